Source: an optimization exercise on an open RTL-to-GDS flow (aim: small area and few clock cycles). Production flows keep margins and buffers that such runs may drop.
Only simulation tests tie the RTL to the original design; equivalence was not proved.
Order is by start time. A run may have started before the one above it ended, and the first run may already hold edits.
Some runs may be left out. An edit can pass the tests and still lose a function that they never use.
Power is estimated from default activity; no workload was simulated.

### design/flow/run.sh
#!/bin/bash
# synth_recipe.tcl (not shown) runs the flow's synth.tcl, then flattens the netlist and writes it again
# the make line also repeats each setting of config.mk as NAME=value (left out here)
make -C /OpenROAD-flow-scripts/flow DESIGN_CONFIG=/design/flow/config.mk WORK_HOME=/design/flow/orfs CLKGATE_MAP_FILE= SYNTH_SCRIPT=/design/flow/synth_recipe.tcl finish
### design/flow/config.mk
export PLATFORM = sky130hd
export DESIGN_NAME = cpu
export DESIGN_NICKNAME = cpu
export VERILOG_FILES = /design/flow/design.v
export SDC_FILE = /design/flow/constraint.sdc
export NUM_CORES = 4
export LEC_CHECK = 0
export CAP_MARGIN = 20
export CORE_MARGIN = 2
export CORE_UTILIZATION = 25
export PLACE_DENSITY = 0.45
export SLEW_MARGIN = 20
### design/flow/constraint.sdc
create_clock -name core_clock -period 11.0 [get_ports {clk}]
set_input_delay 2.2000 -clock core_clock [delete_from_list [all_inputs] [get_ports {clk}]]
set_output_delay 2.2000 -clock core_clock [all_outputs]
set_load 0.01 [all_outputs]
### design/flow/design.v
`default_nettype none
module alu(
    input wire [31:0] In0,
    input wire [31:0] In1,
    input wire [3:0]    Op,
    output reg [31:0] Out,
    output reg                  OF
);
    wire signed [31:0] SIn0 = $signed(In0);
    wire signed [31:0] SIn1 = $signed(In1);
    wire signed [31:0] SOut = $signed(Out);
    always@(*)
    begin
        case (Op)
            4'h1 :
            begin
                Out = In0 & In1;
            end
            4'h2 :
            begin
                Out = In0 | In1;
            end
            4'h3 :
            begin
                Out = In0 ^ In1;
            end
            4'h4 :
            begin
                Out = In0 + In1;
            end
            4'h5 :
            begin
                Out = In0 + In1;
            end
            4'h6 :
            begin
                Out = In0 - In1;
            end
            4'h7 :
            begin
                Out = In0 - In1;
            end
            4'h8 :
            begin
                Out = In0 >> In1;
            end
            4'h9 :
            begin
                Out = In0 << In1;
            end
            default:
            begin
                Out = In0;
            end
        endcase
    end
    always@(*)
    begin
        OF = 1'b0;
        case(Op)
            4'h4:
            begin
                if(((SIn0 > 0) && (SIn1 > 0) && (SOut < 0)) || 
                    ((SIn0 < 0) && (SIn1 < 0) && (SOut > 0)))
                begin
                    OF = 1'b1;
                end
                else
                begin
                    OF = 1'b0;
                end
            end
            4'h6:
            begin
                if(((SIn0 < 0) && (SIn1 > 0) && (SOut > 0)) || 
                    ((SIn0 > 0) && (SIn1 < 0) && (SOut < 0)))
                begin
                    OF = 1'b1;
                end
                else
                begin
                    OF = 1'b0;
                end
            end
        endcase
    end
endmodule
module gpr(
    input  wire                     clk,
    input  wire                     reset_,
    input  wire [4:0]     RdAddr0,
    output wire [31:0]    RdData0,
    input  wire [4:0]     RdAddr1,
    output wire [31:0]    RdData1,
    input  wire                     WE_,
    input  wire [4:0]     WrAddr,
    input  wire [31:0]    WrData
);
    reg [31:0] GPR[0 : 32 - 1];
    integer i;
    assign RdData0 = ((WE_ == 1'b0) && (WrAddr == RdAddr0)) ? WrData : GPR[RdAddr0];
    assign RdData1 = ((WE_ == 1'b0) && (WrAddr == RdAddr1)) ? WrData : GPR[RdAddr1];
    always @(posedge clk or negedge reset_)
    begin
        if(reset_ == 1'b0)
        begin
            for(i = 0; i < 32; i = i + 1)
            begin
                GPR[i] <= 32'h0;
            end
        end
        else
        begin
            if(WE_ == 1'b0)
            begin
                GPR[WrAddr] <= WrData;
            end
        end
    end
endmodule
module bus_if(
    input wire                      clk,
    input wire                      reset_,
    input wire                      Stall,
    input wire                      Flush,
    output reg                      Busy,
    input wire [29:0]     Addr,
    input wire                      As_,
    input wire                      RW,
    input wire [31:0]     WrData,
    output reg [31:0]     RdData,
    input wire [31:0]     SPMRdData,
    output wire [11:0]     SPMAddr,
    output reg                      SPMAs_,
    output wire                     SPMRW,
    output wire [31:0]    SPMWrData,
    input wire [31:0]     BusRdData,
    input wire                      BusRdy_,
    input wire                      BusGrnt_,
    output reg                      BusReq_,
    output reg  [29:0]    BusAddr,
    output reg                      BusAs_,
    output reg                      BusRW,
    output reg  [31:0]    BusWrData
);
    reg  [1:0]    state;
    reg  [31:0]       RdBuf;
    wire [2:0] sIndex;
    assign sIndex = Addr[29:27];
    assign SPMAddr = Addr;
    assign SPMRW = RW;
    assign SPMWrData = WrData;
    always @(*)
    begin
        RdData = 32'h0;
        SPMAs_ = 1'b1;
        Busy = 1'b0;
        case(state)
            2'h0:
            begin 
                if((Flush == 1'b0) && (As_ == 1'b0))
                begin
                    if(sIndex == 1)
                    begin
                        if(Stall == 1'b0)
                        begin
                            SPMAs_ = 1'b0;
                            if(RW == 1'b1)
                            begin
                                RdData = SPMRdData;
                            end
                        end
                    end
                    else
                    begin
                        Busy = 1'b1;
                    end
                end
            end
            2'h1:
            begin 
                Busy = 1'b1;
            end
            2'h2:
            begin 
                if(BusRdy_ == 1'b0)
                begin
                    if(RW == 1'b1)
                    begin
                        RdData = BusRdData;
                    end
                end
                else
                begin
                    Busy = 1'b1;
                end
            end
            2'h3:
            begin 
                if(RW == 1'b1)
                begin
                    RdData = RdBuf;
                end
            end
        endcase
    end
    always @(posedge clk or negedge reset_)
    begin
        if(reset_ == 1'b0)
        begin
            state       <= 2'h0;
            BusReq_     <= 1'b1;
            BusAddr     <= 30'h0;
            BusAs_      <= 1'b1;
            BusRW       <= 1'b1;
            BusWrData   <= 32'h0;
            RdBuf       <= 32'h0;
        end
        else
        begin
            case (state)
                2'h0:
                begin
                    if((Flush == 1'b0) && (As_ == 1'b0) &&
                       (sIndex != 1))
                    begin
                        state       <= 2'h1;
                        BusReq_     <= 1'b0;
                        BusAddr     <= Addr;
                        BusRW       <= RW;
                        BusWrData   <= WrData;
                    end
                end
                2'h1:
                begin
                    if(BusGrnt_ == 1'b0)
                    begin
                        state   <= 2'h2;
                        BusAs_  <= 1'b0;
                    end
                end
                2'h2:
                begin
                    BusAs_ <= 1'b1;
                    if(BusRdy_ == 1'b0)
                    begin
                        BusReq_ <= 1'b1;
                        BusAddr <= 30'h0;
                        BusRW <= 1'b1;
                        BusWrData <= 32'h0;
                        if(BusRW == 1'b1)
                        begin
                            RdBuf <= BusRdData;
                        end
                        if(Stall == 1'b1)
                        begin
                            state <= 2'h3;
                        end
                        else
                        begin
                            state <= 2'h0;
                        end
                    end
                end
                2'h3:
                begin
                    if(Stall == 1'b0)
                    begin
                        state <= 2'h0;
                    end
                end
            endcase
        end
    end
endmodule
module if_reg(
    input wire                  clk,
    input wire                  reset_,
    input wire [31:0] Insn,
    input wire                  Stall,
    input wire                  Flush,
    input wire [29:0] NewPC,
    input wire                  BrTaken,
    input wire [29:0] BrAddr,
    output reg [29:0] IFPC,
    output reg [31:0] IFInsn,
    output reg                  IFEn
);
    always @(posedge clk or negedge reset_)
    begin
        if(reset_ == 1'b0)
        begin
            IFPC    <= 30'h0;
            IFInsn  <= 32'h0;
            IFEn    <= 1'b0;
        end
        else
        begin
            if(Stall == 1'b0)
            begin
                if(Flush == 1'b1)
                begin
                    IFPC    <= NewPC;
                    IFInsn  <= 32'h0;
                    IFEn    <= 1'b0;
                end
                else if (BrTaken == 1'b1)
                begin
                    IFPC    <= BrAddr;
                    IFInsn  <= Insn;
                    IFEn    <= 1'b1;
                end
                else
                begin
                    IFPC    <= IFPC + 1'd1;
                    IFInsn  <= Insn;
                    IFEn    <= 1'b1;
                end
            end
        end
    end
endmodule
module if_stage(
    input wire                      clk,
    input wire                      reset_,
    input wire                      Stall,
    input wire                      Flush,
    input wire [29:0]     NewPC,
    input wire                      BrTaken,
    input wire [29:0]     BrAddr,
    output wire [29:0]    IFPC,
    output wire [31:0]    IFInsn,
    output wire                     IFEn,
    output wire                     Busy,
    input wire [31:0]     SPMRdData,
    output wire [11:0]     SPMAddr,
    output wire                     SPMAs_,
    output wire                     SPMRW,
    output wire [31:0]    SPMWrData,
    input wire [31:0]     BusRdData,
    input wire                      BusRdy_,
    input wire                      BusGrnt_,
    output wire                     BusReq_,
    output wire [29:0]    BusAddr,
    output wire                     BusAs_,
    output wire                     BusRW,
    output wire [31:0]    BusWrData
);
    wire [31:0] Insn;
    bus_if BusIF(
        .clk(clk),
        .reset_(reset_),
        .Stall(Stall),
        .Flush(Flush),
        .Busy(Busy),
        .Addr(IFPC),
        .As_(1'b0),
        .RW(1'b1),
        .WrData(32'h0),
        .RdData(Insn),
        .SPMRdData(SPMRdData),
        .SPMAddr(SPMAddr),
        .SPMAs_(SPMAs_),
        .SPMRW(SPMRW),
        .SPMWrData(SPMWrData),
        .BusRdData(BusRdData),
        .BusRdy_(BusRdy_),
        .BusGrnt_(BusGrnt_),
        .BusReq_(BusReq_),
        .BusAddr(BusAddr),
        .BusAs_(BusAs_),
        .BusRW(BusRW),
        .BusWrData(BusWrData)
    );
    if_reg IFReg(
        .clk(clk),
        .reset_(reset_),
        .Insn(Insn),
        .Stall(Stall),
        .Flush(Flush),
        .NewPC(NewPC),
        .BrTaken(BrTaken),
        .BrAddr(BrAddr),
        .IFPC(IFPC),
        .IFInsn(IFInsn),
        .IFEn(IFEn)
    );
endmodule
module id_decoder(
    input  wire [29:0]    IFPC,
    input  wire [31:0]    IFInsn,
    input  wire                     IFEn,
    input  wire [31:0]    GPRRdData0,
    output wire [4:0]     GPRRdAddr0,
    input  wire [31:0]    GPRRdData1,
    output wire [4:0]     GPRRdAddr1,
    input  wire                     IDEn,
    input  wire [4:0]     IDDstAddr,
    input  wire                     IDGPRWE_,
    input  wire [1:0]       IDMemOp,
    input  wire                     EXEn,
    input  wire [4:0]     EXDstAddr,
    input  wire                     EXGPRWE_,
    input  wire [31:0]    EXFwdData,
    input  wire [31:0]    MemFwdData,
    input  wire [0:0] ExeMode,
    input  wire [31:0]    CRegRdData,
    output wire [4:0]     CRegRdAddr,
    output reg  [3:0]       ALUOp,
    output reg  [31:0]    ALUIn0,
    output reg  [31:0]    ALUIn1,
    output reg  [29:0]    BrAddr,
    output reg                      BrTaken,
    output reg                      BrFlag,
    output reg  [1:0]       MemOp,
    output wire [31:0]    MemWrData,
    output reg  [1:0]      CtrlOp,
    output reg  [4:0]     DstAddr,
    output reg                      GPRWE_,
    output reg  [2:0]      ExpCode,
    output reg                      LDHazard
);
    wire [5:0] Op = IFInsn[31:26];
    wire [4:0] RaAddr = IFInsn[25:21];
    wire [4:0] RbAddr = IFInsn[20:16];
    wire [4:0] RcAddr = IFInsn[15:11];
    wire [15:0] Imm = IFInsn[15:0];
    wire [31:0] ImmS = {{16{Imm[15]}}, Imm};
    wire [31:0] ImmU = {{16{1'b0}}, Imm};
    assign GPRRdAddr0 = RaAddr;
    assign GPRRdAddr1 = RbAddr;
    assign CRegRdAddr = RaAddr;
    reg [31:0] RaData;
    wire signed [31:0] SRaData = $signed(RaData);
    reg [31:0] RbData;
    wire signed [31:0] SRbData = $signed(RaData);
    assign MemWrData = RbData;
    wire [29:0] RetAddr = IFPC + 1'b1;
    wire [29:0] BrTarget = IFPC + ImmS[29:0];
    wire [29:0] JrTarget = RaData[31:2];
    always @(*)
    begin
        if((IDEn == 1'b1) && (IDGPRWE_ == 1'b0) && 
            (IDDstAddr == RaAddr))
        begin
            RaData = EXFwdData;      
        end
        else if((EXEn == 1'b1) && (EXGPRWE_ == 1'b0) && 
                (EXDstAddr == RaAddr))
        begin
            RaData = MemFwdData;     
        end
        else
        begin
            RaData = GPRRdData0;
        end
        if((IDEn == 1'b1) && (IDGPRWE_ == 1'b0) && 
            (IDDstAddr == RbAddr))
        begin
            RbData = EXFwdData;      
        end
        else if((EXEn == 1'b1) && (EXGPRWE_ == 1'b0) && 
                (EXDstAddr == RbAddr))
        begin
            RbData = MemFwdData;     
        end
        else
        begin
            RbData = GPRRdData1;
        end
    end
    always @(*)
    begin
        if((IDEn == 1'b1) && (IDMemOp == 2'h1) && 
            ((IDDstAddr == RaAddr) || (IDDstAddr == RbAddr)))
        begin
            LDHazard = 1'b1;
        end
        else
        begin
            LDHazard = 1'b0;
        end
    end
    always @(*)
    begin
        ALUOp = 4'h0;
        ALUIn0 = RaData;
        ALUIn1 = RbData;
        BrTaken = 1'b0;
        BrFlag = 1'b0;
        BrAddr = {30{1'b0}};
        MemOp = 2'h0;
        CtrlOp = 2'h0;
        DstAddr = RbAddr;
        GPRWE_ = 1'b1;
        ExpCode = 3'h0;
        if(IFEn == 1'b1)
        begin
            case (Op)
                6'h00:
                begin
                    ALUOp = 4'h1;
                    DstAddr = RcAddr;
                    GPRWE_ = 1'b0;
                end
                6'h01  :
                begin
                    ALUOp = 4'h1;
                    ALUIn1 = ImmU;
                    GPRWE_ = 1'b0;
                end
                6'h02   :
                begin
                    ALUOp = 4'h2;
                    DstAddr = RcAddr;
                    GPRWE_ = 1'b0;
                end
                6'h03   :
                begin
                    ALUOp = 4'h2;
                    ALUIn1 = ImmU;
                    GPRWE_ = 1'b0;
                end
                6'h04  :
                begin
                    ALUOp = 4'h3;
                    DstAddr = RcAddr;
                    GPRWE_ = 1'b0;
                end
                6'h05  :
                begin
                    ALUOp = 4'h3;
                    ALUIn1 = ImmU;
                    GPRWE_ = 1'b0;
                end
                6'h06 :
                begin
                    ALUOp = 4'h4;
                    DstAddr = RcAddr;
                    GPRWE_ = 1'b0;
                end
                6'h07 :
                begin
                    ALUOp = 4'h4;
                    ALUIn1 = ImmS;
                    GPRWE_ = 1'b0;
                end
                6'h08 :
                begin
                    ALUOp = 4'h5;
                    DstAddr = RcAddr;
                    GPRWE_ = 1'b0;
                end
                6'h09 :
                begin
                    ALUOp = 4'h5;
                    ALUIn1 = ImmS;               
                    GPRWE_ = 1'b0;
                end
                6'h0A :
                begin
                    ALUOp = 4'h6;
                    DstAddr = RcAddr;
                    GPRWE_ = 1'b0;
                end
                6'h0B :
                begin
                    ALUOp = 4'h7;
                    DstAddr = RcAddr;
                    GPRWE_ = 1'b0;
                end
                6'h0C :
                begin
                    ALUOp = 4'h8;
                    DstAddr = RcAddr;
                    GPRWE_ = 1'b0;
                end
                6'h0D :
                begin
                    ALUOp = 4'h8;
                    ALUIn1 = ImmU;
                    GPRWE_ = 1'b0;
                end
                6'h0E :
                begin
                    ALUOp = 4'h9;
                    DstAddr = RcAddr;
                    GPRWE_ = 1'b0;
                end
                6'h0F :
                begin
                    ALUOp = 4'h9;
                    ALUIn1 = ImmU;
                    GPRWE_ = 1'b0;
                end
                6'h10    :
                begin
                    BrAddr = BrTarget;
                    BrTaken = (RaData == RbData) ? 1'b1 : 1'b0;
                    BrFlag = 1'b1;
                end
                6'h11   :
                begin
                    BrAddr = BrTarget;
                    BrTaken = (RaData != RbData) ? 1'b1 : 1'b0;
                    BrFlag = 1'b1;
                end
                6'h12  :
                begin
                    BrAddr = BrTarget;
                    BrTaken = (SRaData < SRbData) ? 1'b1 : 1'b0;
                    BrFlag = 1'b1;
                end
                6'h13  :
                begin
                    BrAddr = BrTarget;
                    BrTaken = (RaData < RbData) ? 1'b1 : 1'b0;
                    BrFlag = 1'b1;
                end
                6'h14   :
                begin
                    BrAddr = JrTarget;
                    BrTaken = 1'b1;
                    BrFlag = 1'b1;
                end
                6'h15  :
                begin
                    ALUIn0 = {RetAddr, {2{1'b0}}};
                    BrAddr = JrTarget;
                    BrTaken = 1'b1;
                    BrFlag = 1'b1;
                    DstAddr = 5'd31;
                    GPRWE_ = 1'b0;
                end
                6'h16   :
                begin
                    ALUOp = 4'h5;
                    ALUIn1 = ImmS;
                    MemOp = 2'h1;
                    GPRWE_ = 1'b0;
                end
                6'h17   :
                begin
                    ALUOp = 4'h5;
                    ALUIn1 = ImmS;
                    MemOp = 2'h2;
                end
                6'h18  :
                begin
                    ExpCode = 3'h5;
                end
                6'h19  :
                begin
                    if(ExeMode == 1'b0)
                    begin
                        ALUIn0 = CRegRdData;
                        GPRWE_ = 1'b0;
                    end
                    else
                    begin
                        ExpCode = 3'h6;
                    end
                end
                6'h1A  :
                begin
                    if(ExeMode == 1'b0)
                    begin
                        CtrlOp = 2'h1;
                    end
                    else
                    begin
                        ExpCode = 3'h6;
                    end
                end
                6'h1B  :
                begin
                    if(ExeMode == 1'b0)
                    begin
                        CtrlOp = 2'h2;
                    end
                    else
                    begin
                        ExpCode = 3'h6;
                    end
                end
                default :
                begin
                    ExpCode = 3'h2;
                end
            endcase
        end
    end
endmodule
module id_reg(
    input  wire                     clk,
    input  wire                     reset_,
    input  wire [3:0]       ALUOp,
    input  wire [31:0]    ALUIn0,
    input  wire [31:0]    ALUIn1,
    input  wire                     BrFlag,
    input  wire [1:0]       MemOp,
    input  wire [31:0]    MemWrData,
    input  wire [1:0]      CtrlOp,
    input  wire [4:0]     DstAddr,
    input  wire                     GPRWE_,
    input  wire [2:0]      ExpCode,
    input  wire                     Stall,
    input  wire                     Flush,
    input  wire [29:0]    IFPC,
    input  wire                     IFEn,
    output reg  [29:0]    IDPC,
    output reg                      IDEn,
    output reg  [3:0]       IDALUOp,
    output reg  [31:0]    IDALUIn0,
    output reg  [31:0]    IDALUIn1,
    output reg                      IDBrFlag,
    output reg  [1:0]       IDMemOp,
    output reg  [31:0]    IDMemWrData,
    output reg  [1:0]      IDCtrlOp,
    output reg  [4:0]     IDDstAddr,
    output reg                      IDGPRWE_,
    output reg  [2:0]      IDExpCode
);
    always @(posedge clk or negedge reset_)
    begin
        if(reset_ == 1'b0)
        begin
            IDPC        <= 30'h0;
            IDEn        <= 1'b0;
            IDALUOp     <= 4'h0;
            IDALUIn0    <= 32'h0;
            IDALUIn1    <= 32'h0;
            IDBrFlag    <= 1'b0;
            IDMemOp     <= 2'h0;
            IDMemWrData <= 32'h0;
            IDCtrlOp    <= 2'h0;
            IDDstAddr   <= 5'h0;
            IDGPRWE_    <= 1'b1;
            IDExpCode   <= 3'h0;
        end
        else
        begin
            if(Stall == 1'b0)
            begin
                if(Flush == 1'b1)
                begin
                    IDPC        <= 30'h0;
                    IDEn        <= 1'b0;
                    IDALUOp     <= 4'h0;
                    IDALUIn0    <= 32'h0;
                    IDALUIn1    <= 32'h0;
                    IDBrFlag    <= 1'b0;
                    IDMemOp     <= 2'h0;
                    IDMemWrData <= 32'h0;
                    IDCtrlOp    <= 2'h0;
                    IDDstAddr   <= 5'h0;
                    IDGPRWE_    <= 1'b1;
                    IDExpCode   <= 3'h0;
                end
                else
                begin
                    IDPC        <= IFPC;
                    IDEn        <= IFEn;
                    IDALUOp     <= ALUOp;
                    IDALUIn0    <= ALUIn0;
                    IDALUIn1    <= ALUIn1;
                    IDBrFlag    <= BrFlag;
                    IDMemOp     <= MemOp;
                    IDMemWrData <= MemWrData;
                    IDCtrlOp    <= CtrlOp;
                    IDDstAddr   <= DstAddr;
                    IDGPRWE_    <= GPRWE_;
                    IDExpCode   <= ExpCode;
                end
            end
        end
    end
endmodule
module id_stage(
    input  wire                     clk,
    input  wire                     reset_,
    input  wire                     Stall,
    input  wire                     Flush,
    output wire [29:0]    IDPC,
    output wire                     IDEn,
    output wire [3:0]       IDALUOp,
    output wire [31:0]    IDALUIn0,
    output wire [31:0]    IDALUIn1,
    output wire                     IDBrFlag,
    output wire [1:0]       IDMemOp,
    output wire [31:0]    IDMemWrData,
    output wire [1:0]      IDCtrlOp,
    output wire [4:0]     IDDstAddr,
    output wire                     IDGPRWE_,
    output wire [2:0]      IDExpCode,
    input  wire                     IFEn,
    input  wire [29:0]    IFPC,
    input  wire [31:0]    IFInsn,
    input  wire [31:0]    GPRRdData0,
    input  wire [31:0]    GPRRdData1,
    output wire [4:0]     GPRRdAddr0,
    output wire [4:0]     GPRRdAddr1,
    input  wire [0:0] ExeMode,
    input  wire [31:0]    CRegRdData,
    output wire [4:0]     CRegRdAddr,
    input  wire                     EXEn,
    input  wire [31:0]    EXFwdData,
    input  wire [4:0]     EXDstAddr,
    input  wire                     EXGPRWE_,
    input  wire [31:0]    MemFwdData,
    output wire [29:0]    BrAddr,
    output wire                     BrTaken,
    output wire                     LDHazard
);
    wire [3:0] ALUOp;
    wire [31:0] ALUIn0;
    wire [31:0] ALUIn1;
    wire BrFlag;
    wire [1:0] MemOp;
    wire [31:0] MemWrData;
    wire [1:0] CtrlOp;
    wire [4:0] DstAddr;
    wire GPRWE_;
    wire [2:0] ExpCode;
    id_decoder IDDecoder(
        .IFPC          (IFPC),
        .IFInsn        (IFInsn),
        .IFEn          (IFEn),
        .GPRRdData0    (GPRRdData0),
        .GPRRdAddr0    (GPRRdAddr0),
        .GPRRdData1    (GPRRdData1),
        .GPRRdAddr1    (GPRRdAddr1),
        .IDEn          (IDEn),
        .IDDstAddr     (IDDstAddr),
        .IDGPRWE_      (IDGPRWE_),
        .IDMemOp       (IDMemOp),
        .EXEn          (EXEn),
        .EXDstAddr     (EXDstAddr),
        .EXGPRWE_      (EXGPRWE_),
        .EXFwdData     (EXFwdData),
        .MemFwdData    (MemFwdData),
        .ExeMode       (ExeMode),
        .CRegRdData    (CRegRdData),
        .CRegRdAddr    (CRegRdAddr),
        .ALUOp         (ALUOp),
        .ALUIn0        (ALUIn0),
        .ALUIn1        (ALUIn1),
        .BrAddr        (BrAddr),
        .BrTaken       (BrTaken),
        .BrFlag        (BrFlag),
        .MemOp         (MemOp),
        .MemWrData     (MemWrData),
        .CtrlOp        (CtrlOp),
        .DstAddr       (DstAddr),
        .GPRWE_        (GPRWE_),
        .ExpCode       (ExpCode),
        .LDHazard      (LDHazard)
    );
    id_reg IDReg(
        .clk           (clk),
        .reset_        (reset_),
        .ALUOp         (ALUOp),
        .ALUIn0        (ALUIn0),
        .ALUIn1        (ALUIn1),
        .BrFlag        (BrFlag),
        .MemOp         (MemOp),
        .MemWrData     (MemWrData),
        .CtrlOp        (CtrlOp),
        .DstAddr       (DstAddr),
        .GPRWE_        (GPRWE_),
        .ExpCode       (ExpCode),
        .Stall         (Stall),
        .Flush         (Flush),
        .IFPC          (IFPC),
        .IFEn          (IFEn),
        .IDPC          (IDPC),
        .IDEn          (IDEn),
        .IDALUOp       (IDALUOp),
        .IDALUIn0      (IDALUIn0),
        .IDALUIn1      (IDALUIn1),
        .IDBrFlag      (IDBrFlag),
        .IDMemOp       (IDMemOp),
        .IDMemWrData   (IDMemWrData),
        .IDCtrlOp      (IDCtrlOp),
        .IDDstAddr     (IDDstAddr),
        .IDGPRWE_      (IDGPRWE_),
        .IDExpCode     (IDExpCode)
    );
endmodule
module ex_reg(
    input wire                  clk,
    input wire                  reset_,
    input wire [31:0] ALUOut,
    input wire                  ALUOF,
    input wire                  Stall,
    input wire                  Flush,
    input wire                  IntDetect,
    input wire [29:0] IDPC,
    input wire                  IDEn,
    input wire                  IDBrFlag,
    input wire [1:0]    IDMemOp,
    input wire [31:0] IDMemWrData,
    input wire [1:0]   IDCtrlOp,
    input wire [4:0]  IDDstAddr,
    input wire                  IDGPRWE_,
    input wire [2:0]   IDExpCode,
    output reg [29:0] EXPC,
    output reg                  EXEn,
    output reg                  EXBrFlag,
    output reg [1:0]    EXMemOp,
    output reg [31:0] EXMemWrData,
    output reg [1:0]   EXCtrlOp,
    output reg [4:0]  EXDstAddr,
    output reg                  EXGPRWE_,
    output reg [2:0]   EXExpCode,
    output reg [31:0] EXOut
);
    always @(posedge clk or negedge reset_)
    begin
        if(reset_ == 1'b0)
        begin
            EXPC        <= 30'h0;
            EXEn        <= 1'b0;
            EXBrFlag    <= 1'b0;
            EXMemOp     <= 2'h0;
            EXMemWrData <= 32'h0;
            EXCtrlOp    <= 2'h0;
            EXDstAddr   <= 5'd0;
            EXGPRWE_    <= 1'b1;
            EXExpCode   <= 3'h0;
            EXOut       <= 32'h0;
        end 
        else
        begin
            if(Stall == 1'b0)
            begin
                if(Flush == 1'b1)
                begin
                    EXPC        <= 30'h0;
                    EXEn        <= 1'b0;
                    EXBrFlag    <= 1'b0;
                    EXMemOp     <= 2'h0;
                    EXMemWrData <= 32'h0;
                    EXCtrlOp    <= 2'h0;
                    EXDstAddr   <= 5'd0;
                    EXGPRWE_    <= 1'b1;
                    EXExpCode   <= 3'h0;
                    EXOut       <= 32'h0;
                end
                else if(IntDetect == 1'b1)
                begin
                    EXPC        <= IDPC;
                    EXEn        <= IDEn;
                    EXBrFlag    <= IDBrFlag;
                    EXMemOp     <= 2'h0;
                    EXMemWrData <= 32'h0;
                    EXCtrlOp    <= 2'h0;
                    EXDstAddr   <= 5'd0;
                    EXGPRWE_    <= 1'b1;
                    EXExpCode   <= 3'h1;
                    EXOut       <= 32'h0;
                end
                else if(ALUOF == 1'b1)
                begin
                    EXPC        <= IDPC;
                    EXEn        <= IDEn;
                    EXBrFlag    <= IDBrFlag;
                    EXMemOp     <= 2'h0;
                    EXMemWrData <= 32'h0;
                    EXCtrlOp    <= 2'h0;
                    EXDstAddr   <= 5'd0;
                    EXGPRWE_    <= 1'b1;
                    EXExpCode   <= 3'h3;
                    EXOut       <= 32'h0;
                end
                else
                begin
                    EXPC        <= IDPC;
                    EXEn        <= IDEn;
                    EXBrFlag    <= IDBrFlag;
                    EXMemOp     <= IDMemOp;
                    EXMemWrData <= IDMemWrData;
                    EXCtrlOp    <= IDCtrlOp;
                    EXDstAddr   <= IDDstAddr;
                    EXGPRWE_    <= IDGPRWE_;
                    EXExpCode   <= IDExpCode;
                    EXOut       <= ALUOut;
                end
            end
        end
    end
endmodule
module ex_stage(
    input  wire                     clk,
    input  wire                     reset_,
    input  wire                     IntDetect,
    input  wire                     Stall,
    input  wire                     Flush,
    output wire [29:0]    EXPC,
    output wire                     EXEn,
    output wire                     EXBrFlag,
    output wire [1:0]       EXMemOp,
    output wire [31:0]    EXMemWrData,
    output wire [1:0]      EXCtrlOp,
    output wire                     EXGPRWE_,
    output wire [2:0]      EXExpCode,
    output wire [31:0]    EXOut,
    output wire [31:0]    EXFwdData,
    output wire [4:0]     EXDstAddr,
    input  wire [29:0]    IDPC,
    input  wire                     IDEn,
    input  wire [3:0]       IDALUOp,
    input  wire [31:0]    IDALUIn0,
    input  wire [31:0]    IDALUIn1,
    input  wire                     IDBrFlag,
    input  wire [1:0]       IDMemOp,
    input  wire [31:0]    IDMemWrData,
    input  wire [1:0]      IDCtrlOp,
    input  wire [4:0]     IDDstAddr,
    input  wire                     IDGPRWE_,
    input  wire [2:0]      IDExpCode
);
    wire [31:0] ALUOut;
    assign EXFwdData = ALUOut;
    wire ALUOF;
    alu ALU(
        .In0 (IDALUIn0),
        .In1 (IDALUIn1),
        .Op  (IDALUOp),
        .Out (ALUOut),
        .OF  (ALUOF)
    );
    ex_reg EXReg(
        .clk            (clk),
        .reset_         (reset_),
        .ALUOut         (ALUOut),
        .ALUOF          (ALUOF),
        .Stall          (Stall),
        .Flush          (Flush),
        .IntDetect      (IntDetect),
        .IDPC           (IDPC),
        .IDEn           (IDEn),
        .IDBrFlag       (IDBrFlag),
        .IDMemOp        (IDMemOp),
        .IDMemWrData    (IDMemWrData),
        .IDCtrlOp       (IDCtrlOp),
        .IDDstAddr      (IDDstAddr),
        .IDGPRWE_       (IDGPRWE_),
        .IDExpCode      (IDExpCode),
        .EXPC           (EXPC),
        .EXEn           (EXEn),
        .EXBrFlag       (EXBrFlag),
        .EXMemOp        (EXMemOp),
        .EXMemWrData    (EXMemWrData),
        .EXCtrlOp       (EXCtrlOp),
        .EXDstAddr      (EXDstAddr),
        .EXGPRWE_       (EXGPRWE_),
        .EXExpCode      (EXExpCode),
        .EXOut          (EXOut)
    );
endmodule
module mem_ctrl(
    input  wire                     EXEn,
    input  wire [1:0]       EXMemOp,
    input  wire [31:0]    EXMemWrData,
    input  wire [31:0]    EXOut,
    input  wire [31:0]    RdData,
    output wire [29:0]    Addr,
    output reg                      As_,
    output reg                      RW,
    output wire [31:0]    WrData,
    output reg  [31:0]    Out,
    output reg                      MissAlign
);
    wire [1:0] Offset;
    assign WrData = EXMemWrData;
    assign Addr = EXOut[31:2];
    assign Offset = EXOut[1:0];
    always@(*)
    begin
        MissAlign = 1'b0;
        Out = 32'h0;
        As_ = 1'b1;
        RW = 1'b1;
        if(EXEn == 1'b1)
        begin
            case (EXMemOp)
                2'h1:
                begin
                    if(Offset == 2'b00)
                    begin
                        Out = RdData;
                        As_ = 1'b0;
                    end
                    else
                    begin
                        MissAlign = 1'b1;
                    end
                end
                2'h2:
                begin
                    if(Offset == 2'b00)
                    begin
                        RW = 1'b0;
                        As_ = 1'b0;
                    end
                    else
                    begin
                        MissAlign = 1'b1;
                    end
                end
                default:
                begin
                    Out = EXOut;
                end
            endcase
        end
    end
endmodule
module mem_reg(
    input  wire                     clk,
    input  wire                     reset_,
    input  wire [31:0]    Out,
    input  wire                     MissAlign,
    input  wire                     Stall,
    input  wire                     Flush,
    input  wire [29:0]    EXPC,
    input  wire                     EXEn,
    input  wire                     EXBrFlag,
    input  wire [1:0]      EXCtrlOp,
    input  wire [4:0]     EXDstAddr,
    input  wire                     EXGPRWE_,
    input  wire [2:0]      EXExpCode,
    output reg  [29:0]    MemPC,
    output reg                      MemEn,
    output reg                      MemBrFlag,
    output reg  [1:0]      MemCtrlOp,
    output reg  [4:0]     MemDstAddr,
    output reg                      MemGPRWE_,
    output reg  [2:0]      MemExpCode,
    output reg  [31:0]    MemOut
);
    always @(posedge clk or negedge reset_)
    begin
        if(reset_ == 1'b0)
        begin
            MemPC       <= 30'h0;
            MemEn       <= 1'b0;
            MemBrFlag   <= 1'b0;
            MemCtrlOp   <= 2'h0;
            MemDstAddr  <= 5'h0;
            MemGPRWE_   <= 1'b1;
            MemExpCode  <= 3'h0;
            MemOut      <= 32'h0;
        end
        else
        begin
            if(Stall == 1'b0)
            begin
                if(Flush == 1'b1)
                begin
                    MemPC       <= 30'h0;
                    MemEn       <= 1'b0;
                    MemBrFlag   <= 1'b0;
                    MemCtrlOp   <= 2'h0;
                    MemDstAddr  <= 5'h0;
                    MemGPRWE_   <= 1'b1;
                    MemExpCode  <= 3'h0;
                    MemOut      <= 32'h0;
                end
                else if(MissAlign == 1'b1)
                begin
                    MemPC       <= EXPC;
                    MemEn       <= EXEn;
                    MemBrFlag   <= EXBrFlag;
                    MemCtrlOp   <= 2'h0;
                    MemDstAddr  <= 5'h0;
                    MemGPRWE_   <= 1'b1;
                    MemExpCode  <= 3'h4;
                    MemOut      <= 32'h0;
                end
                else
                begin
                    MemPC       <= EXPC;
                    MemEn       <= EXEn;
                    MemBrFlag   <= EXBrFlag;
                    MemCtrlOp   <= EXCtrlOp;
                    MemDstAddr  <= EXDstAddr;
                    MemGPRWE_   <= EXGPRWE_; 
                    MemExpCode  <= EXExpCode;
                    MemOut      <= Out;
                end
            end
        end
    end
endmodule
module mem_stage(
    input  wire                     clk,
    input  wire                     reset_,
    input  wire                     Stall,
    input  wire                     Flush,
    output wire [31:0]    MemFwdData,
    output wire [29:0]    MemPC,
    output wire                     MemEn,
    output wire                     MemBrFlag,
    output wire [1:0]      MemCtrlOp,
    output wire [4:0]     MemDstAddr,
    output wire                     MemGPRWE_,
    output wire [2:0]      MemExpCode,
    output wire [31:0]    MemOut,
    output wire                     Busy,
    input  wire [31:0]    SPMRdData,
    output wire [11:0]     SPMAddr,
    output wire                     SPMAs_,
    output wire                     SPMRW,
    output wire [31:0]    SPMWrData,
    input  wire [31:0]    BusRdData,
    input  wire                     BusRdy_,
    input  wire                     BusGrnt_,
    output wire                     BusReq_,
    output wire [29:0]    BusAddr,
    output wire                     BusAs_,
    output wire                     BusRW,
    output wire [31:0]    BusWrData,
    input  wire                     EXEn,
    input  wire [1:0]       EXMemOp,
    input  wire [31:0]    EXMemWrData,
    input  wire [31:0]    EXOut,
    input  wire [29:0]    EXPC,
    input  wire                     EXBrFlag,
    input  wire [1:0]      EXCtrlOp,
    input  wire [4:0]     EXDstAddr,
    input  wire                     EXGPRWE_,
    input  wire [2:0]      EXExpCode
);
    wire [29:0] Addr;
    wire As_;
    wire RW;
    wire [31:0] WrData;
    wire [31:0] RdData;
    wire MissAlign;
    bus_if BusIf(
        .clk(clk),
        .reset_(reset_),
        .Stall(Stall),
        .Flush(Flush),
        .Busy(Busy),
        .Addr(Addr),
        .As_(As_),
        .RW(RW),
        .WrData(WrData),
        .RdData(RdData),
        .SPMRdData(SPMRdData),
        .SPMAddr(SPMAddr),
        .SPMAs_(SPMAs_),
        .SPMRW(SPMRW),
        .SPMWrData(SPMWrData),
        .BusRdData(BusRdData),
        .BusRdy_(BusRdy_),
        .BusGrnt_(BusGrnt_),
        .BusReq_(BusReq_),
        .BusAddr(BusAddr),
        .BusAs_(BusAs_),
        .BusRW(BusRW),
        .BusWrData(BusWrData)
    );
    mem_ctrl MemCtrl(
        .EXEn(EXEn),
        .EXMemOp(EXMemOp),
        .EXMemWrData(EXMemWrData),
        .EXOut(EXOut),
        .RdData(RdData),
        .Addr(Addr),
        .As_(As_),
        .RW(RW),
        .WrData(WrData),
        .Out(MemFwdData),
        .MissAlign(MissAlign)
    );
    mem_reg MemReg(
        .clk(clk),
        .reset_(reset_),
        .Out(MemFwdData),
        .MissAlign(MissAlign),
        .Stall(Stall),
        .Flush(Flush),
        .EXPC(EXPC),
        .EXEn(EXEn),
        .EXBrFlag(EXBrFlag),
        .EXCtrlOp(EXCtrlOp),
        .EXDstAddr(EXDstAddr),
        .EXGPRWE_(EXGPRWE_),
        .EXExpCode(EXExpCode),
        .MemPC(MemPC),
        .MemEn(MemEn),
        .MemBrFlag(MemBrFlag),
        .MemCtrlOp(MemCtrlOp),
        .MemDstAddr(MemDstAddr),
        .MemGPRWE_(MemGPRWE_),
        .MemExpCode(MemExpCode),
        .MemOut(MemOut)
    );
endmodule
module ctrl(
    input  wire clk,
    input  wire reset_,
    input  wire [4:0]     CRegRdAddr,
    output reg  [31:0]    CRegRdData,
    output reg  [0:0] ExeMode,
    input  wire [7:0]      IRQ,
    output reg                      IntDetect,
    input  wire [29:0]    IDPC,
    input  wire [29:0]    MemPC,
    input  wire                     MemEn,
    input  wire                     MemBrFlag,
    input  wire [1:0]      MemCtrlOp,
    input  wire [4:0]     MemDstAddr,
    input  wire [2:0]      MemExpCode,
    input  wire [31:0]    MemOut,
    input  wire                     IFBusy,
    input  wire                     LDHazard,
    input  wire                     MemBusy,
    output wire                     IFStall,
    output wire                     IDStall,
    output wire                     EXStall,
    output wire                     MemStall,
    output wire                     IFFlush,
    output wire                     IDFlush,
    output wire                     EXFlush,
    output wire                     MemFlush,
    output reg  [29:0]    NewPC
);
    reg                     IntEn;
    reg                     PreExeMode;
    reg                     PreIntEn;
    reg [29:0]    EPC;
    reg [29:0]    ExpVector;
    reg [2:0]      ExpCode;
    reg                     DlyFlag;
    reg [7:0]    Mask;
    reg [29:0]    PrePC;
    reg                     BrFlag;
    wire Stall = IFBusy | MemBusy;
    assign IFStall  = Stall;
    assign IDStall  = Stall;
    assign EXStall  = Stall;
    assign MemStall = Stall;
    reg Flush;
    assign IFFlush  = Flush;
    assign IDFlush  = Flush | LDHazard;
    assign EXFlush  = Flush;
    assign MemFlush = Flush;
    always @(*)
    begin
        NewPC = 30'h0;
        Flush = 1'b0;
        if(MemEn == 1'b1)
        begin
            if(MemExpCode != 3'h0)
            begin
                NewPC = ExpVector;
                Flush = 1'b1;
            end
            else if(MemCtrlOp == 2'h2)
            begin
                NewPC = EPC;
                Flush = 1'b1;
            end
            else if(MemCtrlOp == 2'h1)
            begin
                NewPC = MemPC;
                Flush = 1'b1;
            end
        end
    end
    always @(*)
    begin
        if((IntEn == 1'b1) && (|((~Mask) & IRQ) == 1'b1))
        begin
            IntDetect = 1'b1;
        end
        else 
        begin
            IntDetect = 1'b0;
        end
    end
    always @(*)
    begin
        case(CRegRdAddr)
            5'h0     :
            begin
                CRegRdData = {{32 - 2{1'b0}}, IntEn, ExeMode};
            end
            5'h1 :
            begin
                CRegRdData = {{32 - 2{1'b0}}, PreIntEn, PreExeMode};
            end
            5'h2         :
            begin
                CRegRdData = {IDPC, 2'h0};
            end
            5'h3        :
            begin
                CRegRdData = {EPC, 2'h0};
            end
            5'h4 :
            begin
                CRegRdData = {ExpVector, 2'h0};
            end
            5'h5      :
            begin
                CRegRdData = {{32 - 3{1'b0}}, DlyFlag, ExpCode};
            end
            5'h6   :
            begin
                CRegRdData = {{32 - 8{1'b0}}, Mask};
            end
            5'h7        :
            begin
                CRegRdData = {{32 - 8{1'b0}}, IRQ};
            end
            5'h1d   :
            begin
                CRegRdData = $unsigned(8192);
            end
            5'h1e   :
            begin
                CRegRdData = $unsigned(16384);
            end
            5'h1f    :
            begin
                CRegRdData = {8'd18, 8'd8, 8'd1, 8'd0};
            end
            default:
            begin
                CRegRdData = 32'h0;
            end
        endcase
    end
    always @(posedge clk or negedge reset_)
    begin
        if(reset_ == 1'b0)
        begin
            ExeMode     <= 1'b0;
            IntEn       <= 1'b0;
            PreExeMode  <= 1'b0;
            PreIntEn    <= 1'b0;
            ExpCode     <= 3'h0;
            Mask        <= {8{1'b1}};
            DlyFlag     <= 1'b0;
            EPC         <= 30'h0;
            ExpVector   <= 30'h0;
            PrePC       <= 30'h0;
            BrFlag      <= 1'b0;
        end
        else
        begin
            if((MemEn == 1'b1) && (Stall == 1'b0))
            begin
                PrePC <= MemPC;
                BrFlag <= MemBrFlag;
                if(MemExpCode != 3'h0)
                begin
                    ExeMode     <= 1'b0;
                    IntEn       <= 1'b0;
                    PreExeMode  <= ExeMode;
                    PreIntEn    <= IntEn;
                    ExpCode     <= MemExpCode;
                    DlyFlag     <= BrFlag;
                    EPC         <= PrePC;
                end
                else if(MemCtrlOp == 2'h2)
                begin
                    ExeMode     <= PreExeMode;
                    IntEn       <= PreIntEn;
                end
                else if(MemCtrlOp == 2'h1)
                begin
                    case (MemDstAddr)
                        5'h0:
                        begin
                            ExeMode     <= MemOut[0];
                            IntEn       <= MemOut[1];
                        end
                        5'h1:
                        begin
                            PreExeMode  <= MemOut[0];
                            PreIntEn    <= MemOut[1];
                        end
                        5'h3:
                        begin
                            EPC         <= MemOut[31:2];
                        end
                        5'h4:
                        begin
                            ExpVector   <= MemOut[31:2];
                        end
                        5'h5:
                        begin
                            DlyFlag     <= MemOut[3];
                            ExpCode     <= MemOut[2:0];
                        end
                        5'h6:
                        begin
                            Mask        <= MemOut[7:0];
                        end
                    endcase
                end
            end
        end
    end
endmodule
module cpu(
    input  wire                     clk,
    input  wire                     reset_,
    input  wire [31:0]    M0BusRdData,
    input  wire                     M0BusRdy_,
    input  wire                     M0BusGrnt_,
    output wire                     M0BusReq_,
    output wire [29:0]    M0BusAddr,
    output wire                     M0BusAs_,
    input  wire [31:0]    M1BusRdData,
    input  wire                     M1BusRdy_,
    input  wire                     M1BusGrnt_,
    output wire                     M1BusReq_,
    output wire [29:0]    M1BusAddr,
    output wire                     M1BusAs_,
    output wire                     M1BusRW,
    output wire [31:0]    M1BusWrData,
    input  wire [31:0]    IFSPMRdData,
    output wire [11:0]     IFSPMAddr,
    output wire                     IFSPMAs_,
    input  wire [31:0]    MemSPMRdData,
    output wire [11:0]     MemSPMAddr,
    output wire                     MemSPMAs_,
    output wire                     MemSPMRW,
    output wire [31:0]    MemSPMWrData
);
    wire [7:0]      IRQ = 8'h0;
    wire                     M0BusRW;
    wire [31:0]    M0BusWrData;
    wire IFStall;
    wire IFFlush;
    wire [29:0]   NewPC;
    wire                    BrTaken;
    wire [29:0]   BrAddr;
    wire [29:0]   IFPC;
    wire [31:0]   IFInsn;
    wire                    IFEn;
    wire                    IFBusy;
    wire                    IFSPMRW;
    wire [31:0]   IFSPMWrData;
    if_stage IFStage(
        .clk(clk),
        .reset_(reset_),
        .Stall(IFStall),
        .Flush(IFFlush),
        .NewPC(NewPC),
        .BrTaken(BrTaken),
        .BrAddr(BrAddr),
        .IFPC(IFPC),
        .IFInsn(IFInsn),
        .IFEn(IFEn),
        .Busy(IFBusy),
        .SPMRdData(IFSPMRdData),
        .SPMAddr(IFSPMAddr),
        .SPMAs_(IFSPMAs_),
        .SPMRW(IFSPMRW),
        .SPMWrData(IFSPMWrData),
        .BusRdData(M0BusRdData),
        .BusRdy_(M0BusRdy_),
        .BusGrnt_(M0BusGrnt_),
        .BusReq_(M0BusReq_),
        .BusAddr(M0BusAddr),
        .BusAs_(M0BusAs_),
        .BusRW(M0BusRW),
        .BusWrData(M0BusWrData)
    );
    wire                     IDStall;
    wire                     IDFlush;
    wire [29:0]    IDPC;
    wire                     IDEn;
    wire [3:0]       IDALUOp;
    wire [31:0]    IDALUIn0;
    wire [31:0]    IDALUIn1;
    wire                     IDBrFlag;
    wire [1:0]       IDMemOp;
    wire [31:0]    IDMemWrData;
    wire [1:0]      IDCtrlOp;
    wire [4:0]     IDDstAddr;
    wire                     IDGPRWE_;
    wire [2:0]      IDExpCode;
    wire [31:0]    GPRRdData0;
    wire [31:0]    GPRRdData1;
    wire [4:0]     GPRRdAddr0;
    wire [4:0]     GPRRdAddr1;
    wire [0:0] ExeMode;
    wire [31:0]    CRegRdData;
    wire [4:0]     CRegRdAddr;
    wire                     EXEn;
    wire [31:0]    EXFwdData;
    wire [4:0]     EXDstAddr;
    wire                     EXGPRWE_;
    wire [31:0]    MemFwdData;
    wire                     LDHazard;
    id_stage IDStage(
        .clk(clk),
        .reset_(reset_),
        .Stall(IDStall),
        .Flush(IDFlush),
        .IDPC(IDPC),
        .IDEn(IDEn),
        .IDALUOp(IDALUOp),
        .IDALUIn0(IDALUIn0),
        .IDALUIn1(IDALUIn1),
        .IDBrFlag(IDBrFlag),
        .IDMemOp(IDMemOp),
        .IDMemWrData(IDMemWrData),
        .IDCtrlOp(IDCtrlOp),
        .IDDstAddr(IDDstAddr),
        .IDGPRWE_(IDGPRWE_),
        .IDExpCode(IDExpCode),
        .IFEn(IFEn),
        .IFPC(IFPC),
        .IFInsn(IFInsn),
        .GPRRdData0(GPRRdData0),
        .GPRRdData1(GPRRdData1),
        .GPRRdAddr0(GPRRdAddr0),
        .GPRRdAddr1(GPRRdAddr1),
        .ExeMode(ExeMode),
        .CRegRdData(CRegRdData),
        .CRegRdAddr(CRegRdAddr),
        .EXEn(EXEn),
        .EXFwdData(EXFwdData),
        .EXDstAddr(EXDstAddr),
        .EXGPRWE_(EXGPRWE_),
        .MemFwdData(MemFwdData),
        .BrAddr(BrAddr),
        .BrTaken(BrTaken),
        .LDHazard(LDHazard)
    );
    wire                     IntDetect;
    wire                     EXStall;
    wire                     EXFlush;
    wire [29:0]    EXPC;
    wire                     EXBrFlag;
    wire [1:0]       EXMemOp;
    wire [31:0]    EXMemWrData;
    wire [1:0]      EXCtrlOp;
    wire [2:0]      EXExpCode;
    wire [31:0]    EXOut;
    ex_stage EXStage(
        .clk(clk),
        .reset_(reset_),
        .IntDetect(IntDetect),
        .Stall(EXStall),
        .Flush(EXFlush),
        .EXPC(EXPC),
        .EXEn(EXEn),
        .EXBrFlag(EXBrFlag),
        .EXMemOp(EXMemOp),
        .EXMemWrData(EXMemWrData),
        .EXCtrlOp(EXCtrlOp),
        .EXDstAddr(EXDstAddr),
        .EXGPRWE_(EXGPRWE_),
        .EXExpCode(EXExpCode),
        .EXOut(EXOut),
        .EXFwdData(EXFwdData),
        .IDPC(IDPC),
        .IDEn(IDEn),
        .IDALUOp(IDALUOp),
        .IDALUIn0(IDALUIn0),
        .IDALUIn1(IDALUIn1),
        .IDBrFlag(IDBrFlag),
        .IDMemOp(IDMemOp),
        .IDMemWrData(IDMemWrData),
        .IDCtrlOp(IDCtrlOp),
        .IDDstAddr(IDDstAddr),
        .IDGPRWE_(IDGPRWE_),
        .IDExpCode(IDExpCode)
    );
    wire                     MemStall;
    wire                     MemFlush;
    wire [29:0]    MemPC;
    wire                     MemEn;
    wire                     MemBrFlag;
    wire [1:0]      MemCtrlOp;
    wire [4:0]     MemDstAddr;
    wire                     MemGPRWE_;
    wire [2:0]      MemExpCode;
    wire [31:0]    MemOut;
    wire                     MemBusy;
    mem_stage MemStage(
        .clk(clk),
        .reset_(reset_),
        .Stall(MemStall),
        .Flush(MemFlush),
        .MemFwdData(MemFwdData),
        .MemPC(MemPC),
        .MemEn(MemEn),
        .MemBrFlag(MemBrFlag),
        .MemCtrlOp(MemCtrlOp),
        .MemDstAddr(MemDstAddr),
        .MemGPRWE_(MemGPRWE_),
        .MemExpCode(MemExpCode),
        .MemOut(MemOut),
        .Busy(MemBusy),
        .SPMRdData(MemSPMRdData),
        .SPMAddr(MemSPMAddr),
        .SPMAs_(MemSPMAs_),
        .SPMRW(MemSPMRW),
        .SPMWrData(MemSPMWrData),
        .BusRdData(M1BusRdData),
        .BusRdy_(M1BusRdy_),
        .BusGrnt_(M1BusGrnt_),
        .BusReq_(M1BusReq_),
        .BusAddr(M1BusAddr),
        .BusAs_(M1BusAs_),
        .BusRW(M1BusRW),
        .BusWrData(M1BusWrData),
        .EXEn(EXEn),
        .EXMemOp(EXMemOp),
        .EXMemWrData(EXMemWrData),
        .EXOut(EXOut),
        .EXPC(EXPC),
        .EXBrFlag(EXBrFlag),
        .EXCtrlOp(EXCtrlOp),
        .EXDstAddr(EXDstAddr),
        .EXGPRWE_(EXGPRWE_),
        .EXExpCode(EXExpCode)
    );
    ctrl CtrlModule(
        .clk(clk),
        .reset_(reset_),
        .CRegRdAddr(CRegRdAddr),
        .CRegRdData(CRegRdData),
        .ExeMode(ExeMode),
        .IRQ(IRQ),
        .IntDetect(IntDetect),
        .IDPC(IDPC),
        .MemPC(MemPC),
        .MemEn(MemEn),
        .MemBrFlag(MemBrFlag),
        .MemCtrlOp(MemCtrlOp),
        .MemDstAddr(MemDstAddr),
        .MemExpCode(MemExpCode),
        .MemOut(MemOut),
        .IFBusy(IFBusy),
        .LDHazard(LDHazard),
        .MemBusy(MemBusy),
        .IFStall(IFStall),
        .IDStall(IDStall),
        .EXStall(EXStall),
        .MemStall(MemStall),
        .IFFlush (IFFlush),
        .IDFlush(IDFlush),
        .EXFlush(EXFlush),
        .MemFlush(MemFlush),
        .NewPC(NewPC)
    );
    gpr GPR(
        .clk(clk),
        .reset_(reset_),
        .RdAddr0(GPRRdAddr0),
        .RdData0(GPRRdData0),
        .RdAddr1(GPRRdAddr1),
        .RdData1(GPRRdData1),
        .WE_(MemGPRWE_),
        .WrAddr(MemDstAddr),
        .WrData(MemOut)
    );
endmodule
==> flow_summary_export.csv, run 1 <==
group,metric,value,unit
cts,post_cts_buffers,0,
worst_setup_path,cp_top_family,"compound AO/OA/AOI/OAI gates",
worst_hold_path,hp-start,"EXStage.EXReg.EXPC[12]",
timing,max_freq,0.110,GHz
timing,maxSlewViolCount,0,
cts,cts_num_sinks,1688,
timing,setup_viol_count_final,0,
cts,clock_path_buffers,4,
worst_setup_path,worst_ep_required_time,11.79,ns
global_routing,grt-ovfl-total,0,
global_routing,globalRouteTotalUtil,28.6,%
cells_and_area,fin_cells,14669,
worst_setup_path,arrival,9.86,ns
place,gp_congestion,0.954,
cells_and_area,post-route-util,29.6,%
floorplanning,initial_core_util,25.1,%
worst_setup_path,path_class,"reg -> reg",
cells_and_area,layout-drive-gt1-share,23.2,%
worst_setup_path,slowest_delay,0.70,ns
worst_setup_path,cp_max_fo,23,
worst_hold_path,holdCritPathClass,"reg -> reg",
timing,min_period,9.07,ns
place,hpwl,378000,um
cells_and_area,area_growth,18.0,%
synth,yosys.cell_count.top_type,"dfrtp_1",
drt,vias,88859,
synth,seq_area_frac_synth,44.5,%
synth,synth_xor_area_share,1.10,%
drt,avgRoutedWirePerCell,38.8,um
synth,synth.top_cells.by_area,"dfrtp_1 44%, mux2_2 14%, a22oi_1 7.8%",
worst_setup_path,endpoint_kind,"flop",
cts,post_cts_resized,0,
timing,finalHoldViolations,0,
global_routing,grt_pass1_vias,86334,
power_and_ir_drop,ir_drop,141,uV
global_routing,antenna_found_initial,50,
floorplanning,die_h,620,um
drt,wl_met3,54600,um
drt,initialDrtViolationCount,11942,
drt,ant_nets,0,
timing,rsz0062_at_grt,"no",
timing,max_slew_margin,15.0,%
synth,ys_dominant_reg_cell,"dfrtp_1",
synth,ys_warn_count,11,
drt,drc_errors,0,
timing,tns,0,ns
synth,synth_compound_area_share,20.0,%
global_routing,grt_max_degree,171,
cts,cts_max_level,4,
drt,wl_met2,251000,um
synth,synth_mux_area_share,16.6,%
outcome,outcome,"complete, no violations",
floorplanning,row_count,226,
drt,vias_per_cell,6.06,
cts,cts_root_buf,"clkbuf_16",
cts,clk_pin_slew_worst_paths,0.06,ns
synth,synth_top_cell_by_area,"dfrtp_1",
worst_setup_path,crit_start,"IDStage.IDReg.IDALUOp[2]",
worst_setup_path,r2r-start,"IDStage.IDReg.IDALUOp[2]",
synth,synth_edf_count,0,
cts,clk_latency,0.99,ns
synth,ys_ff_latch,1688,
power_and_ir_drop,power.density,275,nW/um^2
synth,synth_top_family_by_area,"compound AO/OA/AOI/OAI gates",
timing,clock_skew,0.109,ns
synth,synth_fa_ha_area_share,2.18,%
synth,async_flop_share,100,%
timing,min_period_over_period,82.5,%
drt,met1Wirelength,215000,um
worst_setup_path,critical_path_buf_inv_count,4,
job,maxCapViolations,0,
synth,yosys.area_share.simple,11.2,%
worst_setup_path,setup.worst_path.start_class,"flop",
floorplanning,die_x,620,um
synth,synth_top_cells_by_count,"1672 x dfrtp_1, 1207 x mux2_2, 1045 x nand2_1",
worst_setup_path,cp_slowest_cell,"a2111oi_0",
floorplanning,die-area,385000,um^2
synth,synthCells,9441,
synth,netlist.area_leader.share,44.1,%
timing,tightest_slew,1.27,ns
place,placed_cells_incl_taps,14276,
cells_and_area,nets,9764,
place,port-buffer-count,289,
cells_and_area,fillers,39141,
synth,syn-cell-area,95000,um^2
floorplanning,core_area,379000,um^2
cts,cts_tree,"yes",
global_routing,grt_pass1_wl,766000,um
power_and_ir_drop,cellLeakagePower,49.4,nW
floorplanning,ios,290,
synth,avgSynthCellArea,10.1,um^2
cts,ctsHoldBuffers,0,
cts,cts_made_buffers,204,
drt,drt_pass1_iterations,9,
drt,totalWireLength,569000,um
synth,syn-num-nets,9739,
drt,dr.max_layer_used,"met5",
synth,yosysUniqueCellTypes,94,
-- layer usage --
metal  track usage [%]  vias up
met4              20.3       41
met2              44.3     5857
li1                  -    35327
met5                 0        -
met1              34.4    45830
met3              7.44     1804
-- power breakdown --
group          internal (mW)  switching [mW]
Sequential              7.30            1.42
Combinational           4.38            10.5
Clock                   4.15            3.03
-- registers in the layout (all words and copies together), names as in the netlist, 32 cells and up --
register                   cells
IDStage.IDReg.IDALUIn1        32
MemStage.BusIf.BusWrData      32
EXStage.EXReg.EXMemWrData     32
MemStage.MemReg.MemOut        32
GPR.GPR                     1024
EXStage.EXReg.EXOut           32
IDStage.IDReg.IDMemWrData     32
MemStage.BusIf.RdBuf          32
IDStage.IDReg.IDALUIn0        32
IFStage.BusIF.RdBuf           32
IFStage.IFReg.IFInsn          32
-- placed cells by master (no fill, tap or decap), drive strengths merged, types with 71 or more instances in the layout --
master / synthesis / layout
a22o: 200 / 200
xnor2: 81 / 81
mux2i: 118 / 118
clkbuf: 697 / 304
a22oi: 985 / 985
nand4: 102 / 102
nand2: 1045 / 1045
and3: 71 / 71
a21oi: 378 / 378
nand3: 172 / 172
inv: 138 / 146
ha: 162 / 162
mux2: 1212 / 1212
buf: 217 / 445
clkdlybuf4s50: 0 / 288
dfrtp: 1672 / 1672
nor2: 477 / 477
nor3: 136 / 136
o21ai: 412 / 412
nor4: 83 / 83
-- final cells by class --
| class | count | area (um^2) | area share, % |
|---|---|---|---|
| diodes | 22 | 55.1 | 0.0491 |
| clock buffers | 304 | 6010 | 5.36 |
| clock inverters | 67 | 871 | 0.777 |
| inverters | 140 | 526 | 0.469 |
| multi-input cells | 6699 | 49400 | 44.0 |
| flip-flops and latches | 1688 | 42300 | 37.7 |
| well taps | 5016 | 6280 | 5.60 |
| repair buffers | 733 | 6710 | 5.99 |
-- kinds of logic (layout without fill, tap and decap cells) --
group / Yosys count / in the layout
compound gates: 2705 / 2705
buf+inv: 1054 / 1244
other cells: 0 / 22
fa+ha+maj: 164 / 164
xor+xnor: 119 / 119
flops: 1688 / 1688
mux: 1372 / 1372
simple gates: 2339 / 2339
-- worst min-delay path, stage by stage (launching register included) --
cell	delay, ns
dfrtp_1	0.34
nand2_1	0.05
nand2_1	0.05
-- per-stage QoR --
| step | hold WS, ns | power (mW) | setup WS [ns] | cell area, um^2 |
|---|---|---|---|---|
| 5_1_grt | 0.479 | 31.6 | 1.35 | 112000 |
| 6_report | 0.469 | 30.8 | 1.93 | 112000 |
| 2_1_floorplan | 0.433 | 15.6 | 3.28 | 95000 |
| 3_5_place_dp | 0.455 | 23.2 | 1.91 | 105000 |
| 3_3_place_gp | 0.449 | 23.2 | 1.81 | 105000 |
| 4_1_cts | 0.469 | 30.4 | 2.08 | 112000 |
-- path summary, 6_finish.rpt --
| check | to | slack (ns) | cells past startpoint |
|---|---|---|---|
| max in group asynchronous | GPR.GPR[1][31] | 7.33 | 3 |
| max | IFStage.IFReg.IFPC[23] | 1.93 | 30 |
| min in group asynchronous | IFStage.BusIF.BusAddr[16] | 1.30 | 1 |
| max reg2reg | IFStage.IFReg.IFPC[23] | 1.93 | 30 |
| min | EXStage.EXReg.EXPC[12] | 0.47 | 2 |
| min reg2reg | EXStage.EXReg.EXPC[12] | 0.47 | 2 |
==> run 2, diff against run 1 <==
==> design/flow/design.v (replaced) <==
`default_nettype none
module gpr(
    input  wire                     clk,
    input  wire [4:0]     RdAddr0,
    output reg  [31:0]    RdData0,
    input  wire [4:0]     RdAddr1,
    output reg  [31:0]    RdData1,
    input  wire                     WE,
    input  wire [4:0]     WrAddr,
    input  wire [31:0]    WrData
);
    reg [31:0] GPR [0 : 32 - 1];
    wire [32-1:0] Sel0 = {{32-1{1'b0}}, 1'b1} << RdAddr0;
    wire [32-1:0] Sel1 = {{32-1{1'b0}}, 1'b1} << RdAddr1;
    integer i;
    always @(*)
    begin
        RdData0 = 32'h0;
        RdData1 = 32'h0;
        for (i = 0; i < 32; i = i + 1)
        begin
            RdData0 = RdData0 | ({32{Sel0[i]}} & GPR[i]);
            RdData1 = RdData1 | ({32{Sel1[i]}} & GPR[i]);
        end
    end
    always @(posedge clk)
    begin
        if (WE)
        begin
            GPR[WrAddr] <= WrData;
        end
    end
endmodule
module cpu(
    input  wire                     clk,
    input  wire                     reset_,
    input  wire [31:0]    M0BusRdData,
    input  wire                     M0BusRdy_,
    input  wire                     M0BusGrnt_,
    output wire                     M0BusReq_,
    output wire [29:0]    M0BusAddr,
    output wire                     M0BusAs_,
    input  wire [31:0]    M1BusRdData,
    input  wire                     M1BusRdy_,
    input  wire                     M1BusGrnt_,
    output wire                     M1BusReq_,
    output wire [29:0]    M1BusAddr,
    output wire                     M1BusAs_,
    output wire                     M1BusRW,
    output wire [31:0]    M1BusWrData,
    input  wire [31:0]    IFSPMRdData,
    output wire [11:0]     IFSPMAddr,
    output wire                     IFSPMAs_,
    input  wire [31:0]    MemSPMRdData,
    output wire [11:0]     MemSPMAddr,
    output wire                     MemSPMAs_,
    output wire                     MemSPMRW,
    output wire [31:0]    MemSPMWrData
);
    localparam ST_IDLE = 2'd0;
    localparam ST_REQ  = 2'd1;
    localparam ST_ACC  = 2'd2;
    localparam ST_WAIT = 2'd3;
    reg  [29:0]    PC;
    reg  [31:0]    IR;
    reg                      IRV;
    reg  [1:0]               M0St;
    reg  [1:0]               M1St;
    reg                      ExeMode;
    reg                      IntEn;
    reg                      PreExeMode;
    reg                      PreIntEn;
    reg  [2:0]      ExpCode;
    reg                      DlyFlag;
    reg  [7:0]    Mask;
    reg  [29:0]    EPC;
    reg  [29:0]    ExpVector;
    reg  [29:0]    PrePC;
    reg                      BrFlag;
    reg                      LdPend;
    reg  [4:0]     LdDst;
    reg  [31:0]    LdAddr;
    wire                     PCSpm = (PC[29:27] == 1);
    wire                     FetchRdy = PCSpm | ((M0St == ST_WAIT) & ~M0BusRdy_);
    wire [31:0]    FetchInsn = PCSpm ? IFSPMRdData : M0BusRdData;
    wire [29:0]    PCInc = PC + 1'b1;
    assign IFSPMAddr = PC[11:0];
    assign IFSPMAs_  = ~PCSpm;
    assign M0BusReq_ = (M0St == ST_IDLE) ? PCSpm : 1'b0;
    assign M0BusAs_  = ~(M0St == ST_ACC);
    assign M0BusAddr = PC;
    wire [5:0]       Op  = IR[31:26];
    wire [4:0]     RaA = IR[25:21];
    wire [4:0]     RbA = IR[20:16];
    wire [4:0]     RcA = IR[15:11];
    wire [15:0]      Imm = IR[15:0];
    wire [31:0]    ImmS = {{16{Imm[15]}}, Imm};
    wire [31:0]    ImmU = {{16{1'b0}}, Imm};
    wire IsAlu  = (Op[5:4] == 2'b00);
    wire IsR    = IsAlu & (~Op[0] | (Op == 6'h0B));
    wire IsImmS = (Op == 6'h07) | (Op == 6'h09) |
                  (Op == 6'h16) | (Op == 6'h17);
    wire IsCmp  = (Op[5:2] == 4'b0100);                  
    wire IsBr   = IsCmp | (Op == 6'h14) | (Op == 6'h15);
    wire IsCall = (Op == 6'h15);
    wire IsLd   = (Op == 6'h16);
    wire IsSt   = (Op == 6'h17);
    wire IsMem  = IsLd | IsSt;
    wire IsRdcr = (Op == 6'h19);
    wire IsWrcr = (Op == 6'h1A);
    wire IsExrt = (Op == 6'h1B);
    wire IsTrap = (Op == 6'h18);
    wire IsUndef = Op[5] | (Op[4:2] == 3'b111);
    wire IsAdds = (Op == 6'h06) | (Op == 6'h07);
    wire IsSubs = (Op == 6'h0A);
    wire IsSub  = (Op == 6'h0A) | (Op == 6'h0B) | IsCmp;
    wire IsShl  = (Op[5:1] == 5'b00111);
    wire IsShift = (Op[5:2] == 4'b0011);
    wire [31:0] GPRRaD;
    wire [31:0] GPRRbD;
    wire MatchA = LdPend & (RaA == LdDst);
    wire MatchB = LdPend & (RbA == LdDst);
    wire Squash = MatchA | MatchB;
    wire Valid  = IRV & ~Squash;
    wire [31:0] RaD = MatchA ? LdAddr : GPRRaD;
    wire [31:0] RbD = MatchB ? LdAddr : GPRRbD;
    wire                  GPRWE;
    wire [4:0]  GPRWrAddr = IsCall ? 5'd31 : (IsR ? RcA : RbA);
    wire [31:0] GPRWrData;
    gpr GPR(
        .clk(clk),
        .RdAddr0(RaA),
        .RdData0(GPRRaD),
        .RdAddr1(RbA),
        .RdData1(GPRRbD),
        .WE(GPRWE),
        .WrAddr(GPRWrAddr),
        .WrData(GPRWrData)
    );
    wire [31:0] In1 = (IsR | IsCmp) ? RbD : (IsImmS ? ImmS : ImmU);
    wire [31:0] AddB = IsSub ? ~In1 : In1;
    wire [32:0] SumC = {1'b0, RaD} + {1'b0, AddB} + {{32{1'b0}}, IsSub};
    wire [31:0] Sum = SumC[31:0];
    wire                  Eq = (Sum == 32'h0);
    wire                  Lt = ~SumC[32];
    wire In0Pos = ~RaD[31] & (|RaD);
    wire In0Neg = RaD[31];
    wire In1Pos = ~In1[31] & (|In1);
    wire In1Neg = In1[31];
    wire OutPos = ~Sum[31] & ~Eq;
    wire OutNeg = Sum[31];
    wire OF = (IsAdds & ((In0Pos & In1Pos & OutNeg) | (In0Neg & In1Neg & OutPos))) |
              (IsSubs & ((In0Neg & In1Pos & OutPos) | (In0Pos & In1Neg & OutNeg)));
    function [31:0] rev32;
        input [31:0] x;
        integer k;
        begin
            for (k = 0; k < 32; k = k + 1)
                rev32[k] = x[32 - 1 - k];
        end
    endfunction
    wire [31:0] ShIn  = IsShl ? rev32(RaD) : RaD;
    wire [31:0] ShR   = ShIn >> In1[4:0];
    wire [31:0] ShOut = (|In1[31:5]) ? 32'h0 :
                                  (IsShl ? rev32(ShR) : ShR);
    reg [31:0] CRegRd;
    always @(*)
    begin
        case (RaA)
            5'h0     : CRegRd = {30'h0, IntEn, ExeMode};
            5'h1 : CRegRd = {30'h0, PreIntEn, PreExeMode};
            5'h2         : CRegRd = {PC, 2'h0};
            5'h3        : CRegRd = {EPC, 2'h0};
            5'h4 : CRegRd = {ExpVector, 2'h0};
            5'h5      : CRegRd = {28'h0, DlyFlag, ExpCode};
            5'h6   : CRegRd = {24'h0, Mask};
            5'h1d   : CRegRd = $unsigned(8192);
            5'h1e   : CRegRd = $unsigned(16384);
            5'h1f    : CRegRd = {8'd18, 8'd8, 8'd1, 8'd0};
            default               : CRegRd = 32'h0;
        endcase
    end
    wire MisAlign = IsMem & (Sum[1:0] != 2'b00);
    wire MemInSpm = (Sum[31:29] == 3'b001);
    wire MemGo    = Valid & IsMem & ~MisAlign;
    wire BusMem   = MemGo & ~MemInSpm;
    wire M1Done   = (M1St == ST_WAIT) & ~M1BusRdy_;
    assign MemSPMAs_    = ~(MemGo & MemInSpm);
    assign MemSPMAddr   = Sum[13:2];
    assign MemSPMRW     = ~IsSt;
    assign MemSPMWrData = RbD;
    assign M1BusReq_    = (M1St == ST_IDLE) ? ~BusMem : 1'b0;
    assign M1BusAs_     = ~(M1St == ST_ACC);
    assign M1BusAddr    = Sum[31:2];
    assign M1BusRW      = ~IsSt;
    assign M1BusWrData  = RbD;
    wire [31:0] LoadData = MemInSpm ? MemSPMRdData : M1BusRdData;
    wire Priv = ExeMode & (IsRdcr | IsWrcr | IsExrt);
    wire Exc  = Valid & (IsUndef | IsTrap | Priv | OF | MisAlign);
    wire Exrt = Valid & IsExrt;
    wire [2:0] ExcCode = IsUndef ? 3'h2 :
                                  IsTrap  ? 3'h5 :
                                  Priv    ? 3'h6 :
                                  OF      ? 3'h3 :
                                            3'h4;
    wire Taken = IsBr & ((Op == 6'h10)   ?  Eq :
                         (Op == 6'h11)  ? ~Eq :
                         (Op == 6'h13) ?  Lt :
                         (Op == 6'h12) ? 1'b0 : 1'b1);
    wire [29:0] BrTarget = IsCmp ? (PC + ImmS[29:0]) : RaD[31:2];
    reg [31:0] Result;
    always @(*)
    begin
        case (Op[3:1])
            3'b000:  Result = RaD & In1;
            3'b001:  Result = RaD | In1;
            3'b010:  Result = RaD ^ In1;
            3'b110,
            3'b111:  Result = ShOut;
            default: Result = Sum;
        endcase
        if (IsCall) Result = {PCInc, 2'h0};
        if (IsLd)   Result = LoadData;
        if (IsRdcr) Result = CRegRd;
    end
    wire NeedFetch = IsBr | Exc | Exrt;
    wire Commit = IRV & (~NeedFetch | FetchRdy) & (~BusMem | M1Done);
    wire Redirect = Commit & (Exc | Exrt | Taken);
    wire [29:0] NewPC = Exc ? ExpVector : (Exrt ? EPC : BrTarget);
    assign GPRWE = Commit & Valid & ~Exc & (IsAlu | IsCall | IsLd | IsRdcr);
    assign GPRWrData = Result;
    always @(posedge clk or negedge reset_)
    begin
        if (reset_ == 1'b0)
        begin
            PC   <= 30'h0;
            IRV  <= 1'b0;
            M0St <= ST_IDLE;
            M1St <= ST_IDLE;
        end
        else
        begin
            if (Redirect)
            begin
                PC  <= NewPC;
                IRV <= ~(Exc | Exrt);
            end
            else if (FetchRdy & (~IRV | Commit))
            begin
                PC  <= PCInc;
                IRV <= 1'b1;
            end
            else if (Commit)
            begin
                IRV <= 1'b0;
            end
            case (M0St)
                ST_IDLE: if (~PCSpm) M0St <= M0BusGrnt_ ? ST_REQ : ST_ACC;
                ST_REQ:  if (~M0BusGrnt_) M0St <= ST_ACC;
                ST_ACC:  M0St <= ST_WAIT;
                ST_WAIT: if (~M0BusRdy_) M0St <= ST_IDLE;
            endcase
            case (M1St)
                ST_IDLE: if (BusMem) M1St <= M1BusGrnt_ ? ST_REQ : ST_ACC;
                ST_REQ:  if (~M1BusGrnt_) M1St <= ST_ACC;
                ST_ACC:  M1St <= ST_WAIT;
                ST_WAIT: if (~M1BusRdy_) M1St <= ST_IDLE;
            endcase
        end
    end
    always @(posedge clk)
    begin
        if (FetchRdy & (~IRV | Commit))
        begin
            IR <= FetchInsn;
        end
    end
    always @(posedge clk or negedge reset_)
    begin
        if (reset_ == 1'b0)
        begin
            LdPend <= 1'b0;
        end
        else if (Commit)
        begin
            LdPend <= Valid & IsLd & ~Exc;
        end
    end
    always @(posedge clk)
    begin
        if (Commit)
        begin
            LdDst  <= RbA;
            LdAddr <= Sum;
        end
    end
    always @(posedge clk or negedge reset_)
    begin
        if (reset_ == 1'b0)
        begin
            ExeMode     <= 1'b0;
            IntEn       <= 1'b0;
            PreExeMode  <= 1'b0;
            PreIntEn    <= 1'b0;
            ExpCode     <= 3'h0;
            Mask        <= {8{1'b1}};
            DlyFlag     <= 1'b0;
            EPC         <= 30'h0;
            ExpVector   <= 30'h0;
            PrePC       <= 30'h0;
            BrFlag      <= 1'b0;
        end
        else if (Commit & Valid)
        begin
            PrePC  <= PC;
            BrFlag <= IsBr;
            if (Exc)
            begin
                ExeMode     <= 1'b0;
                IntEn       <= 1'b0;
                PreExeMode  <= ExeMode;
                PreIntEn    <= IntEn;
                ExpCode     <= ExcCode;
                DlyFlag     <= BrFlag;
                EPC         <= PrePC;
            end
            else if (IsExrt)
            begin
                ExeMode     <= PreExeMode;
                IntEn       <= PreIntEn;
            end
            else if (IsWrcr)
            begin
                case (RbA)
                    5'h0:
                    begin
                        ExeMode     <= RaD[0];
                        IntEn       <= RaD[1];
                    end
                    5'h1:
                    begin
                        PreExeMode  <= RaD[0];
                        PreIntEn    <= RaD[1];
                    end
                    5'h3:        EPC       <= RaD[31:2];
                    5'h4: ExpVector <= RaD[31:2];
                    5'h5:
                    begin
                        DlyFlag     <= RaD[3];
                        ExpCode     <= RaD[2:0];
                    end
                    5'h6:   Mask      <= RaD[7:0];
                    default: ;
                endcase
            end
        end
    end
endmodule
==> run 2 against run 1 <==
- the layout now fails its checks (negative setup slack)
- sequential share of layout area is 5.6 points higher
- largest cell class is now registers
- setup slack lost 2.1 ns
- register-to-register slack worse by 1.2 ns
- via count shrank 25%
- synthesized area shrank 28%
- cell area fell by 25%
- die area is 28% lower
- core utilization rose by 1.2 points
- flip-flop and latch count down 452
==> flow_summary_export.csv, run 2 <==
group,metric,value,unit
worst_setup_path,endpoint_kind,"output pin",
cells_and_area,layout-drive-gt1-share,15.8,%
cts,cts_max_level,4,
drt,totalWireLength,457000,um
synth,syn-cell-area,68700,um^2
cells_and_area,layout_common_cells,"1093 x edfxtp_1, 710 x and3_1, 436 x buf_4, 408 x a22oi_1, 316 x nand3_1",
worst_setup_path,cp_top_family,"compound AO/OA/AOI/OAI gates",
worst_setup_path,worst_ep_required_time,8.80,ns
timing,setup_viol_count_final,1,
timing,maxSlewViolCount,0,
cells_and_area,largest_register_ffs,1024,
cells_and_area,fin_cells,10352,
global_routing,grt_max_degree,99,
synth,syn-num-nets,6533,
cells_and_area,post-route-util,30.8,%
synth,yosys.cell_count.top_type,"edfxtp_1",
cells_and_area,final_common_cell,"edfxtp_1",
place,gp_congestion,1.01,
drt,drt_pass1_iterations,7,
cts,cts_made_buffers,146,
job,maxCapViolations,0,
synth,async_flop_share,11.6,%
cells_and_area,nets,6870,
worst_setup_path,crit_chain,"buf_4, buf_4, mux2_2, a32o_1, a221oi_1, o2111ai_1, nor3_1, nor2_1, a21oi_1, xnor2_1, ha_1, a21o_1, a21o_1, a21o_1, a21oi_1, o21bai_1, a21oi_1, nor2_1, a31oi_1, nand4b_1, or4_2, a21boi_0, clkdlybuf4s50_1",
worst_setup_path,rrSetupSlack,0.72,ns
synth,synthCells,6262,
cts,clk_latency,0.88,ns
global_routing,grt_pass1_vias,61902,
drt,initialDrtViolationCount,12273,
cts,clk_pin_slew_worst_paths,0.06,ns
floorplanning,die_h,528,um
cts,cts_tree,"yes",
synth,ys_warn_count,2,
worst_setup_path,arrival,8.95,ns
cts,ctsHoldBuffers,0,
worst_setup_path,slowest_delay,0.88,ns
drt,drc_errors,0,
cells_and_area,top_register,"GPR.GPR",
global_routing,globalRouteTotalUtil,31.4,%
floorplanning,die-area,279000,um^2
timing,clock_skew,0.0942,ns
worst_setup_path,setup.worst_path.start_class,"flop",
synth,synth_edf_count,1093,
cells_and_area,largestRegisters,"GPR.GPR (1024), IR (32), LdAddr (32)",
global_routing,grt_pass1_wl,592000,um
worst_hold_path,min_to,"Mask[4]",
cts,cts_num_sinks,1236,
drt,vias,66632,
global_routing,grt-ovfl-total,0,
worst_setup_path,r2r-start,"IR[19]",
synth,yosysUniqueCellTypes,101,
timing,max_freq,0.0897,GHz
outcome,outcome,"complete, but fails checks",
drt,vias_per_cell,6.44,
timing,tightest_slew,1.34,ns
worst_setup_path,critical_path_buf_inv_count,3,
floorplanning,row_count,192,
floorplanning,ios,290,
synth,ys_dominant_reg_cell,"edfxtp_1",
cts,cts_root_buf,"clkbuf_16",
worst_hold_path,holdCritPathClass,"reg -> reg",
cts,clock_path_buffers,3,
timing,timing.final.ws_setup,-0.150,ns
timing,finalHoldViolations,0,
synth,avgSynthCellArea,11.0,um^2
worst_setup_path,cp_max_fo,22,
worst_setup_path,r2r_cells,29,
synth,seq_area_frac_synth,53.0,%
synth,netlist.area_leader.share,47.8,%
global_routing,antenna_found_initial,53,
worst_hold_path,whs_path_depth,2,
floorplanning,die_x,528,um
outcome,so_faults,"negative setup slack",
place,hpwl,313000,um
cells_and_area,area_growth,22.4,%
worst_setup_path,r2r-end,"GPR.GPR[11][11]",
synth,synth_top_cell_by_area,"edfxtp_1",
synth,synth_top_cells_by_count,"1093 x edfxtp_1, 711 x and3_1, 412 x clkbuf_1",
drt,ant_nets,0,
synth,ys_ff_latch,1236,
timing,min_period,11.15,ns
floorplanning,initial_core_util,25.1,%
worst_setup_path,path_class,"reg -> out",
place,port-buffer-count,289,
timing,hold_slack,0.464,ns
synth,synth.top_cells.by_area,"edfxtp_1 48%, and3_1 6.5%, dfrtp_1 4.9%",
timing,tns,-0.150,ns
timing,max_slew_margin,10.3,%
timing,min_period_over_period,101,%
drt,avgRoutedWirePerCell,44.1,um
worst_setup_path,cp_slowest_cell,"a21oi_1",
place,placed_cells_incl_taps,10012,
worst_hold_path,hp-start,"Mask[4]",
floorplanning,core_area,273000,um^2
[run 2: cell count changes after synthesis, sizes merged, moves of 284 or more]
cell	change
nand2	-768
and3	+640
dfrtp	-1537
edfxtp	+1093
a22oi	-577
mux2	-1111
clkbuf	-284
[run 2: final cells by class]
type | instances | area (um^2)
multi-input cells | 4324 | 30400
inverters | 111 | 417
clock inverters | 93 | 1160
flip-flops and latches | 1236 | 36400
fillers | 27793 | 189000
clock buffers | 177 | 3810
well taps | 3589 | 4490
diodes | 42 | 105
repair buffers | 780 | 7260
[run 2: metrics by stage]
step | area (um^2) | setup WS, ns
after floorplan | 68700 | 1.23
after global placement | 78600 | -0.526
after detailed placement | 78700 | 0.477
after CTS | 83800 | 0.0153
after global routing | 84000 | -0.0101
final | 84100 | -0.150
[run 2: logic make-up (layout without fill, tap and decap cells)]
family | count (synthesis) | count (layout) | share of synthesized area, %
and+or+nand+nor | 2207 | 2208 | 17.5
AOI/OAI and AO/OA | 1568 | 1568 | 16.5
DFF | 1236 | 1236 | 53.0
buffers and inverters | 703 | 1161 | 4.48
muxes | 300 | 300 | 4.56
adders and majority gates | 137 | 137 | 2.52
xor gates and xnor gates | 111 | 111 | 1.42
other | 0 | 42 | 0
[run 2: what timing repair did]
item                       4_1_cts  5_1_grt
setup endpoints to repair        2        2
gates resized for setup         12       21
pin swaps                        1        3
buffers inserted                20        7
gates cloned                     0        1
[run 2: metal layers]
layer,track usage (%),vias up,share of wire [%]
li1,-,25388,-
met1,38.4,33605,37
met2,45.7,6024,42
met3,10.6,1581,13
met4,23.1,34,8.7
met5,0,-,0.056
[run 2: how the worst max path moves through the flow]
stage          startpoint   endpoint  slack (ns)  cells after the start
6_report           IR[19]  M1BusReq_       -0.15                     23
5_1_grt            IR[19]  M1BusReq_       -0.01                     21
4_1_cts            IR[17]  M1BusReq_        0.02                     23
3_5_place_dp       IR[20]  M1BusReq_        0.48                     23
3_3_place_gp       IR[25]  M1BusReq_       -0.53                     20
2_1_floorplan      IR[18]  MemSPMAs_        1.23                     28
[run 2: worst min-delay path, stage by stage (launching register included)]
cell and delay (ns):
dfstp_2 0.36, nand2_1 0.04, o21ai_1 0.05
Power of run 2 is not shown: the default activity estimate is doubtful for this run.
==> run 3, diff against run 2 <==
--- a/design/flow/design.v
+++ b/design/flow/design.v
@@ -149,6 +149,6 @@
     wire In1Neg = In1[31];
-    wire OutPos = ~Sum[31] & ~Eq;
     wire OutNeg = Sum[31];
-    wire OF = (IsAdds & ((In0Pos & In1Pos & OutNeg) | (In0Neg & In1Neg & OutPos))) |
-              (IsSubs & ((In0Neg & In1Pos & OutPos) | (In0Pos & In1Neg & OutNeg)));
+    wire BothMin = (RaD == 32'h8000_0000) & (In1 == 32'h8000_0000);
+    wire OF = (IsAdds & ((In0Pos & In1Pos & OutNeg) | (In0Neg & In1Neg & ~OutNeg & ~BothMin))) |
+              (IsSubs & ((In0Neg & In1Pos & ~OutNeg) | (In0Pos & In1Neg & OutNeg)));
     function [31:0] rev32;
@@ -183,3 +183,8 @@
     wire MisAlign = IsMem & (Sum[1:0] != 2'b00);
-    wire MemInSpm = (Sum[31:29] == 3'b001);
+    wire [16:0] LoSum = {1'b0, RaD[15:0]} + {1'b0, Imm};
+    wire        HiInc = ~Imm[15] &  LoSum[16] & (&RaD[28:16]);
+    wire        HiDec =  Imm[15] & ~LoSum[16] & ~(|RaD[28:16]);
+    wire MemInSpm = ((RaD[31:29] == 3'b001) & ~HiInc & ~HiDec) |
+                    ((RaD[31:29] == 3'b000) &  HiInc) |
+                    ((RaD[31:29] == 3'b010) &  HiDec);
     wire MemGo    = Valid & IsMem & ~MisAlign;
@@ -193,3 +198,3 @@
     assign M1BusAs_     = ~(M1St == ST_ACC);
-    assign M1BusAddr    = Sum[31:2];
+    assign M1BusAddr    = M1Addr;
     assign M1BusRW      = ~IsSt;
@@ -270,2 +275,7 @@
     end
+    reg [29:0] M1Addr;
+    always @(posedge clk)
+    begin
+        M1Addr <= Sum[31:2];
+    end
     always @(posedge clk)
==> design/flow/flow/run.sh (new file) <==
#!/bin/bash
# Layout flow: the standard synthesis (unchanged), then a second technology mapping of
# the combinational logic only, for area (flip-flops are kept exactly as synthesis made
# them), then the standard layout from the floorplan on. Each tool's output goes to a
# log file of its own in the work folder.
set -euo pipefail
W=$(pwd)
R=$W/orfs/results/$FLOW_PLATFORM/cpu/base

bash standard.sh synth > $W/log_1_standard_synth.log 2>&1
cp $R/1_2_yosys.v $W/standard_1_2_yosys.v

export REMAP_DIR=$W
export REMAP_LIB=$FLOW_HOME/platforms/$FLOW_PLATFORM/lib/sky130_fd_sc_hd__tt_025C_1v80.lib
export REMAP_IN=$W/standard_1_2_yosys.v
export REMAP_OUT=$W/remapped_1_2_yosys.v
export REMAP_SEQ="$(grep -oE 'sky130_fd_sc_hd__(df|edf|sdf|dl)[a-z0-9]*_[0-9]+' $REMAP_IN | sort -u | sed 's/^/=/' | tr '\n' ' ')"
export REMAP_DONT="$(sed -n '/DONT_USE_CELLS += /,/^$/p' $FLOW_HOME/platforms/$FLOW_PLATFORM/config.mk | grep -oE 'sky130_fd_sc_hd__[a-z0-9_]+' | sed 's/^/-dont_use /' | tr '\n' ' ')"
yosys -c $W/flow/remap.tcl > $W/log_2_remap.log 2>&1

cp $REMAP_OUT $R/1_2_yosys.v
touch $R/1_2_yosys.v
bash standard.sh finish > $W/log_3_standard_layout.log 2>&1
==> design/flow/flow/remap.abc (new file) <==
&get -n
&st
&dch -f
&nf -R 1000 -p -C 32 -F 8 -A 4
&put
==> design/flow/flow/remap.tcl (new file) <==
# Second technology mapping of the combinational logic of the standard synthesis.
# Every flip-flop instance stays as it is (name, cell type, connections); only the
# gates between them are mapped again, for area.
yosys read_liberty -ignore_miss_func $::env(REMAP_LIB)
yosys read_verilog $::env(REMAP_IN)
yosys hierarchy -top $::env(FLOW_TOP)
yosys blackbox {*}$::env(REMAP_SEQ)
yosys flatten
yosys opt -purge
yosys abc -liberty $::env(REMAP_LIB) {*}$::env(REMAP_DONT) -script $::env(REMAP_DIR)/flow/remap.abc
yosys opt_clean -purge
yosys write_verilog -noattr -nohex -nodec $::env(REMAP_DIR)/remap_tmp.v
# read the mapped netlist back against the library's cells only
yosys design -reset
yosys read_liberty -lib $::env(REMAP_LIB)
yosys read_verilog $::env(REMAP_DIR)/remap_tmp.v
yosys hierarchy -top $::env(FLOW_TOP)
yosys splitnets
yosys opt_clean -purge
yosys hilomap -singleton -hicell sky130_fd_sc_hd__conb_1 HI -locell sky130_fd_sc_hd__conb_1 LO
yosys insbuf -buf sky130_fd_sc_hd__buf_4 A X
yosys tee -o $::env(REMAP_DIR)/remap_stat.txt stat -liberty $::env(REMAP_LIB)
yosys check -assert -mapped
yosys write_verilog -noattr -nohex -nodec $::env(REMAP_OUT)
==> design/flow/standard.sh (new file) <==
#!/bin/bash
# synth_recipe.tcl (not shown) runs the flow's synth.tcl, then flattens the netlist and writes it again
# the make line also repeats each setting of config.mk as NAME=value (left out here)
make -C /OpenROAD-flow-scripts/flow DESIGN_CONFIG=/design/flow/config.mk WORK_HOME=/design/flow/orfs CLKGATE_MAP_FILE= SYNTH_SCRIPT=/design/flow/synth_recipe.tcl "${@:-finish}"
removed: design/flow/run.sh
==> run 3 against run 2 <==
- now clean on timing, DRC and antenna
- final cell count down 12%
- global-route usage fell by 0.13 points
- maximum frequency rose by 3.9%
- critical path depth shrank 2
- non-clock buffer count down 58
- flip-flop and latch count up 30
- die area is 12% lower
- sequential share of layout area rose by 4.6 points
- via count down 12%
- highest routed layer unchanged
==> flow_summary_export.csv, run 3 <==
group,metric,value,unit
worst_setup_path,r2r_cells,40,
worst_setup_path,cp_max_fo,14,
timing,timing.final.ws_setup,0.269,ns
timing,rsz0062_at_grt,"no",
floorplanning,die_h,495,um
synth,avgSynthCellArea,12.2,um^2
global_routing,grt.busiest_layer,"met2",
worst_setup_path,endpoint_kind,"output pin",
drt,ant_nets,0,
cells_and_area,nets,5887,
job,maxCapViolations,0,
synth,syn-num-nets,5088,
floorplanning,initial_core_util,25.1,%
global_routing,met3_usage,10.4,%
drt,totalWireLength,398000,um
worst_setup_path,worst_ep_required_time,8.80,ns
floorplanning,row_count,180,
timing,clock_skew,0.0666,ns
worst_setup_path,rrSetupSlack,0.34,ns
timing,finalHoldViolations,0,
timing,max_freq,0.0932,GHz
worst_setup_path,setup.worst_path.start_class,"flop",
global_routing,grt-ovfl-total,0,
place,gp_congestion,0.999,
cells_and_area,area_growth,28.0,%
worst_hold_path,min_to,"PrePC[23]",
floorplanning,core_area,240000,um^2
place,hpwl,259000,um
cells_and_area,fin_cells,9083,
drt,initialDrtViolationCount,13144,
global_routing,met1_usage,40.5,%
timing,setup_viol_count_final,0,
cells_and_area,layout-drive-gt1-share,14.4,%
cts,clk_latency,0.86,ns
global_routing,grt_pass1_wl,517000,um
floorplanning,ios,290,
timing,tightest_slew,1.26,ns
global_routing,grt_pass1_vias,54411,
timing,hold_slack,0.486,ns
timing,max_slew_margin,16.2,%
floorplanning,die-area,245000,um^2
cts,cts_root_buf,"clkbuf_16",
drt,vias_per_cell,6.44,
drt,avgRoutedWirePerCell,43.8,um
cells_and_area,final_common_cell,"edfxtp_1",
cts,clock_path_buffers,3,
worst_setup_path,r2r-end,"PC[13]",
worst_hold_path,whs_path_depth,2,
drt,vias,58492,
place,port-buffer-count,289,
synth,ys_warn_count,2,
worst_setup_path,arrival,8.53,ns
cts,cts_num_sinks,1266,
outcome,outcome,"complete, no violations",
worst_setup_path,r2r-start,"IR[17]",
worst_hold_path,hp-start,"PrePC[23]",
timing,min_period,10.73,ns
place,pre_cts_ws,0.252,ns
timing,maxSlewViolCount,0,
floorplanning,die_x,495,um
drt,drc_errors,0,
worst_hold_path,holdCritPathClass,"reg -> reg",
drt,drt_pass1_iterations,17,
global_routing,antenna_found_initial,30,
cells_and_area,top_register,"GPR.GPR",
global_routing,grt_max_degree,105,
cts,cts_made_buffers,150,
timing,min_period_over_period,97.6,%
cts,clk_pin_slew_worst_paths,0.07,ns
place,placed_cells_incl_taps,8783,
global_routing,globalRouteTotalUtil,31.3,%
synth,syn-cell-area,60300,um^2
worst_setup_path,crit_start,"IR[23]",
synth,synthCells,4954,
cells_and_area,layout_common_cells,"1093 x edfxtp_1, 517 x nand2_1, 452 x nor2_1, 403 x a222oi_1, 368 x buf_4",
cts,ctsHoldBuffers,0,
cts,cts_max_level,4,
worst_setup_path,path_class,"reg -> out",
cells_and_area,largestRegisters,"GPR.GPR (1024), IR (32), LdAddr (32)",
global_routing,grt_use_met2,45.0,%
timing,tns,0,ns
cells_and_area,largest_register_ffs,1024,
cts,cts_tree,"yes",
[run 3: area by class of cell]
class	instances	area (um^2)
Fill cell	24009	163000
Sequential cell	1266	37000
Multi-Input combinational cell	3552	23800
Timing Repair Buffer	722	6960
Clock buffer	191	4080
Tap cell	3185	3990
Clock inverter	87	1080
Inverter	61	229
Antenna cell	19	47.5
[run 3: worst max-delay path, cell delays in order (launching register included)]
cell             delay [ns]
edfxtp_1               0.65
nand2_1                0.16
buf_4                  0.19
or2_0                  0.61
nor3_2                 0.13
buf_4                  0.35
buf_4                  0.30
a222oi_1               0.35
nand4_1                0.21
o32ai_2                0.97
buf_4                  0.39
a2bb2oi_1              0.23
o31ai_1                0.11
maj3_1                 0.37
o2111ai_1              0.27
a21oi_1                0.12
nor2_1                 0.24
nor3_1                 0.12
nor4_1                 0.46
o21ai_4                0.30
a211oi_1               0.48
clkdlybuf4s50_1        0.64
[run 3: what timing repair did]
| action | 4_1_cts | 5_1_grt |
|---|---|---|
| setup buffers | 0 | 1 |
| hold endpoints to repair | 0 | 0 |
| gates resized for setup | 0 | 4 |
| setup endpoints to repair | 0 | 671 |
[run 3: metrics by stage]
stage	utilization [%]	cell area, um^2
2_1_floorplan	-	60500
3_3_place_gp	29.9	71900
3_5_place_dp	29.9	71900
4_1_cts	32.1	77100
5_1_grt	32.1	77200
6_report	32.1	77200
[run 3: worst max-delay path by stage]
stage          slack [ns]  depth (start not counted)             end
6_report             0.27                         21       M1BusReq_
3_3_place_gp         0.27                         46          PC[13]
5_1_grt              0.01                         46          PC[27]
2_1_floorplan        0.10                         36          PC[13]
4_1_cts              0.15                         26  MemSPMAddr[11]
3_5_place_dp         0.25                         46          PC[13]
[run 3: layer usage]
metal | wire, um | vias up | share of wire (%)
met3 | 51700 | 1473 | 13
met4 | 29600 | 29 | 7.4
met5 | 272 | - | 0.068
met1 | 152000 | 29285 | 38
met2 | 165000 | 5460 | 41
li1 | - | 22245 | -
Power of run 3 is not shown: the default activity estimate is doubtful for this run.
==> run 4, diff against run 3 <==
--- a/design/flow/design.v
+++ b/design/flow/design.v
@@ -68,2 +68,5 @@
     reg  [1:0]               M1St;
+    reg  [29:0]    M1Addr;
+    reg                      M1RW;
+    reg  [31:0]    M1WrData;
     reg                      ExeMode;
@@ -80,4 +83,5 @@
     reg                      LdPend;
+    reg                      OvfDone;
+    reg                      OvfR;
     reg  [4:0]     LdDst;
-    reg  [31:0]    LdAddr;
     wire                     PCSpm = (PC[29:27] == 1);
@@ -88,3 +92,2 @@
     assign IFSPMAs_  = ~PCSpm;
-    assign M0BusReq_ = (M0St == ST_IDLE) ? PCSpm : 1'b0;
     assign M0BusAs_  = ~(M0St == ST_ACC);
@@ -118,2 +121,4 @@
     wire IsShift = (Op[5:2] == 4'b0011);
+    wire M0Start = ~PCSpm & ~(IRV & IsMem) & (M1St == ST_IDLE);
+    assign M0BusReq_ = (M0St == ST_IDLE) ? ~M0Start : 1'b0;
     wire [31:0] GPRRaD;
@@ -124,2 +129,3 @@
     wire Valid  = IRV & ~Squash;
+    wire [31:0] LdAddr = {M1Addr, 2'h0};
     wire [31:0] RaD = MatchA ? LdAddr : GPRRaD;
@@ -143,3 +149,3 @@
     wire [31:0] Sum = SumC[31:0];
-    wire                  Eq = (Sum == 32'h0);
+    wire                  Eq = (RaD == RbD);
     wire                  Lt = ~SumC[32];
@@ -199,7 +205,9 @@
     assign M1BusAddr    = M1Addr;
-    assign M1BusRW      = ~IsSt;
-    assign M1BusWrData  = RbD;
+    assign M1BusRW      = M1RW;
+    assign M1BusWrData  = M1WrData;
+    wire BusMemDone = IsSt ? (M1St == ST_IDLE) : (M1Done & M1RW);
     wire [31:0] LoadData = MemInSpm ? MemSPMRdData : M1BusRdData;
     wire Priv = ExeMode & (IsRdcr | IsWrcr | IsExrt);
-    wire Exc  = Valid & (IsUndef | IsTrap | Priv | OF | MisAlign);
+    wire IsAddSub = IsAdds | IsSubs;
+    wire Exc  = Valid & (IsUndef | IsTrap | Priv | (IsAddSub & OvfR) | MisAlign);
     wire Exrt = Valid & IsExrt;
@@ -215,2 +223,5 @@
     wire [29:0] BrTarget = IsCmp ? (PC + ImmS[29:0]) : RaD[31:2];
+    wire FetchIsBr = (FetchInsn[31:28] == 4'b0100) | (FetchInsn[31:27] == 5'b01010);
+    wire FetchHits = (FetchInsn[25:21] == RbA) | (FetchInsn[20:16] == RbA);
+    wire LdAddrBusy = (M1St != ST_IDLE) & (~FetchRdy | (FetchIsBr & FetchHits));
     reg [31:0] Result;
@@ -230,4 +241,7 @@
     end
-    wire NeedFetch = IsBr | Exc | Exrt;
-    wire Commit = IRV & (~NeedFetch | FetchRdy) & (~BusMem | M1Done);
+    wire Commit = IRV & (~IsBr | FetchRdy) &
+                  (~(Exc | Exrt) | FetchRdy | (M0St == ST_IDLE)) &
+                  (~BusMem | BusMemDone) &
+                  ~(Valid & IsLd & ~Exc & ~BusMem & LdAddrBusy) &
+                  ~(Valid & IsAddSub & ~OvfDone);
     wire Redirect = Commit & (Exc | Exrt | Taken);
@@ -262,3 +276,3 @@
             case (M0St)
-                ST_IDLE: if (~PCSpm) M0St <= M0BusGrnt_ ? ST_REQ : ST_ACC;
+                ST_IDLE: if (M0Start) M0St <= M0BusGrnt_ ? ST_REQ : ST_ACC;
                 ST_REQ:  if (~M0BusGrnt_) M0St <= ST_ACC;
@@ -275,6 +289,10 @@
     end
-    reg [29:0] M1Addr;
     always @(posedge clk)
     begin
-        M1Addr <= Sum[31:2];
+        if ((M1St == ST_IDLE) & IRV & ~Squash)
+        begin
+            M1Addr   <= Sum[31:2];
+            M1RW     <= ~IsSt;
+            M1WrData <= RbD;
+        end
     end
@@ -303,5 +321,19 @@
             LdDst  <= RbA;
-            LdAddr <= Sum;
         end
     end
+    always @(posedge clk or negedge reset_)
+    begin
+        if (reset_ == 1'b0)
+        begin
+            OvfDone <= 1'b0;
+        end
+        else
+        begin
+            OvfDone <= IRV & Valid & IsAddSub & ~Commit;
+        end
+    end
+    always @(posedge clk)
+    begin
+        OvfR <= OF;
+    end
     always @(posedge clk or negedge reset_)
--- a/design/flow/flow/run.sh
+++ b/design/flow/flow/run.sh
@@ -3,4 +3,4 @@
 # the combinational logic only, for area (flip-flops are kept exactly as synthesis made
-# them), then the standard layout from the floorplan on. Each tool's output goes to a
-# log file of its own in the work folder.
+# them), then the standard layout from the floorplan on, with small port buffers and
+
 set -euo pipefail
@@ -22,2 +22,5 @@
 touch $R/1_2_yosys.v
-bash standard.sh finish > $W/log_3_standard_layout.log 2>&1
+
+# every port still gets its buffer, a small one
+PORTBUF="-buffer_cell sky130_fd_sc_hd__buf_1"
+bash standard.sh "BUFFER_PORTS_ARGS=$PORTBUF" finish > $W/log_3_standard_layout.log 2>&1
==> run 4 against run 3 <==
- via count grew 3.1%
- setup slack got worse by 0.050 ns
- cell area is 1.4% lower
==> flow_summary_export.csv, run 4 <==
group,metric,value,unit
floorplanning,initial_core_util,25.1,%
global_routing,grt-ovfl-total,0,
drt,totalWireLength,426000,um
place,port-buffer-count,289,
cells_and_area,largestRegisters,"GPR.GPR (1024), IR (32), M1WrData (32)",
worst_setup_path,worst_ep_required_time,8.80,ns
cts,clk_latency,0.87,ns
worst_setup_path,r2r-end,"ExpCode[1]",
floorplanning,row_count,181,
worst_setup_path,r2r-start,"IR[21]",
timing,setup_viol_count_final,0,
cells_and_area,largest_register_ffs,1024,
drt,vias,60301,
synth,syn-num-nets,5076,
cts,ctsHoldBuffers,0,
timing,tns,0,ns
place,hpwl,291000,um
cells_and_area,multi_input_area,24100,um^2
timing,max_slew_margin,16.1,%
cts,cts_num_sinks,1269,
outcome,outcome,"complete, no violations",
cells_and_area,ff_latch_area,37400,um^2
cts,clk_pin_slew_worst_paths,0.05,ns
worst_hold_path,whs_path_depth,1,
drt,vias_per_cell,6.61,
cts,cts_made_buffers,151,
worst_setup_path,rrSetupSlack,0.56,ns
worst_hold_path,min_to,"PrePC[25]",
timing,maxSlewViolCount,0,
worst_setup_path,path_class,"reg -> out",
place,gp_congestion,1.04,
timing,tightest_slew,1.25,ns
timing,min_period,10.78,ns
worst_setup_path,setup.worst_path.start_class,"flop",
cts,cts_max_level,4,
job,maxCapViolations,0,
synth,synthCells,4942,
drt,drc_errors,0,
timing,max_freq,0.0927,GHz
worst_hold_path,hp-start,"PrePC[25]",
global_routing,grt_pass1_wl,550000,um
global_routing,antenna_found_initial,30,
cells_and_area,layout_common_cells,"1124 x edfxtp_1, 491 x nand2_1, 437 x buf_4, 422 x a222oi_1, 331 x nor2_1",
floorplanning,core_area,243000,um^2
cells_and_area,nets,5918,
worst_setup_path,r2r_cells,49,
synth,avgSynthCellArea,12.3,um^2
timing,finalHoldViolations,0,
floorplanning,die_x,498,um
cells_and_area,fillers,24393,
synth,ys_warn_count,2,
worst_hold_path,holdCritPathClass,"reg -> reg",
cts,cts_root_buf,"clkbuf_16",
timing,rsz0062_at_grt,"no",
worst_setup_path,cp_max_fo,38,
floorplanning,ios,290,
timing,clock_skew,0.0874,ns
global_routing,globalRouteTotalUtil,33.0,%
worst_setup_path,crit_start,"IR[21]",
drt,ant_nets,0,
synth,syn-cell-area,61000,um^2
drt,initialDrtViolationCount,13780,
cts,clock_path_buffers,3,
cells_and_area,top_register,"GPR.GPR",
floorplanning,die_h,498,um
worst_setup_path,endpoint_kind,"output pin",
cts,cts_tree,"yes",
drt,drt_pass1_iterations,14,
timing,min_period_over_period,98.0,%
global_routing,grt_max_degree,71,
drt,avgRoutedWirePerCell,46.7,um
global_routing,grt_pass1_vias,55948,
cells_and_area,final_common_cell,"edfxtp_1",
cells_and_area,layout-drive-gt1-share,14.9,%
floorplanning,die-area,248000,um^2
cells_and_area,area_growth,24.7,%
worst_setup_path,arrival,8.58,ns
## run 4: final cells by class
class	count	area share, %
Antenna cell	15	0.0493
Clock buffer	175	5.15
Clock inverter	102	1.71
Inverter	67	0.330
Multi-Input combinational cell	3534	31.7
Sequential cell	1269	49.1
Tap cell	3202	5.26
Timing Repair Buffer	761	6.69
## run 4: worst max path at each step
stage          depth (start not counted)    endpoint  slack [ns]
2_1_floorplan                         40      PC[17]        0.02
4_1_cts                               50  ExpCode[1]        0.21
3_5_place_dp                          49  ExpCode[1]        0.29
3_3_place_gp                          50  ExpCode[1]        0.02
5_1_grt                               49  ExpCode[1]        0.04
6_report                              26   MemSPMAs_        0.22
## run 4: metrics by stage
stage | instances | util [%] | cell area [um^2] | hold WS, ns | setup WS, ns
global placement | 8829 | 29.1 | 70700 | 0.466 | 0.0176
finish | 9125 | 31.3 | 76100 | 0.481 | 0.218
CTS | 9106 | 31.3 | 76000 | 0.486 | 0.207
floorplan | 4942 | - | 61200 | 0.453 | 0.0227
detailed placement | 8829 | 29.1 | 70800 | 0.474 | 0.290
global route | 9110 | 31.3 | 76100 | 0.508 | 0.0437
## run 4: critical path, cell delays in order (launching register included)
cell,delay [ns]
edfxtp_1,0.51
buf_4,0.25
or3_1,0.51
nor2_4,0.48
buf_4,0.51
buf_4,0.62
a222oi_1,0.23
nand3_1,0.16
nor3_1,0.06
nand4_1,0.33
o21ai_1,0.31
buf_4,0.31
xnor2_1,0.22
nor2_1,0.06
o22ai_1,0.11
o21ai_0,0.09
o21ai_0,0.10
a21oi_1,0.06
a221oi_1,0.22
a21oi_1,0.08
a41oi_1,0.60
nand3_1,0.17
or4_1,0.48
o311ai_4,0.15
buf_4,0.61
nand2_1,0.18
buf_1,0.19
## run 4: what timing repair did
action                                  in CTS  in global routing
endpoints found under the setup margin       0                 40
endpoints found under the hold margin        0                  0
setup buffers                                0                  3
resized for setup                            0                  6
## run 4: per-layer routing
metal	vias up	GRT usage (%)	share of wire [%]
li1	22423	-	-
met1	30353	41.1	37
met2	5919	48.6	42
met3	1588	12.0	14
met4	18	20.3	7.9
met5	-	0	0.036
Power of run 4 is left out: the tool's default activity adds up to more than one toggle a clock period on the data nets, which glitch-free logic cannot reach.
==> run 5, diff against run 4 <==
--- a/design/flow/flow/run.sh
+++ b/design/flow/flow/run.sh
@@ -25,2 +25,3 @@
 PORTBUF="-buffer_cell sky130_fd_sc_hd__buf_1"
-bash standard.sh "BUFFER_PORTS_ARGS=$PORTBUF" finish > $W/log_3_standard_layout.log 2>&1
+CTSARGS="-sink_clustering_enable -repair_clock_nets -dont_use_dummy_load"
+bash standard.sh "BUFFER_PORTS_ARGS=$PORTBUF" "CTS_ARGS=$CTSARGS" finish > $W/log_3_standard_layout.log 2>&1
--- a/design/flow/config.mk
+++ b/design/flow/config.mk
@@ -9,4 +9,4 @@
 export CORE_MARGIN = 2
-export CORE_UTILIZATION = 25
-export PLACE_DENSITY = 0.45
+export CORE_UTILIZATION = 40
+export PLACE_DENSITY = 0.6
 export SLEW_MARGIN = 20
==> run 5 against run 4 <==
- count of clock-buffer cells in the layout shrank 32
- first-iteration DRC count grew 21%
- global-route usage grew 15 points
- final cell count shrank 15%
- synthesized cell count is the same
- die area shrank 37%
- critical path type unchanged
- critical endpoint unchanged
==> flow_summary_export.csv, run 5 <==
group,metric,value,unit
drt,initialDrtViolationCount,16686,
cells_and_area,top_register,"GPR.GPR",
floorplanning,core_area,152000,um^2
synth,avgSynthCellArea,12.3,um^2
cells_and_area,fin_cells,7796,
drt,vias,60367,
cells_and_area,nets,5883,
floorplanning,initial_core_util,40.2,%
cts,clk_latency,0.81,ns
worst_setup_path,arrival,8.46,ns
timing,clock_skew,0.0919,ns
timing,finalHoldViolations,0,
timing,max_slew_margin,14.4,%
cts,clk_pin_slew_worst_paths,0.06,ns
cells_and_area,layout_common_cells,"1124 x edfxtp_1, 491 x nand2_1, 422 x a222oi_1, 415 x buf_4, 334 x nor2_1",
synth,syn-num-nets,5076,
place,gp_congestion,1.08,
cells_and_area,largestRegisters,"GPR.GPR (1024), IR (32), M1WrData (32)",
job,maxCapViolations,0,
cts,cts_made_buffers,143,
floorplanning,die_h,395,um
global_routing,grt_pass1_vias,55449,
place,hpwl,261000,um
outcome,outcome,"complete, no violations",
global_routing,grt-ovfl-total,0,
global_routing,grt_max_degree,71,
worst_setup_path,slowest_delay,0.80,ns
worst_setup_path,setup.worst_path.start_class,"flop",
drt,vias_per_cell,7.74,
cts,cts_max_level,4,
timing,min_period,10.66,ns
synth,ys_warn_count,2,
timing,min_period_over_period,96.9,%
cells_and_area,final_common_cell,"edfxtp_1",
floorplanning,row_count,143,
drt,avgRoutedWirePerCell,49.8,um
synth,synthCells,4942,
timing,rsz0062_at_grt,"yes",
cells_and_area,area_growth,19.2,%
drt,drt_pass1_iterations,19,
timing,maxSlewViolCount,0,
global_routing,antenna_found_initial,32,
cells_and_area,fillers,13755,
global_routing,grt_pass1_wl,506000,um
cells_and_area,ff_latch_area,37400,um^2
worst_setup_path,endpoint_kind,"output pin",
worst_setup_path,worst_ep_required_time,8.80,ns
timing,max_freq,0.0938,GHz
cts,cts_root_buf,"clkbuf_16",
timing,setup_viol_count_final,0,
floorplanning,die_x,395,um
cells_and_area,layout-drive-gt1-share,13.2,%
cts,cts_num_sinks,1269,
drt,totalWireLength,388000,um
timing,tns,0,ns
drt,ant_nets,0,
place,port-buffer-count,289,
cts,cts_tree,"yes",
worst_setup_path,cp_slowest_cell,"edfxtp_1",
cts,clock_path_buffers,3,
cells_and_area,largest_register_ffs,1024,
global_routing,globalRouteTotalUtil,48.2,%
worst_hold_path,holdCritPathClass,"reg -> reg",
floorplanning,die-area,156000,um^2
cts,ctsHoldBuffers,0,
synth,syn-cell-area,61000,um^2
cells_and_area,multi_input_area,24100,um^2
floorplanning,ios,290,
worst_setup_path,cp_max_fo,38,
drt,drc_errors,0,
place,placed_cells_incl_taps,7619,
timing,tightest_slew,1.27,ns
worst_setup_path,path_class,"reg -> out",
==> run 5: cell count changes in the layout (fill, tap and decap cells not counted), moves of 10 or more <==
cell / before / now
buf_4: 437 / 415
bufinv_16: 21 / 0
clkbuf_1: 21 / 0
clkbuf_16: 153 / 143
clkinv_1: 89 / 67
clkinv_2: 24 / 0
==> run 5: layout make-up <==
type | count | area share, %
well taps | 2030 | 3.49
repair buffers | 734 | 6.64
clock buffers | 143 | 4.92
diodes | 19 | 0.0654
multi-input cells | 3534 | 33.1
inverters | 67 | 0.346
flip-flops and latches | 1269 | 51.4
==> run 5: path summary, 6_finish.rpt <==
check                                from               to  slack [ns]  depth (start not counted)
max in group asynchronous          reset_         PrePC[6]        7.58                          3
worst min register to register  PrePC[17]        PrePC[17]        0.48                          1
worst max-delay path               IR[22]        MemSPMAs_        0.34                         26
worst min-delay path            PrePC[17]        PrePC[17]        0.48                          1
worst max register to register     IR[22]  GPR.GPR[11][23]        0.39                         34
min in group asynchronous          reset_          EPC[26]        1.48                          1
==> run 5: per-layer routing <==
layer	wire length (um)	global-route usage, %
met1	135000	60.6
met2	154000	66.6
met3	63900	21.4
met4	34500	31.6
met5	440	0.616
==> run 5: repair_timing <==
| action | in CTS | in global routing |
|---|---|---|
| endpoints found under the setup margin | 0 | 108 |
| buffers inserted | 0 | 14 |
| resized for setup | 0 | 5 |
==> run 5: metrics by stage <==
| step | utilization (%) | cell area (um^2) | worst slack [ns] | hold WS [ns] |
|---|---|---|---|---|
| 2_1_floorplan | - | 61200 | 0.0227 | 0.453 |
| 3_3_place_gp | 45.4 | 68900 | 0.575 | 0.463 |
| 3_5_place_dp | 45.4 | 68900 | 0.471 | 0.471 |
| 4_1_cts | 47.8 | 72500 | 0.450 | 0.482 |
| 5_1_grt | 47.9 | 72700 | -0.113 | 0.491 |
| 6_report | 47.9 | 72700 | 0.338 | 0.481 |
==> run 5: critical path, delay by kind of cell, from the launching register on <==
family,cells,cell delay [ns]
flops,1,0.80
simple gates,8,2.34
buf+inv,5,2.02
compound gates,12,2.13
fa+ha+maj,1,0.39
Power of run 5 is left out for the same reason.
==> run 6, diff against run 5 <==
--- a/design/flow/flow/run.sh
+++ b/design/flow/flow/run.sh
@@ -25,3 +25,2 @@
 PORTBUF="-buffer_cell sky130_fd_sc_hd__buf_1"
-CTSARGS="-sink_clustering_enable -repair_clock_nets -dont_use_dummy_load"
-bash standard.sh "BUFFER_PORTS_ARGS=$PORTBUF" "CTS_ARGS=$CTSARGS" finish > $W/log_3_standard_layout.log 2>&1
+bash standard.sh "BUFFER_PORTS_ARGS=$PORTBUF" finish > $W/log_3_standard_layout.log 2>&1
--- a/design/flow/config.mk
+++ b/design/flow/config.mk
@@ -9,4 +9,4 @@
 export CORE_MARGIN = 2
-export CORE_UTILIZATION = 40
-export PLACE_DENSITY = 0.6
+export CORE_UTILIZATION = 35
+export PLACE_DENSITY = 0.55
 export SLEW_MARGIN = 20
==> run 6 against run 5 <==
- still clean on timing, DRC and antenna
- flip-flop and latch count stayed put
- count of clock-buffer cells in the layout is 20 higher
- sequential share of layout area is 0.97 points lower
- setup slack better by 0.061 ns
- clock skew is 0.0056 ns lower
- critical path depth is 21 higher
- via count is 0.15% lower
- hold slack hardly changed
- critical endpoint is now ExpCode[1]
==> flow_summary_export.csv, run 6 <==
group,metric,value,unit
outcome,outcome,"complete, no violations",
cells_and_area,layout-drive-gt1-share,14.3,%
cts,cts_tree,"yes",
worst_setup_path,arrival,11.33,ns
cells_and_area,largest_register_ffs,1024,
drt,vias,60277,
timing,maxSlewViolCount,0,
place,gp_congestion,1.09,
synth,synthCells,4942,
cts,clock_path_buffers,3,
worst_setup_path,cp_max_fo,12,
worst_setup_path,r2r-start,"IR[24]",
drt,avgRoutedWirePerCell,48.1,um
cts,clk_latency,0.87,ns
cells_and_area,largestRegisters,"GPR.GPR (1024), IR (32), M1WrData (32)",
floorplanning,die_h,422,um
timing,rsz0062_at_grt,"no",
drt,vias_per_cell,7.34,
drt,ant_nets,0,
worst_setup_path,worst_ep_required_time,11.73,ns
drt,drt_pass1_iterations,15,
timing,finalHoldViolations,0,
drt,totalWireLength,395000,um
global_routing,globalRouteTotalUtil,42.9,%
global_routing,grt_pass1_wl,516000,um
timing,tightest_slew,1.37,ns
timing,min_period_over_period,96.4,%
worst_setup_path,cpMostUsedCell,"buf_4",
global_routing,grt-ovfl-total,0,
place,hpwl,268000,um
worst_setup_path,endpoint_kind,"flop",
worst_setup_path,rrSetupSlack,0.40,ns
floorplanning,row_count,153,
place,place_area,69400,um^2
global_routing,grt_max_degree,66,
synth,syn-cell-area,61000,um^2
worst_setup_path,crit_start,"IR[24]",
floorplanning,ios,290,
floorplanning,core_area,174000,um^2
worst_setup_path,path_class,"reg -> reg",
floorplanning,initial_core_util,35.1,%
worst_setup_path,setup.worst_path.start_class,"flop",
cells_and_area,final_common_cell,"edfxtp_1",
cts,cts_made_buffers,141,
worst_setup_path,cp_slowest_cell,"edfxtp_1",
cells_and_area,post-route-cell-area,74100,um^2
cells_and_area,area_growth,21.5,%
worst_setup_path,slowest_delay,0.60,ns
synth,syn-num-nets,5076,
timing,min_period,10.60,ns
cts,cts_max_level,4,
floorplanning,die_x,422,um
cells_and_area,fillers,16176,
timing,tns,0,ns
timing,clock_skew,0.0863,ns
worst_hold_path,hp-start,"PrePC[21]",
worst_hold_path,holdCritPathClass,"reg -> reg",
job,maxCapViolations,0,
place,port-buffer-count,289,
timing,max_slew_margin,7.80,%
cells_and_area,layout_common_cells,"1124 x edfxtp_1, 491 x nand2_1, 436 x buf_4, 422 x a222oi_1, 335 x nor2_1",
timing,max_freq,0.0943,GHz
drt,initialDrtViolationCount,15749,
synth,avgSynthCellArea,12.3,um^2
timing,setup_viol_count_final,0,
drt,drc_errors,0,
cells_and_area,top_register,"GPR.GPR",
cts,cts_root_buf,"clkbuf_16",
global_routing,grt_pass1_vias,55722,
synth,ys_warn_count,2,
global_routing,antenna_found_initial,31,
cts,clk_pin_slew_worst_paths,0.06,ns
cts,cts_num_sinks,1269,
floorplanning,die-area,178000,um^2
cells_and_area,nets,5901,
run 6: final cells by class:
type	count	area [um^2]	area share [%]
Sequential cell	1269	37400	50.4
Multi-Input combinational cell	3534	24000	32.4
Timing Repair Buffer	754	4940	6.67
Clock buffer	163	3640	4.91
Tap cell	2325	2910	3.92
Clock inverter	89	971	1.31
Inverter	67	251	0.339
Antenna cell	9	22.5	0.0304
run 6: critical path: cells and delay by family, from the launching register on:
kind                     cells  cell delay [ns]
AO/OA/AOI/OAI               18             4.26
AND/OR/NAND/NOR             18             3.09
buffers and inverters        8             1.69
flip-flops                   1             0.60
adder cells (fa/ha/maj)      2             0.43
XOR/XNOR                     1             0.35
run 6: final timing paths:
kind / cells past startpoint / to
max: 47 / ExpCode[1]
min: 1 / PrePC[21]
max reg2reg: 47 / ExpCode[1]
min reg2reg: 1 / PrePC[21]
max in group asynchronous: 3 / ExpVector[9]
min in group asynchronous: 1 / PrePC[16]
run 6: timing repair:
item	4_1_cts	5_1_grt
buffers inserted	0	8
gates resized for setup	0	3
endpoints found under the setup margin	0	72
hold buffers	0	0
endpoints found under the hold margin	0	0
run 6: metrics by stage:
stage / worst slack [ns] / cells / utilization (%) / hold slack [ns]
final: 0.399 / 8210 / 42.7 / 0.481
after global routing: 0.0240 / 8202 / 42.7 / 0.505
after CTS: 0.674 / 8192 / 42.6 / 0.486
after detailed placement: 0.741 / 7940 / 40.0 / 0.471
after global placement: 0.655 / 7939 / 40.0 / 0.462
after floorplan: 0.0227 / 4942 / - / 0.453
run 6: per-layer routing:
layer | vias to the layer above | track usage [%] | part of all wire [%] | wire, um
li1 | 22351 | - | - | -
met1 | 29651 | 51.6 | 34 | 135000
met2 | 6323 | 61.0 | 41 | 160000
met3 | 1926 | 17.6 | 15 | 59800
met4 | 26 | 32.4 | 9.9 | 39100
met5 | - | 0.215 | 0.076 | 299
Power of run 6 is left out for the same reason.
==> run 7, diff against run 6 <==
--- a/design/flow/flow/run.sh
+++ b/design/flow/flow/run.sh
@@ -25,2 +25,3 @@
 PORTBUF="-buffer_cell sky130_fd_sc_hd__buf_1"
-bash standard.sh "BUFFER_PORTS_ARGS=$PORTBUF" finish > $W/log_3_standard_layout.log 2>&1
+CTSARGS="-sink_clustering_enable -repair_clock_nets -dont_use_dummy_load"
+bash standard.sh "BUFFER_PORTS_ARGS=$PORTBUF" "CTS_ARGS=$CTSARGS" finish > $W/log_3_standard_layout.log 2>&1
==> run 7 against run 6 <==
- flip-flop and latch count is the same
- largest cell class unchanged
- die area is the same
- highest routed layer unchanged
- synthesized cell count is the same
- hold slack is essentially flat
==> flow_summary_export.csv, run 7 <==
group,metric,value,unit
outcome,outcome,"complete, no violations",
cts,cts_num_sinks,1269,
cts,cts_root_buf,"clkbuf_16",
floorplanning,row_count,153,
place,gp_congestion,1.09,
global_routing,grt_pass1_vias,55396,
cells_and_area,fillers,16240,
drt,drc_errors,0,
floorplanning,initial_core_util,35.1,%
timing,tns,0,ns
timing,max_slew_margin,16.8,%
cells_and_area,nets,5899,
cells_and_area,final_common_cell,"edfxtp_1",
cts,clk_pin_slew_worst_paths,0.05,ns
cells_and_area,layout-drive-gt1-share,13.4,%
place,hpwl,268000,um
cells_and_area,area_growth,19.7,%
synth,synthCells,4942,
cts,clk_latency,0.87,ns
floorplanning,die-area,178000,um^2
cts,cts_tree,"yes",
cells_and_area,layout_common_cells,"1124 x edfxtp_1, 490 x nand2_1, 434 x buf_4, 422 x a222oi_1, 335 x nor2_1",
timing,tightest_slew,1.24,ns
floorplanning,die_x,422,um
global_routing,grt_max_degree,66,
timing,clock_skew,0.143,ns
global_routing,grt_pass1_wl,515000,um
floorplanning,ios,290,
drt,ant_nets,0,
cts,cts_made_buffers,141,
floorplanning,core_area,174000,um^2
worst_setup_path,cp_top_family,"compound AO/OA/AOI/OAI gates",
drt,vias,59854,
synth,avgSynthCellArea,12.3,um^2
worst_setup_path,critical_path_buf_inv_count,9,
place,port-buffer-count,289,
cts,ctsHoldBuffers,0,
worst_setup_path,setup.worst_path.start_class,"flop",
synth,ys_warn_count,2,
cts,clock_path_buffers,3,
timing,max_freq,0.0947,GHz
worst_setup_path,worst_ep_required_time,11.68,ns
global_routing,met1_usage,51.7,%
global_routing,grt_use_met2,60.5,%
global_routing,globalRouteTotalUtil,42.8,%
drt,initialDrtViolationCount,14930,
global_routing,grt-ovfl-total,0,
worst_setup_path,path_class,"reg -> reg",
timing,setup_viol_count_final,0,
timing,min_period_over_period,96.0,%
drt,totalWireLength,394000,um
timing,min_period,10.56,ns
worst_hold_path,holdCritPathClass,"reg -> reg",
timing,rsz0062_at_grt,"no",
worst_setup_path,arrival,11.24,ns
cells_and_area,top_register,"GPR.GPR",
drt,vias_per_cell,7.39,
global_routing,grt.busiest_layer,"met2",
worst_setup_path,endpoint_kind,"flop",
global_routing,antenna_found_initial,17,
worst_setup_path,cpMostUsedCell,"buf_4",
worst_setup_path,cp_max_fo,12,
drt,avgRoutedWirePerCell,48.7,um
timing,finalHoldViolations,0,
drt,drt_pass1_iterations,14,
job,maxCapViolations,0,
timing,maxSlewViolCount,0,
synth,syn-num-nets,5076,
global_routing,met3_usage,17.2,%
floorplanning,die_h,422,um
synth,syn-cell-area,61000,um^2
worst_setup_path,slowest_delay,0.59,ns
worst_setup_path,cp_slowest_cell,"edfxtp_1",
cells_and_area,largest_register_ffs,1024,
cells_and_area,largestRegisters,"GPR.GPR (1024), IR (32), M1WrData (32)",
cts,cts_max_level,4,
## run 7: cell count changes in the layout (fill, tap and decap cells not counted), moves of 2 or more
cell        change
clkbuf_8        -3
inv_6           -3
bufinv_16      -10
clkinv_8        -2
clkinv_16       -7
clkinv_4        -5
inv_16          -4
diode_2         +3
clkinvlp_4      -9
buf_4           -2
clkinv_2       -21
clkbuf_1       -19
clkinv_1       -28
## run 7: final cells by class
cell class | instances | area, um^2 | area share (%)
clock buffers | 141 | 3530 | 4.83
inverters | 67 | 251 | 0.344
multi-input cells | 3534 | 24000 | 32.9
well taps | 2325 | 2910 | 3.98
repair buffers | 752 | 4930 | 6.75
diodes | 12 | 30.0 | 0.0411
flip-flops and latches | 1269 | 37400 | 51.2
## run 7: path summary, 6_finish.rpt
kind	from	endpoint	slack, ns	depth (start not counted)
max	IR[18]	ExpCode[1]	0.44	51
min	PrePC[21]	PrePC[21]	0.48	1
max reg2reg	IR[18]	ExpCode[1]	0.44	51
min reg2reg	PrePC[21]	PrePC[21]	0.48	1
max in group asynchronous	reset_	ExpVector[9]	7.56	3
min in group asynchronous	reset_	PrePC[27]	1.55	1
## run 7: through the flow
step                utilization, %  hold WS (ns)  worst slack (ns)  cell area [um^2]  std cells
floorplan                        -         0.453            0.0227             61200       4942
global placement              40.0         0.462             0.655             69400       7939
detailed placement            40.0         0.471             0.741             69400       7940
CTS                           42.0         0.485             0.664             72900       8081
global route                  42.0         0.502           0.00261             73000       8088
finish                        42.1         0.481             0.440             73000       8100
## run 7: per-layer routing
| layer | share of wire [%] | routed length (um) |
|---|---|---|
| met5 | 0.044 | 172 |
| met4 | 10 | 40000 |
| met3 | 15 | 59000 |
| met2 | 40 | 159000 |
| met1 | 34 | 136000 |
## run 7: repair_timing
action	in CTS	in global routing
resized for setup	0	5
buffers inserted	0	6
setup endpoints to repair	0	72
Power of run 7 is left out for the same reason.

[what the ideal ports hide]
How much do the figures lean on ideal ports? The routed layouts below were timed once more, with nothing changed but the port constraints.
Step 1, drivers: a clkbuf_16 drives clk and a buf_2 each remaining input, both assumed.
Step 2 times the ports against the registers' clock, not the clock port: input delays grow and output delays shrink by t, the midpoint of the rising clock arrivals with the driver on.
Slacks: ideal / step 1 / step 2; pairs: ideal / step 1.
run | shift t [ns] | setup slack, ns | worst slew at a driven data input, ns
run 1 | 1.040 | 1.928 / 1.928 / 1.838 | 0.17
run 2 | 0.926 | -0.150 / -0.242 / 0.684 | 0.11
run 3 | 0.913 | 0.269 / 0.180 / 0.342 | 0.05
run 4 | 0.917 | 0.218 / 0.128 / 0.555 | 0.18
run 5 | 0.859 | 0.338 / 0.247 / 0.395 | 0.04
run 6 | 0.913 | 0.399 / 0.399 / 0.399 | 0.04
run 7 | 0.886 | 0.440 / 0.440 / 0.440 | 0.04
The setup slack of run 1, which loses most, moves by 0.000 ns with the drivers and by -0.090 ns with both steps.
